From an optimization exercise on the open Yosys and OpenROAD flow, aimed at small area and a short achievable clock period; shortcuts taken in it are not production practice. Function was checked by simulation only, so behaviour that the tests miss may differ from the original. Runs are listed by start time; runs that overlapped did not see each other's results, and the first one shown may already differ from the original design. Some runs may be left out. An edit can pass the tests and still lose a function that they never use. Power figures rest on the tool's default switching activity, not on a simulated workload.

## flow/design.v

```verilog
module alu_top (
    input  logic        clk,
    input  logic [31:0] a,
    input  logic [31:0] b,
    input  logic [3:0]  op,
    output logic [31:0] z
);
    logic [31:0] a_q, b_q, z_q, z_c;
    logic [3:0]  op_q;
    always_ff @(posedge clk) begin
        a_q  <= a;
        b_q  <= b;
        op_q <= op;
        z_q  <= z_c;
    end
    alu #(.width(32)) u_alu (.A(a_q), .B(b_q), .op(op_q), .Z(z_c));
    assign z = z_q;
endmodule

module alu 
#(parameter int width = 8)
(A, B, op, Z);
    input logic [width-1:0] A,B;
    input logic [3:0] op;
    output logic [width-1:0] Z;
    always @(*) begin;
        if (op == 4'b0000) Z = A+B;  
        else if (op == 4'b0001) Z = A-B;  
        else if (op == 4'b0010) Z = A*B;  
        else if (op == 4'b0011) Z = (B == 0) ? {width{1'b1}} : A/B;  
        else if (op == 4'b0100) Z = A&B;  
        else if (op == 4'b0101) Z = A|B;  
        else if (op == 4'b0110) Z = !A;  
        else if (op == 4'b0111) Z = A<<B;  
        else if (op == 4'b1000) Z = A>>B;  
        else Z=0;
    end
endmodule
```

## flow/run.sh

```bash
#!/bin/bash
# synth_recipe.tcl (not shown) runs the flow's synth.tcl, then flattens the netlist and writes it again
# the make line also repeats each setting of config.mk as NAME=value (left out here)
make -C /OpenROAD-flow-scripts/flow DESIGN_CONFIG=/design/flow/config.mk WORK_HOME=/design/flow/orfs CLKGATE_MAP_FILE= SYNTH_SCRIPT=/design/flow/synth_recipe.tcl finish
```

## flow/config.mk

```make
export PLATFORM = sky130hd
export DESIGN_NAME = alu_top
export DESIGN_NICKNAME = alu_top
export VERILOG_FILES = /design/flow/design.v
export SDC_FILE = /design/flow/constraint.sdc
export NUM_CORES = 4
export LEC_CHECK = 0
export CAP_MARGIN = 20
export CORE_MARGIN = 2
export CORE_UTILIZATION = 55
export CTS_CLUSTER_DIAMETER = 40
export CTS_CLUSTER_SIZE = 8
export SLEW_MARGIN = 20
```

## flow/constraint.sdc

```tcl
create_clock -name core_clock -period 90.0 [get_ports {clk}]
set_input_delay 18.0000 -clock core_clock [delete_from_list [all_inputs] [get_ports {clk}]]
set_output_delay 18.0000 -clock core_clock [all_outputs]
set_load 0.01 [all_outputs]
```

==> key figures, run 1 <==
Placement
  – Pre-CTS setup slack: ~7400 ps
  – Sum of net half-perimeters after detailed placement: 196000 um
  – Number of input and output port buffers inserted: 100
  – Weighted congestion reported at the end of routability-driven placement: 1.11

Global routing
  – Remaining global-route overflow: 0
  – Global-route wire length before repair: 375000 um
  – Largest net degree at the start of global routing: 61
  – Vias in the first global route: 57800
  – Antenna violations before repair: 20
  – Gr usage total: a little under 50%

STA
  – Slew @ Worst Pin: 1310 ps
  – Setup violators final: 0
  – Final Worst Setup Slack: 4680 ps
  – FMAX: approximately 12 MHz
  – Worst Skew: 21.9 ps
  – Max-slew violation count: 0
  – Final period utilization: between 90 and 100%
  – Slew headroom: between 10% and 20%
  – Period minus WS final: 85320 ps
  – Hold Violations, Final: 0
  – Setup TNS Final: 0 ps
  – RSZ-0062 raised after global routing: no

Worst setup path
  – Type of the worst setup path: register to register
  – Startpoint types: register
  – Crit. End Element: register
  – Crit path required time: 90330 ps
  – Worst reg-to-reg setup slack: 4680 ps
  – CP Max Fanout: 44
  – Most frequent cell on the critical path: sky130_fd_sc_hd__ha_1
  – Launch point of the worst reg-to-reg path: b_q[16]
  – Library cell contributing the largest single delay on the critical path: sky130_fd_sc_hd__o211ai_1
  – Worst endpoint data arrival time: 85650 ps
  – Cell count of the worst reg-to-reg path: 278
  – Slowest Stage Delay on Critical Path: 1050 ps
  – Critical R2R Capture: z_q[0]

Synth
  – Top cell type by total area after synthesis: sky130_fd_sc_hd__ha_1
  – Register bit total from synthesis: 100
  – Synth top area cells: sky130_fd_sc_hd__ha_1 17%, sky130_fd_sc_hd__fa_1 15%, sky130_fd_sc_hd__nand2_1 6.3%, sky130_fd_sc_hd__nor2_1 5.3%, sky130_fd_sc_hd__a21oi_1 5.2%
  – Top cell type's share of synthesized area: 17.3%
  – Library cell with the highest instance count after synthesis: sky130_fd_sc_hd__nand2_1
  – Post-Synthesis Mean Instance Area: 7.21 um^2
  – Count of flip-flops with a built-in enable after synthesis: 0
  – Primary FF master, synth: sky130_fd_sc_hd__dfxtp_1
  – Part of the Yosys area used for sequential elements: under 10%
  – Post-synthesis async set-or-reset flop share: 0%
  – Synth cell types: 97
  – Synth Warn #: 2
  – Total nets after synthesis: 8741
  – Post-synthesis instance area: 0.0542 mm^2
  – Top cell types by occurrence after synthesis: 908 x sky130_fd_sc_hd__nand2_1, 758 x sky130_fd_sc_hd__nor2_1, 750 x sky130_fd_sc_hd__ha_1, 685 x sky130_fd_sc_hd__inv_1, 560 x sky130_fd_sc_hd__a21oi_1
  – Number of instances in the synthesized netlist: 7512

Run status
  – Result of the run: finished clean

Clocking
  – CTS tree: built
  – Setup repair bufs after CTS: 0
  – Count of cells resized by post-cts repair: 0
  – Clock buffer depth: 2
  – Clock latency (worst-skew pair): 450 ps
  – TritonCTS Sinks: 100
  – Root buffer cell: sky130_fd_sc_hd__clkbuf_16
  – H-tree levels: 3
  – Hold Buf Count CTS: 0
  – Clock slew at the register clock pins of the worst setup and hold paths: 100 ps
  – Number of clock buffers inserted by TritonCTS: 9

Route
  – Final routed wire length divided by cell count: 29.5 um
  – Total vias in the final route: 61400
  – DRC errors left: 0
  – First-pass iteration count of the detailed router: 7
  – Antenna violation net count after detailed routing: 0
  – Post-detailed-routing wire length: ~260000 um
  – Drt first-iter violations: 9170
  – DR vias/cell: 7.02

Power
  – P_leak: 26.8 nW
  – Worst IR drop on VDD: between 0.2 and 0.25 mV
  – Power per unit of standard cell area: between 30 and 40 mW/mm^2

Final layout
  – Area grow syn2layout: 5.63%
  – Proportion of layout cells with a drive suffix above 1: approximately 5.3%
  – Number of nets in the layout: 8669

Min path
  – Hold Crit Class: register to register
  – Number of stages on the worst hold path: 4
  – Min-delay src: op_q[0]
  – Worst min-delay path endpoint: z_q[31]

Floorplan
  – Horizontal die dimension: 318 um
  – Std-Cell Rows: between 100 and 150
  – I/O pin cnt: 101
  – Starting Density: roughly 55%
  – Area of the placeable core: between 0.09 and 0.1 mm^2
  – Die Span Y: about 320 um
  – Die area: 0.101 mm^2

Job
  – MaxCap Viol Count: 0
## routing by layer
layer	track usage [%]	wire (um)
met5	0.615	311
met4	32.8	21800
met2	67.3	97500
met1	63.4	96200
met3	20.3	42300
## state kept, by name (all words and copies together) (netlist names)
register and flops:
a_q 32, op_q 4, z_q 32, b_q 32
## placed cells by master, fill, tap and decap left out, types with 23 or more instances in the layout
| cell | Yosys | layout |
|---|---|---|
| sky130_fd_sc_hd__xnor2_1 | 271 | 271 |
| sky130_fd_sc_hd__nor2b_1 | 59 | 59 |
| sky130_fd_sc_hd__o211ai_1 | 88 | 88 |
| sky130_fd_sc_hd__nor2_1 | 758 | 755 |
| sky130_fd_sc_hd__o21a_1 | 118 | 118 |
| sky130_fd_sc_hd__o31ai_1 | 55 | 54 |
| sky130_fd_sc_hd__ha_1 | 750 | 750 |
| sky130_fd_sc_hd__dfxtp_1 | 100 | 93 |
| sky130_fd_sc_hd__and2_1 | 50 | 50 |
| sky130_fd_sc_hd__nand4_1 | 67 | 67 |
| sky130_fd_sc_hd__a211o_1 | 27 | 27 |
| sky130_fd_sc_hd__xor2_1 | 152 | 152 |
| sky130_fd_sc_hd__a31o_2 | 24 | 24 |
| sky130_fd_sc_hd__nand3_1 | 135 | 135 |
| sky130_fd_sc_hd__nor4_1 | 38 | 36 |
| sky130_fd_sc_hd__o221ai_1 | 34 | 34 |
| sky130_fd_sc_hd__or3_1 | 72 | 72 |
| sky130_fd_sc_hd__nand2_1 | 908 | 908 |
| sky130_fd_sc_hd__nor3_1 | 187 | 180 |
| sky130_fd_sc_hd__a21oi_1 | 560 | 557 |
| sky130_fd_sc_hd__clkdlybuf4s50_1 | 0 | 100 |
| sky130_fd_sc_hd__inv_1 | 685 | 675 |
| sky130_fd_sc_hd__a221oi_1 | 36 | 36 |
| sky130_fd_sc_hd__mux2_2 | 56 | 56 |
| sky130_fd_sc_hd__or2_2 | 43 | 43 |
| sky130_fd_sc_hd__o21ai_0 | 412 | 412 |
| sky130_fd_sc_hd__a2111oi_0 | 25 | 25 |
| sky130_fd_sc_hd__nand2b_1 | 66 | 66 |
| sky130_fd_sc_hd__a31oi_1 | 82 | 79 |
| sky130_fd_sc_hd__a21boi_0 | 29 | 29 |
| sky130_fd_sc_hd__fa_1 | 410 | 410 |
| sky130_fd_sc_hd__buf_4 | 0 | 161 |
| sky130_fd_sc_hd__o21bai_1 | 50 | 49 |
| sky130_fd_sc_hd__a211oi_1 | 122 | 121 |
| sky130_fd_sc_hd__and3_1 | 53 | 53 |
| sky130_fd_sc_hd__o31a_1 | 23 | 23 |
| sky130_fd_sc_hd__o22ai_1 | 48 | 48 |
| sky130_fd_sc_hd__mux2i_1 | 61 | 61 |
| sky130_fd_sc_hd__a21o_1 | 186 | 186 |
## worst max-delay path by stage
stage	slack (ps)	to	from	depth (start not counted)
final	4680	z_q[0]	b_q[16]	278
after global routing	1030	z_q[0]	b_q[16]	278
after CTS	7070	z_q[0]	b_q[16]	279
after detailed placement	7370	z_q[0]	b_q[16]	280
after global placement	8260	z_q[0]	b_q[16]	278
after floorplan	20400	z_q[0]	b_q[0]	312
## stage by stage
step	instances	instance area, um^2	hold WS, ps	utilization, %	power (mW)
final	8748	57200	1010	58.4	1.86
after global routing	8733	57200	1050	58.4	2.03
after CTS	8732	57100	985	58.3	1.82
after detailed placement	8716	56900	957	58.0	1.76
after global placement	8716	56800	966	58.0	1.72
after floorplan	7512	54200	769	-	1.28
## area by class of cell
type | instances | area (um^2)
tap | 1287 | 1610
clock inverter | 6 | 57.6
inverter | 695 | 2610
fill | 9375 | 40800
clock buffer | 10 | 239
sequential | 100 | 2020
antenna | 16 | 40.0
multi-input combinational | 6373 | 48400
timing repair buffer | 261 | 2210
## worst max-delay path, delay by kind of cell (launching register included)
family	cells	cell delay (ps)
AO/OA/AOI/OAI	152	47050
AND/OR/NAND/NOR	78	22810
adder cells (fa/ha/maj)	31	10570
buffers and inverters	14	2760
multiplexers	3	1140
flip-flops	1	660
## cell families (layout without fill, tap and decap cells)
group	after synthesis	count (layout)	synth area share (%)
simple gates	2504	2504	20.8
compound gates	2161	2161	26.3
fa+ha+maj	1160	1160	32.5
buf+inv	1039	972	7.23
xor+xnor	423	423	6.84
mux	125	125	2.62
flops	100	100	3.70
other cells	0	16	0
## power by group
group          internal [mW]  switching, mW  total (mW)
clock                 0.0202         0.0268      0.0470
sequential            0.0514        0.00713      0.0585
combinational          0.703           1.05        1.75
==> run 2, diff against run 1 <==
==> flow/design.v (replaced) <==
module alu_top (
    input  logic        clk,
    input  logic [31:0] a,
    input  logic [31:0] b,
    input  logic [3:0]  op,
    output logic [31:0] z
);
    logic [31:0] a_q, b_q, z_q, z_c;
    logic [3:0]  op_q;
    always_ff @(posedge clk) begin
        a_q  <= a;
        b_q  <= b;
        op_q <= op;
        z_q  <= z_c;
    end
    alu #(.width(32)) u_alu (.A(a_q), .B(b_q), .op(op_q), .Z(z_c));
    assign z = z_q;
endmodule

module alu
#(parameter int width = 8)
(A, B, op, Z);
    input  logic [width-1:0] A, B;
    input  logic [3:0]       op;
    output logic [width-1:0] Z;
    localparam int W = 35;           
    localparam int NR = 17;          
    logic is_add, is_sub, is_mul, is_div, is_and, is_or, is_not, is_shl, is_shr;
    assign is_add = (op == 4'd0);
    assign is_sub = (op == 4'd1);
    assign is_mul = (op == 4'd2);
    assign is_div = (op == 4'd3);
    assign is_and = (op == 4'd4);
    assign is_or  = (op == 4'd5);
    assign is_not = (op == 4'd6);
    assign is_shl = (op == 4'd7);
    assign is_shr = (op == 4'd8);
    logic [31:0] n16, n8, n4, n2, D;
    logic [4:0]  s;
    assign s[4] = ~|B[31:16];
    assign n16  = s[4] ? {B[15:0], 16'b0} : B;
    assign s[3] = ~|n16[31:24];
    assign n8   = s[3] ? {n16[23:0], 8'b0} : n16;
    assign s[2] = ~|n8[31:28];
    assign n4   = s[2] ? {n8[27:0], 4'b0} : n8;
    assign s[1] = ~|n4[31:30];
    assign n2   = s[1] ? {n4[29:0], 2'b0} : n4;
    assign s[0] = ~n2[31];
    assign D    = s[0] ? {n2[30:0], 1'b0} : n2;
    logic [4:0]  amt;
    logic [62:0] L;
    logic [62:0] l4, l3, l2, l1;
    assign amt = is_div ? s : (is_shl ? B[4:0] : ~B[4:0]);
    assign l4 = amt[4] ? {15'b0, A, 16'b0} : {31'b0, A};
    assign l3 = amt[3] ? {l4[54:0], 8'b0} : l4;
    assign l2 = amt[2] ? {l3[58:0], 4'b0} : l3;
    assign l1 = amt[1] ? {l2[60:0], 2'b0} : l2;
    assign L  = amt[0] ? {l1[61:0], 1'b0} : l1;
    logic [31:0] X;
    assign X = is_mul ? A : D;
    logic [W-1:0] S [0:NR];
    logic [W-1:0] C [0:NR];
    logic [33:0]  qpos, qneg;       
    assign S[NR] = is_div ? {6'b0, L[62:34]} : '0;
    assign C[NR] = '0;
    genvar j, k;
    generate
        for (j = NR - 1; j >= 0; j = j - 1) begin : row
            logic [W-1:0] a, b, y;
            logic [1:0]   nb;
            logic [6:0]   est;
            logic         q_one, q_two, q_neg, q_pos;
            logic         m_one, m_two, m_neg;
            logic         one, two, neg;
            assign nb = is_div ? L[2*j+1:2*j] : 2'b00;
            assign a = {S[j+1][W-3:0], nb};
            assign b = {C[j+1][W-3:0], 1'b0, neg};
            assign est = a[W-1:W-7] + b[W-1:W-7];
            srt_sel u_sel (.e(est), .d(D[30:28]), .one(q_one), .two(q_two), .pos(q_pos), .neg(q_neg));
            if (j < 16) begin : booth
                logic b_hi, b_mid, b_lo;
                assign b_hi  = B[2*j+1];
                assign b_mid = B[2*j];
                if (j == 0) begin : b0
                    assign b_lo = 1'b0;
                end else begin : bn
                    assign b_lo = B[2*j-1];
                end
                assign m_one = b_mid ^ b_lo;
                assign m_two = (b_hi & ~b_mid & ~b_lo) | (~b_hi & b_mid & b_lo);
                assign m_neg = b_hi;
            end else begin : nobooth
                assign m_one = 1'b0;
                assign m_two = 1'b0;
                assign m_neg = 1'b0;
            end
            assign one = is_mul ? m_one : q_one;
            assign two = is_mul ? m_two : q_two;
            assign neg = is_mul ? m_neg : q_pos;
            for (k = 0; k < W; k = k + 1) begin : bit_
                logic x1, x2;
                if (k < 32) begin : g1
                    assign x1 = X[k];
                end else begin : z1
                    assign x1 = 1'b0;
                end
                if (k >= 1 && k <= 32) begin : g2
                    assign x2 = X[k-1];
                end else begin : z2
                    assign x2 = 1'b0;
                end
                assign y[k] = ((one & x1) | (two & x2)) ^ neg;
            end
            assign S[j] = a ^ b ^ y;
            assign C[j] = {((a & b) | (a & y) | (b & y)), 1'b0} >> 0;
            if (j < 16) begin : qd
                assign qpos[2*j+1:2*j] = {q_two & q_pos, q_one & q_pos};
                assign qneg[2*j+1:2*j] = {q_two & q_neg, q_one & q_neg};
            end
        end
    endgenerate
    logic [W-1:0] rem;
    logic         rem_neg;
    assign rem     = S[0] + C[0];
    assign rem_neg = rem[W-1];
    logic [31:0] fa, fb, sum;
    logic        fc;
    always_comb begin
        if (is_mul) begin
            fa = S[0][31:0]; fb = C[0][31:0]; fc = 1'b0;
        end else if (is_div) begin
            fa = qpos[31:0]; fb = ~qneg[31:0]; fc = ~rem_neg;
        end else if (is_sub) begin
            fa = A; fb = ~B; fc = 1'b1;
        end else begin
            fa = A; fb = B; fc = 1'b0;
        end
    end
    assign sum = fa + fb + {31'b0, fc};
    logic bz, big;
    assign bz  = ~|B;
    assign big = |B[31:5];
    always_comb begin
        case (op)
            4'd0, 4'd1, 4'd2: Z = sum;
            4'd3:             Z = bz ? 32'hFFFFFFFF : sum;
            4'd4:             Z = A & B;
            4'd5:             Z = A | B;
            4'd6:             Z = {31'b0, ~|A};
            4'd7:             Z = big ? 32'b0 : L[31:0];
            4'd8:             Z = big ? 32'b0 : L[62:31];
            default:          Z = 32'b0;
        endcase
    end
endmodule
module srt_sel (
    input  logic [6:0] e,
    input  logic [2:0] d,
    output logic       one, two, pos, neg
);
    logic signed [6:0] se;
    logic [7:0] dd;
    assign se = e;
    assign dd = 8'b1 << d;
    logic ge2, ge1, ge0, gem1;
    assign ge2  = (dd[0] & (se >= 7'sd12)) |
                   (dd[1] & (se >= 7'sd14)) |
                   (dd[2] & (se >= 7'sd15)) |
                   (dd[3] & (se >= 7'sd17)) |
                   (dd[4] & (se >= 7'sd19)) |
                   (dd[5] & (se >= 7'sd20)) |
                   (dd[6] & (se >= 7'sd22)) |
                   (dd[7] & (se >= 7'sd24));
    assign ge1  = (dd[0] & (se >= 7'sd4)) |
                   (dd[1] & (se >= 7'sd5)) |
                   (dd[2] & (se >= 7'sd5)) |
                   (dd[3] & (se >= 7'sd6)) |
                   (dd[4] & (se >= 7'sd7)) |
                   (dd[5] & (se >= 7'sd7)) |
                   (dd[6] & (se >= 7'sd8)) |
                   (dd[7] & (se >= 7'sd9));
    assign ge0  = (dd[0] & (se >= -7'sd4)) |
                   (dd[1] & (se >= -7'sd5)) |
                   (dd[2] & (se >= -7'sd5)) |
                   (dd[3] & (se >= -7'sd5)) |
                   (dd[4] & (se >= -7'sd6)) |
                   (dd[5] & (se >= -7'sd6)) |
                   (dd[6] & (se >= -7'sd6)) |
                   (dd[7] & (se >= -7'sd7));
    assign gem1 = (dd[0] & (se >= -7'sd13)) |
                   (dd[1] & (se >= -7'sd15)) |
                   (dd[2] & (se >= -7'sd16)) |
                   (dd[3] & (se >= -7'sd17)) |
                   (dd[4] & (se >= -7'sd19)) |
                   (dd[5] & (se >= -7'sd20)) |
                   (dd[6] & (se >= -7'sd21)) |
                   (dd[7] & (se >= -7'sd23));
    assign two = ge2 | ~gem1;
    assign one = (ge1 & ~ge2) | (gem1 & ~ge0);
    assign pos = ge1;
    assign neg = ~ge0;
endmodule
==> run 2 against run 1 <==
- the layout now fails its checks (max-capacitance violations, max-slew violations)
- routed wire length is 5.5% lower
- die area shrank 14%
- clock-buffer cell count is 1 lower
- critical endpoint is now z_q[31]
- design area decreased by 11%
- non-clock buffer count up 163
- cell count shrank 18%
- critical path type unchanged
- worst setup slack got worse by 190 ps
- area after synthesis down 15%
- sequential share of layout area up 0.43 points
- flip-flop and latch count unchanged
- maximum frequency decreased by 0.23%
==> key figures, run 2 <==
Synth
  – Synth cell types: 118 (was 97)
  – Count of flip-flops with a built-in enable after synthesis: 0 (unchanged)
  – Library cell with the highest instance count after synthesis: sky130_fd_sc_hd__fa_1 (was sky130_fd_sc_hd__nand2_1)
  – Total nets after synthesis: 6901 (was 8741)
  – Multiplexer area fraction after synthesis: 4.70% (was 2.62%)
  – Share of synthesized cell area in full adder, half adder and majority cells: 27.3% (was 32.5%)
  – Number of instances in the synthesized netlist: 6115 (was 7512)
  – Primary FF master, synth: sky130_fd_sc_hd__dfxtp_1 (unchanged)
  – Post-Synthesis Mean Instance Area: 7.57 um^2 (was 7.21 um^2)
  – Top cell type's share of synthesized area: 20.9% (was 17.3%)
  – Top cell type by total area after synthesis: sky130_fd_sc_hd__fa_1 (was sky130_fd_sc_hd__ha_1)
  – Top cell types by occurrence after synthesis: 484 x sky130_fd_sc_hd__fa_1, 464 x sky130_fd_sc_hd__nand2_1, 451 x sky130_fd_sc_hd__a21oi_1, 449 x sky130_fd_sc_hd__inv_1, 448 x sky130_fd_sc_hd__xnor2_1 (was 908 x sky130_fd_sc_hd__nand2_1, 758 x sky130_fd_sc_hd__nor2_1, 750 x sky130_fd_sc_hd__ha_1, 685 x sky130_fd_sc_hd__inv_1, 560 x sky130_fd_sc_hd__a21oi_1)
  – Part of the Yosys area used for sequential elements: 4.33% (was 3.70%)
  – Synthesized-area fraction occupied by ao, oa, aoi and oai cells: 28.2% (was 26.3%)
  – Synth Area in Simple Gates: 14.2% (was 20.8%)
  – Largest family of logic cells by synthesized area: compound AO/OA/AOI/OAI gates (was adder cells)
  – Xor-xnor portion of the synthesized cell area: 13.4% (was 6.84%)
  – Register bit total from synthesis: 100 (unchanged)
  – Post-synthesis instance area: 0.0463 mm^2 (was 0.0542 mm^2)
  – Synth Warn #: 4 (was 2)
  – Post-synthesis async set-or-reset flop share: 0% (unchanged)
  – Synth top area cells: sky130_fd_sc_hd__fa_1 21%, sky130_fd_sc_hd__xnor2_1 8.5%, sky130_fd_sc_hd__ha_1 6.3%, sky130_fd_sc_hd__a21oi_1 4.9%, sky130_fd_sc_hd__xor2_1 4.7% (was sky130_fd_sc_hd__ha_1 17%, sky130_fd_sc_hd__fa_1 15%, sky130_fd_sc_hd__nand2_1 6.3%, sky130_fd_sc_hd__nor2_1 5.3%, sky130_fd_sc_hd__a21oi_1 5.2%)

Final layout
  – Number of fillers in the final layout: 7741 (was 9375)
  – Summed area of non-filler cells in the final layout: 0.0508 mm^2 (was 0.0572 mm^2)
  – Proportion of layout cells with a drive suffix above 1: 10.4% (was 5.35%)
  – Biggest regs: a_q x32, b_q x32, z_q x32 (unchanged)
  – Most common cell after layout, fill and taps aside: sky130_fd_sc_hd__fa_1 (was sky130_fd_sc_hd__nand2_1)
  – Number of nets in the layout: 6826 (was 8669)
  – Most frequent cells in the layout: 483 x sky130_fd_sc_hd__fa_1, 456 x sky130_fd_sc_hd__nand2_1, 447 x sky130_fd_sc_hd__inv_1 (was 908 x sky130_fd_sc_hd__nand2_1, 755 x sky130_fd_sc_hd__nor2_1, 750 x sky130_fd_sc_hd__ha_1)
  – Area grow syn2layout: 9.82% (was 5.63%)

Clocking
  – Clock buffer depth: 2 (unchanged)
  – Clock latency (worst-skew pair): 370 ps (was 450 ps)
  – TritonCTS Sinks: 100 (unchanged)
  – CTS tree: built (unchanged)
  – Number of clock buffers inserted by TritonCTS: 9 (unchanged)
  – Hold Buf Count CTS: 0 (unchanged)
  – Root buffer cell: sky130_fd_sc_hd__clkbuf_16 (unchanged)
  – H-tree levels: 3 (unchanged)
  – Clock slew at the register clock pins of the worst setup and hold paths: 90 ps (was 100 ps)

Placement
  – Sum of net half-perimeters after detailed placement: 186000 um (was 196000 um)
  – Pre-CTS setup slack: -1020 ps (was 7370 ps)
  – Weighted congestion reported at the end of routability-driven placement: 1.15 (was 1.11)
  – Cell area after placement: 0.0491 mm^2 (was 0.0569 mm^2)
  – Number of input and output port buffers inserted: 100 (unchanged)

Worst setup path
  – Crit path depth: 412 (was 278)
  – Crit. End Element: register (unchanged)
  – Cell count of the worst reg-to-reg path: 412 (was 278)
  – Worst path buffer plus inverter count: 66 (was 14)
  – CP delay by family, top: compound AO/OA/AOI/OAI gates (unchanged)
  – Type of the worst setup path: register to register (unchanged)
  – Slowest Stage Delay on Critical Path: 970 ps (was 1050 ps)
  – CP Max Fanout: 32 (was 44)
  – Crit path required time: 90220 ps (was 90330 ps)
  – Startpoint types: register (unchanged)
  – Worst endpoint data arrival time: 85730 ps (was 85650 ps)
  – Library cell contributing the largest single delay on the critical path: sky130_fd_sc_hd__dfxtp_1 (was sky130_fd_sc_hd__o211ai_1)

Global routing
  – Vias in the first global route: 49200 (was 57800)
  – Largest net degree at the start of global routing: 85 (was 61)
  – Global-route wire length before repair: 347000 um (was 375000 um)
  – Gr usage total: 54.8% (was 49.4%)
  – Remaining global-route overflow: 0 (unchanged)
  – Antenna violations before repair: 22 (was 20)

STA
  – Worst Skew: 15.4 ps (was 21.9 ps)
  – Final Worst Setup Slack: 4490 ps (was 4680 ps)
  – Slew @ Worst Pin: 1750 ps (was 1310 ps)
  – Period minus WS final: 85510 ps (was 85320 ps)
  – Max-slew violation count: 4 (was 0)
  – Slew headroom: -17.0% (was 11.7%)
  – Setup violators final: 0 (unchanged)
  – Final period utilization: 95.0% (was 94.8%)
  – FMAX: 11.7 MHz (about the same)
  – Hold Violations, Final: 0 (unchanged)

Run status
  – Violated checks: max-capacitance violations, max-slew violations
  – Result of the run: finished with violations (was finished clean)

Route
  – Total vias in the final route: 52800 (was 61400)
  – First-pass iteration count of the detailed router: 14 (was 7)
  – Final routed wire length divided by cell count: 34.1 um (was 29.5 um)
  – DR vias/cell: 7.39 (was 7.02)
  – Post-detailed-routing wire length: 244000 um (was 258000 um)
  – DRC errors left: 0 (unchanged)
  – Drt first-iter violations: 8324 (was 9170)
  – Antenna violation net count after detailed routing: 0 (unchanged)

Min path
  – Number of stages on the worst hold path: 3 (was 4)
  – Hold Crit Class: register to register (unchanged)

Floorplan
  – Area of the placeable core: 0.0834 mm^2 (was 0.0980 mm^2)
  – Starting Density: 55.5% (was 55.3%)
  – Die area: 0.0865 mm^2 (was 0.101 mm^2)
  – I/O pin cnt: 101 (unchanged)
  – Die Span Y: 294 um (was 318 um)
  – Horizontal die dimension: 294 um (was 318 um)
  – Std-Cell Rows: 106 (was 115)

Job
  – MaxCap Viol Count: 1 (was 0)
## run 2: changes by cell type after synthesis, moves of 111 or more
| cell | before | now |
|---|---|---|
| sky130_fd_sc_hd__ha_1 | 750 | 233 |
| sky130_fd_sc_hd__inv_1 | 685 | 449 |
| sky130_fd_sc_hd__mux2i_1 | 61 | 197 |
| sky130_fd_sc_hd__xnor2_1 | 271 | 448 |
| sky130_fd_sc_hd__a21o_1 | 186 | 75 |
| sky130_fd_sc_hd__a22oi_1 | 20 | 270 |
| sky130_fd_sc_hd__clkbuf_1 | 270 | 425 |
| sky130_fd_sc_hd__nand2_1 | 908 | 464 |
| sky130_fd_sc_hd__nor2_1 | 758 | 414 |
| sky130_fd_sc_hd__o22ai_1 | 48 | 305 |
## run 2: routing by layer
metal  part of all wire [%]  GRT usage (%)  vias to the layer above  wire, um
met5                   0.19           1.70                        -       454
met4                     11           42.1                       24     26200
met3                     16           23.1                     1491     39800
met2                     39           76.1                     4882     94200
met1                     34           66.4                    24800     83300
li1                       -              -                    21600         -
## run 2: logic make-up after synthesis
logic type               after synthesis
AO/OA/AOI/OAI                       2000
AND/OR/NAND/NOR                     1413
buffers and inverters                965
adder cells (fa/ha/maj)              720
XOR/XNOR                             702
multiplexers                         215
flip-flops                           100
## run 2: layout make-up
cell class	count	area, um^2	share of cell area (%)
well taps	1080	1350	2.66
clock inverters	7	76.3	0.150
multi-input cells	5054	41800	82.3
repair buffers	424	3600	7.08
diodes	18	45.0	0.0886
flip-flops and latches	100	2010	3.96
inverters	451	1690	3.33
clock buffers	9	225	0.443
## run 2: path summary, 6_finish.rpt
path	start	endpoint	slack (ps)
worst min-delay path	op_q[3]	z_q[0]	750
worst max-delay path	b_q[10]	z_q[31]	4490
worst min register to register	op_q[3]	z_q[0]	750
worst max register to register	b_q[10]	z_q[31]	4490
## run 2: per-stage QoR
stage / hold WS, ps / std cells / setup TNS [ps] / utilization [%]
final: 748 / 7143 / 0 / 60.9
after global routing: 792 / 7129 / -1070 / 60.9
after CTS: 745 / 7060 / 0 / 59.3
after detailed placement: 722 / 7042 / -3480 / 58.8
after global placement: 730 / 7041 / 0 / 58.8
after floorplan: 571 / 6115 / 0 / -
## run 2: timing repair
item | in CTS | in global routing
resized for setup | 11 | 186
hold endpoints to repair | 0 | 0
pin swaps | 1 | 45
buffers inserted | 0 | 62
endpoints found under the setup margin | 8 | 32
gates cloned | 2 | 2
## run 2: worst min-delay path, cell delays in order (launching register included)
cell and delay [ps]:
sky130_fd_sc_hd__dfxtp_1 370, sky130_fd_sc_hd__inv_1 120, sky130_fd_sc_hd__a221oi_1 90, sky130_fd_sc_hd__o2111ai_1 120
Power of run 2 is left out: the tool's default activity adds up to more than one toggle a clock period on the data nets, which glitch-free logic cannot reach.
==> run 3, diff against run 2 <==
==> flow/design.v (replaced) <==
module alu_top (
    input  logic        clk,
    input  logic [31:0] a,
    input  logic [31:0] b,
    input  logic [3:0]  op,
    output logic [31:0] z
);
    logic [31:0] a_q, b_q, z_q, z_c;
    logic [3:0]  op_q;
    always_ff @(posedge clk) begin
        a_q  <= a;
        b_q  <= b;
        op_q <= op;
        z_q  <= z_c;
    end
    alu #(.width(32)) u_alu (.A(a_q), .B(b_q), .op(op_q), .Z(z_c));
    assign z = z_q;
endmodule

module alu
#(parameter int width = 8)
(A, B, op, Z);
    input  logic [width-1:0] A, B;
    input  logic [3:0]       op;
    output logic [width-1:0] Z;
    localparam int W  = 36;          
    localparam int NR = 16;          
    logic is_mul, is_div, is_shl;
    assign is_mul = (op == 4'd2);
    assign is_div = (op == 4'd3);
    assign is_shl = (op == 4'd7);
    logic [31:0] n16, n8, n4, n2, D;
    logic [4:0]  s;
    assign s[4] = ~|B[31:16];
    assign n16  = s[4] ? {B[15:0], 16'b0} : B;
    assign s[3] = ~|n16[31:24];
    assign n8   = s[3] ? {n16[23:0], 8'b0} : n16;
    assign s[2] = ~|n8[31:28];
    assign n4   = s[2] ? {n8[27:0], 4'b0} : n8;
    assign s[1] = ~|n4[31:30];
    assign n2   = s[1] ? {n4[29:0], 2'b0} : n4;
    assign s[0] = ~n2[31];
    assign D    = s[0] ? {n2[30:0], 1'b0} : n2;
    logic [4:0]  amt;
    logic [62:0] L, l4, l3, l2, l1;
    assign amt = is_div ? s : (is_shl ? B[4:0] : ~B[4:0]);
    assign l4 = amt[4] ? {15'b0, A, 16'b0} : {31'b0, A};
    assign l3 = amt[3] ? {l4[54:0], 8'b0} : l4;
    assign l2 = amt[2] ? {l3[58:0], 4'b0} : l3;
    assign l1 = amt[1] ? {l2[60:0], 2'b0} : l2;
    assign L  = amt[0] ? {l1[61:0], 1'b0} : l1;
    logic [31:0] X;
    logic [33:0] D3;
    logic        d3c;
    assign X = is_mul ? A : D;
    pfx_add #(.N(34), .LV(6)) u_d3 (.a({2'b0, D}), .b({1'b0, D, 1'b0}), .ci(1'b0), .s(D3), .co(d3c));
    logic [W-1:0] S [0:NR];
    logic [W-1:0] C [0:NR];
    logic [31:0]  qpos, qneg;       
    assign S[NR] = is_div ? {5'b0, L[62:32]} : '0;
    assign C[NR] = '0;
    genvar j, k;
    generate
        for (j = NR - 1; j >= 0; j = j - 1) begin : row
            logic [W-1:0] a, b, y, mj;
            logic [1:0]   nb;
            logic         q_one, q_two, q_three, q_pos, q_neg;
            logic         m_one, m_two, m_neg;
            logic         one, two, three, neg;
            assign nb = is_div ? L[2*j+1:2*j] : 2'b00;
            assign a = {S[j+1][W-3:0], nb};
            assign b = {C[j+1][W-3:0], 2'b00};
            srt_sel u_sel (.sa(a[W-1:W-6]), .sb(b[W-1:W-6]), .d(D[30:29]), .one(q_one), .two(q_two),
                           .three(q_three), .pos(q_pos), .neg(q_neg));
            logic b_hi, b_mid, b_lo;
            assign b_hi  = B[2*j+1];
            assign b_mid = B[2*j];
            if (j == 0) begin : b0
                assign b_lo = 1'b0;
            end else begin : bn
                assign b_lo = B[2*j-1];
            end
            assign m_one = b_mid ^ b_lo;
            assign m_two = (b_hi & ~b_mid & ~b_lo) | (~b_hi & b_mid & b_lo);
            assign m_neg = b_hi & ~(b_mid & b_lo);
            assign one   = is_mul ? m_one : q_one;
            assign two   = is_mul ? m_two : q_two;
            assign three = ~is_mul & q_three;
            assign neg   = is_mul ? m_neg : q_pos;
            for (k = 0; k < W; k = k + 1) begin : bit_
                logic x1, x2, x3;
                if (k < 32) begin : g1
                    assign x1 = X[k];
                end else begin : z1
                    assign x1 = 1'b0;
                end
                if (k >= 1 && k <= 32) begin : g2
                    assign x2 = X[k-1];
                end else begin : z2
                    assign x2 = 1'b0;
                end
                if (k < 34) begin : g3
                    assign x3 = D3[k];
                end else begin : z3
                    assign x3 = 1'b0;
                end
                assign y[k] = ((one & x1) | (two & x2) | (three & x3)) ^ neg;
            end
            assign S[j] = a ^ b ^ y;
            assign mj   = (a & b) | (a & y) | (b & y);
            assign C[j] = {mj[W-2:0], neg};
            assign qpos[2*j+1:2*j] = {(q_two | q_three) & q_pos, (q_one | q_three) & q_pos};
            assign qneg[2*j+1:2*j] = {(q_two | q_three) & q_neg, (q_one | q_three) & q_neg};
        end
    endgenerate
    logic rem_neg;
    pfx_sign #(.N(W), .LV(6)) u_rem (.a(S[0]), .b(C[0]), .neg(rem_neg));
    logic [31:0] fa, fb, sum;
    logic        fc, sco;
    always_comb begin
        if (is_mul) begin
            fa = S[0][31:0]; fb = C[0][31:0]; fc = 1'b0;
        end else if (is_div) begin
            fa = qpos; fb = ~qneg; fc = ~rem_neg;
        end else if (op[0]) begin
            fa = A; fb = ~B; fc = 1'b1;
        end else begin
            fa = A; fb = B; fc = 1'b0;
        end
    end
    pfx_add #(.N(32), .LV(5)) u_sum (.a(fa), .b(fb), .ci(fc), .s(sum), .co(sco));
    logic bz, big;
    assign bz  = ~|B;
    assign big = |B[31:5];
    always_comb begin
        case (op)
            4'd0, 4'd1, 4'd2: Z = sum;
            4'd3:             Z = bz ? 32'hFFFFFFFF : sum;
            4'd4:             Z = A & B;
            4'd5:             Z = A | B;
            4'd6:             Z = {31'b0, ~|A};
            4'd7:             Z = big ? 32'b0 : L[31:0];
            4'd8:             Z = big ? 32'b0 : L[62:31];
            default:          Z = 32'b0;
        endcase
    end
endmodule
module pfx_add #(parameter int N = 8, parameter int LV = 3) (
    input  logic [N-1:0] a, b,
    input  logic         ci,
    output logic [N-1:0] s,
    output logic         co
);
    logic [N-1:0] g [0:LV];
    logic [N-1:0] p [0:LV];
    logic [N-1:0] p0;
    assign p0 = a ^ b;
    assign g[0] = (a & b) | {{(N-1){1'b0}}, p0[0] & ci};
    assign p[0] = p0;
    genvar l, i;
    generate
        for (l = 0; l < LV; l = l + 1) begin : lvl
            for (i = 0; i < N; i = i + 1) begin : nd
                if (((i >> l) & 1) == 1) begin : cmb
                    localparam int K = ((i >> l) << l) - 1;
                    assign g[l+1][i] = g[l][i] | (p[l][i] & g[l][K]);
                    assign p[l+1][i] = p[l][i] & p[l][K];
                end else begin : pass
                    assign g[l+1][i] = g[l][i];
                    assign p[l+1][i] = p[l][i];
                end
            end
        end
    endgenerate
    assign s  = p0 ^ {g[LV][N-2:0], ci};
    assign co = g[LV][N-1];
endmodule
module pfx_sign #(parameter int N = 8, parameter int LV = 3) (
    input  logic [N-1:0] a, b,
    output logic         neg
);
    localparam int M  = N - 1;
    logic [M-1:0] g [0:LV];
    logic [M-1:0] p [0:LV];
    assign g[0] = a[M-1:0] & b[M-1:0];
    assign p[0] = a[M-1:0] ^ b[M-1:0];
    genvar l, i;
    generate
        for (l = 0; l < LV; l = l + 1) begin : lvl
            for (i = 0; i < M; i = i + 1) begin : nd
                if (i >= (1 << l)) begin : cmb
                    assign g[l+1][i] = g[l][i] | (p[l][i] & g[l][i - (1 << l)]);
                    assign p[l+1][i] = p[l][i] & p[l][i - (1 << l)];
                end else begin : pass
                    assign g[l+1][i] = g[l][i];
                    assign p[l+1][i] = p[l][i];
                end
            end
        end
    endgenerate
    assign neg = a[M] ^ b[M] ^ g[LV][M-1];
endmodule
module srt_sel (
    input  logic [5:0] sa, sb,
    input  logic [1:0] d,
    output logic       one, two, three, pos, neg
);
    logic [5:0] g0, p0, g1, p1, g2, p2, g3, e;
    assign g0 = sa & sb;
    assign p0 = sa ^ sb;
    assign g1 = {g0[5:1] | (p0[5:1] & g0[4:0]), g0[0]};
    assign p1 = {p0[5:1] & p0[4:0], p0[0]};
    assign g2 = {g1[5:2] | (p1[5:2] & g1[3:0]), g1[1:0]};
    assign p2 = {p1[5:2] & p1[3:0], p1[1:0]};
    assign g3 = {g2[5:4] | (p2[5:4] & g2[1:0]), g2[3:0]};
    assign e  = p0 ^ {g3[4:0], 1'b0};
    logic [4:0] r;
    always_comb begin
        case ({d, e})
            8'd32: r = 5'b00101;
            8'd33: r = 5'b00101;
            8'd34: r = 5'b00101;
            8'd35: r = 5'b00101;
            8'd36: r = 5'b00101;
            8'd37: r = 5'b00101;
            8'd38: r = 5'b00101;
            8'd39: r = 5'b00101;
            8'd40: r = 5'b00101;
            8'd41: r = 5'b00101;
            8'd42: r = 5'b00101;
            8'd43: r = 5'b00101;
            8'd44: r = 5'b00101;
            8'd45: r = 5'b00101;
            8'd46: r = 5'b00101;
            8'd47: r = 5'b00101;
            8'd48: r = 5'b00101;
            8'd49: r = 5'b00101;
            8'd50: r = 5'b00101;
            8'd51: r = 5'b00101;
            8'd52: r = 5'b00101;
            8'd53: r = 5'b00101;
            8'd54: r = 5'b00101;
            8'd55: r = 5'b00101;
            8'd56: r = 5'b00101;
            8'd57: r = 5'b00101;
            8'd58: r = 5'b01001;
            8'd59: r = 5'b01001;
            8'd60: r = 5'b10001;
            8'd61: r = 5'b10001;
            8'd62: r = 5'b10001;
            8'd63: r = 5'b00000;
            8'd0: r = 5'b00000;
            8'd1: r = 5'b10010;
            8'd2: r = 5'b10010;
            8'd3: r = 5'b01010;
            8'd4: r = 5'b01010;
            8'd5: r = 5'b00110;
            8'd6: r = 5'b00110;
            8'd7: r = 5'b00110;
            8'd8: r = 5'b00110;
            8'd9: r = 5'b00110;
            8'd10: r = 5'b00110;
            8'd11: r = 5'b00110;
            8'd12: r = 5'b00110;
            8'd13: r = 5'b00110;
            8'd14: r = 5'b00110;
            8'd15: r = 5'b00110;
            8'd16: r = 5'b00110;
            8'd17: r = 5'b00110;
            8'd18: r = 5'b00110;
            8'd19: r = 5'b00110;
            8'd20: r = 5'b00110;
            8'd21: r = 5'b00110;
            8'd22: r = 5'b00110;
            8'd23: r = 5'b00110;
            8'd24: r = 5'b00110;
            8'd25: r = 5'b00110;
            8'd26: r = 5'b00110;
            8'd27: r = 5'b00110;
            8'd28: r = 5'b00110;
            8'd29: r = 5'b00110;
            8'd30: r = 5'b00110;
            8'd31: r = 5'b00110;
            8'd96: r = 5'b00101;
            8'd97: r = 5'b00101;
            8'd98: r = 5'b00101;
            8'd99: r = 5'b00101;
            8'd100: r = 5'b00101;
            8'd101: r = 5'b00101;
            8'd102: r = 5'b00101;
            8'd103: r = 5'b00101;
            8'd104: r = 5'b00101;
            8'd105: r = 5'b00101;
            8'd106: r = 5'b00101;
            8'd107: r = 5'b00101;
            8'd108: r = 5'b00101;
            8'd109: r = 5'b00101;
            8'd110: r = 5'b00101;
            8'd111: r = 5'b00101;
            8'd112: r = 5'b00101;
            8'd113: r = 5'b00101;
            8'd114: r = 5'b00101;
            8'd115: r = 5'b00101;
            8'd116: r = 5'b00101;
            8'd117: r = 5'b00101;
            8'd118: r = 5'b00101;
            8'd119: r = 5'b00101;
            8'd120: r = 5'b00101;
            8'd121: r = 5'b01001;
            8'd122: r = 5'b01001;
            8'd123: r = 5'b01001;
            8'd124: r = 5'b10001;
            8'd125: r = 5'b10001;
            8'd126: r = 5'b10001;
            8'd127: r = 5'b00000;
            8'd64: r = 5'b00000;
            8'd65: r = 5'b10010;
            8'd66: r = 5'b10010;
            8'd67: r = 5'b01010;
            8'd68: r = 5'b01010;
            8'd69: r = 5'b01010;
            8'd70: r = 5'b00110;
            8'd71: r = 5'b00110;
            8'd72: r = 5'b00110;
            8'd73: r = 5'b00110;
            8'd74: r = 5'b00110;
            8'd75: r = 5'b00110;
            8'd76: r = 5'b00110;
            8'd77: r = 5'b00110;
            8'd78: r = 5'b00110;
            8'd79: r = 5'b00110;
            8'd80: r = 5'b00110;
            8'd81: r = 5'b00110;
            8'd82: r = 5'b00110;
            8'd83: r = 5'b00110;
            8'd84: r = 5'b00110;
            8'd85: r = 5'b00110;
            8'd86: r = 5'b00110;
            8'd87: r = 5'b00110;
            8'd88: r = 5'b00110;
            8'd89: r = 5'b00110;
            8'd90: r = 5'b00110;
            8'd91: r = 5'b00110;
            8'd92: r = 5'b00110;
            8'd93: r = 5'b00110;
            8'd94: r = 5'b00110;
            8'd95: r = 5'b00110;
            8'd160: r = 5'b00101;
            8'd161: r = 5'b00101;
            8'd162: r = 5'b00101;
            8'd163: r = 5'b00101;
            8'd164: r = 5'b00101;
            8'd165: r = 5'b00101;
            8'd166: r = 5'b00101;
            8'd167: r = 5'b00101;
            8'd168: r = 5'b00101;
            8'd169: r = 5'b00101;
            8'd170: r = 5'b00101;
            8'd171: r = 5'b00101;
            8'd172: r = 5'b00101;
            8'd173: r = 5'b00101;
            8'd174: r = 5'b00101;
            8'd175: r = 5'b00101;
            8'd176: r = 5'b00101;
            8'd177: r = 5'b00101;
            8'd178: r = 5'b00101;
            8'd179: r = 5'b00101;
            8'd180: r = 5'b00101;
            8'd181: r = 5'b00101;
            8'd182: r = 5'b00101;
            8'd183: r = 5'b00101;
            8'd184: r = 5'b01001;
            8'd185: r = 5'b01001;
            8'd186: r = 5'b01001;
            8'd187: r = 5'b10001;
            8'd188: r = 5'b10001;
            8'd189: r = 5'b10001;
            8'd190: r = 5'b10001;
            8'd191: r = 5'b00000;
            8'd128: r = 5'b00000;
            8'd129: r = 5'b10010;
            8'd130: r = 5'b10010;
            8'd131: r = 5'b10010;
            8'd132: r = 5'b01010;
            8'd133: r = 5'b01010;
            8'd134: r = 5'b01010;
            8'd135: r = 5'b00110;
            8'd136: r = 5'b00110;
            8'd137: r = 5'b00110;
            8'd138: r = 5'b00110;
            8'd139: r = 5'b00110;
            8'd140: r = 5'b00110;
            8'd141: r = 5'b00110;
            8'd142: r = 5'b00110;
            8'd143: r = 5'b00110;
            8'd144: r = 5'b00110;
            8'd145: r = 5'b00110;
            8'd146: r = 5'b00110;
            8'd147: r = 5'b00110;
            8'd148: r = 5'b00110;
            8'd149: r = 5'b00110;
            8'd150: r = 5'b00110;
            8'd151: r = 5'b00110;
            8'd152: r = 5'b00110;
            8'd153: r = 5'b00110;
            8'd154: r = 5'b00110;
            8'd155: r = 5'b00110;
            8'd156: r = 5'b00110;
            8'd157: r = 5'b00110;
            8'd158: r = 5'b00110;
            8'd159: r = 5'b00110;
            8'd224: r = 5'b00101;
            8'd225: r = 5'b00101;
            8'd226: r = 5'b00101;
            8'd227: r = 5'b00101;
            8'd228: r = 5'b00101;
            8'd229: r = 5'b00101;
            8'd230: r = 5'b00101;
            8'd231: r = 5'b00101;
            8'd232: r = 5'b00101;
            8'd233: r = 5'b00101;
            8'd234: r = 5'b00101;
            8'd235: r = 5'b00101;
            8'd236: r = 5'b00101;
            8'd237: r = 5'b00101;
            8'd238: r = 5'b00101;
            8'd239: r = 5'b00101;
            8'd240: r = 5'b00101;
            8'd241: r = 5'b00101;
            8'd242: r = 5'b00101;
            8'd243: r = 5'b00101;
            8'd244: r = 5'b00101;
            8'd245: r = 5'b00101;
            8'd246: r = 5'b00101;
            8'd247: r = 5'b01001;
            8'd248: r = 5'b01001;
            8'd249: r = 5'b01001;
            8'd250: r = 5'b01001;
            8'd251: r = 5'b10001;
            8'd252: r = 5'b10001;
            8'd253: r = 5'b10001;
            8'd254: r = 5'b10001;
            8'd255: r = 5'b00000;
            8'd192: r = 5'b00000;
            8'd193: r = 5'b10010;
            8'd194: r = 5'b10010;
            8'd195: r = 5'b10010;
            8'd196: r = 5'b01010;
            8'd197: r = 5'b01010;
            8'd198: r = 5'b01010;
            8'd199: r = 5'b01010;
            8'd200: r = 5'b00110;
            8'd201: r = 5'b00110;
            8'd202: r = 5'b00110;
            8'd203: r = 5'b00110;
            8'd204: r = 5'b00110;
            8'd205: r = 5'b00110;
            8'd206: r = 5'b00110;
            8'd207: r = 5'b00110;
            8'd208: r = 5'b00110;
            8'd209: r = 5'b00110;
            8'd210: r = 5'b00110;
            8'd211: r = 5'b00110;
            8'd212: r = 5'b00110;
            8'd213: r = 5'b00110;
            8'd214: r = 5'b00110;
            8'd215: r = 5'b00110;
            8'd216: r = 5'b00110;
            8'd217: r = 5'b00110;
            8'd218: r = 5'b00110;
            8'd219: r = 5'b00110;
            8'd220: r = 5'b00110;
            8'd221: r = 5'b00110;
            8'd222: r = 5'b00110;
            8'd223: r = 5'b00110;
            default: r = 5'b00000;
        endcase
    end
    assign {one, two, three, pos, neg} = r;
endmodule
--- a/flow/config.mk
+++ b/flow/config.mk
@@ -5,6 +5,7 @@
 export SDC_FILE = /design/flow/constraint.sdc
 export NUM_CORES = 4
 export LEC_CHECK = 0
+export ABC_AREA = 1
 export CAP_MARGIN = 20
 export CORE_MARGIN = 2
 export CORE_UTILIZATION = 55
==> run 3 against run 2 <==
- now clean on timing, DRC and antenna
- global-route usage is 0.68 points lower
- non-clock buffer count decreased by 118
- maximum frequency increased by 11%
- synthesized cell count increased by 17%
- routed wire length is 2.7% higher
- sequential share of layout area about the same
==> key figures, run 3 <==
Final layout
  – Number of fillers in the final layout: 8564 (was 7741)
  – Most common cell after layout, fill and taps aside: sky130_fd_sc_hd__nand2_1 (was sky130_fd_sc_hd__fa_1)
  – Final core utilization: 58.1% (was 60.9%)
  – Biggest regs: a_q x32, b_q x32, z_q x32 (unchanged)
  – Most frequent cells in the layout: 1387 x sky130_fd_sc_hd__nand2_1, 995 x sky130_fd_sc_hd__inv_1, 564 x sky130_fd_sc_hd__o21ai_0 (was 483 x sky130_fd_sc_hd__fa_1, 456 x sky130_fd_sc_hd__nand2_1, 447 x sky130_fd_sc_hd__inv_1)
  – Area grow syn2layout: 5.14% (was 9.82%)
  – Number of nets in the layout: 7865 (was 6826)
  – Proportion of layout cells with a drive suffix above 1: 6.91% (was 10.4%)

STA
  – Max-slew violation count: 0 (was 4)
  – Slew @ Worst Pin: 1350 ps (was 1750 ps)
  – Worst Skew: 24.4 ps (was 15.4 ps)
  – Final Worst Setup Slack: 12720 ps (was 4490 ps)
  – Period minus WS final: 77280 ps (was 85510 ps)
  – FMAX: 12.9 MHz (was 11.7 MHz)
  – Setup TNS Final: 0 ps (unchanged)
  – Setup violators final: 0 (unchanged)
  – Slew headroom: 9.33% (was -17.0%)
  – Final period utilization: 85.9% (was 95.0%)
  – Hold Violations, Final: 0 (unchanged)
  – RSZ-0062 raised after global routing: no

Worst setup path
  – Slowest Stage Delay on Critical Path: 880 ps (was 970 ps)
  – Crit path required time: 90310 ps (was 90220 ps)
  – Launch point of the worst reg-to-reg path: b_q[29] (was b_q[10])
  – Crit. End Element: register (unchanged)
  – Type of the worst setup path: register to register (unchanged)
  – Library cell contributing the largest single delay on the critical path: sky130_fd_sc_hd__o32ai_1 (was sky130_fd_sc_hd__dfxtp_1)
  – CP Max Fanout: 36 (was 32)
  – First element of the critical path: b_q[29] (was b_q[10])
  – Most frequent cell on the critical path: sky130_fd_sc_hd__nand2_1
  – Startpoint types: register (unchanged)
  – Worst endpoint data arrival time: 77590 ps (was 85730 ps)
  – Worst reg-to-reg setup slack: 12720 ps (was 4490 ps)

Route
  – Antenna violation net count after detailed routing: 0 (unchanged)
  – Total vias in the final route: 56800 (was 52800)
  – Final routed wire length divided by cell count: 30.6 um (was 34.1 um)
  – DR vias/cell: 6.94 (was 7.39)
  – Post-detailed-routing wire length: 250000 um (was 244000 um)
  – DRC errors left: 0 (unchanged)
  – First-pass iteration count of the detailed router: 8 (was 14)
  – Drt first-iter violations: 10100 (was 8324)

Placement
  – Sum of net half-perimeters after detailed placement: 196000 um (was 186000 um)
  – Weighted congestion reported at the end of routability-driven placement: 1.14 (was 1.15)
  – Pre-CTS setup slack: 14230 ps (was -1020 ps)
  – Number of input and output port buffers inserted: 100 (unchanged)

Clocking
  – Root buffer cell: sky130_fd_sc_hd__clkbuf_16 (unchanged)
  – Hold Buf Count CTS: 0 (unchanged)
  – Clock latency (worst-skew pair): 400 ps (was 370 ps)
  – Number of clock buffers inserted by TritonCTS: 9 (unchanged)
  – Clock buffer depth: 2 (unchanged)
  – Count of cells resized by post-cts repair: 0 (was 11)
  – H-tree levels: 3 (unchanged)
  – Clock slew at the register clock pins of the worst setup and hold paths: 100 ps (was 90 ps)
  – Setup repair bufs after CTS: 0 (unchanged)
  – TritonCTS Sinks: 100 (unchanged)
  – CTS tree: built (unchanged)

Global routing
  – Antenna violations before repair: 9 (was 22)
  – Vias in the first global route: 53200 (was 49200)
  – Remaining global-route overflow: 0 (unchanged)
  – Largest net degree at the start of global routing: 81 (was 85)
  – Gr usage total: 54.1% (was 54.8%)
  – Global-route wire length before repair: 362000 um (was 347000 um)

Min path
  – Hold Crit Class: register to register (unchanged)
  – Min-delay src: b_q[26] (was op_q[3])

Synth
  – Number of instances in the synthesized netlist: 7167 (was 6115)
  – Share of synthesized cell area in full adder, half adder and majority cells: 27.6% (was 27.3%)
  – Xor-xnor portion of the synthesized cell area: 10.7% (was 13.4%)
  – Top cell type's share of synthesized area: 19.7% (was 20.9%)
  – Synthesized-area fraction occupied by ao, oa, aoi and oai cells: 21.6% (was 28.2%)
  – Top cell type by total area after synthesis: sky130_fd_sc_hd__fa_1 (unchanged)
  – Post-synthesis instance area: 0.0486 mm^2 (was 0.0463 mm^2)
  – Synth top area cells: sky130_fd_sc_hd__fa_1 20%, sky130_fd_sc_hd__nand2_1 11%, sky130_fd_sc_hd__xor2_1 9.6%, sky130_fd_sc_hd__ha_1 7.9%, sky130_fd_sc_hd__inv_1 7.7% (was sky130_fd_sc_hd__fa_1 21%, sky130_fd_sc_hd__xnor2_1 8.5%, sky130_fd_sc_hd__ha_1 6.3%, sky130_fd_sc_hd__a21oi_1 4.9%, sky130_fd_sc_hd__xor2_1 4.7%)
  – Register bit total from synthesis: 100 (unchanged)
  – Post-Synthesis Mean Instance Area: 6.78 um^2 (was 7.57 um^2)
  – Part of the Yosys area used for sequential elements: 4.12% (was 4.33%)
  – Library cell with the highest instance count after synthesis: sky130_fd_sc_hd__nand2_1 (was sky130_fd_sc_hd__fa_1)
  – Total nets after synthesis: 8021 (was 6901)
  – Post-synthesis async set-or-reset flop share: 0% (unchanged)
  – Synth Warn #: 16 (was 4)
  – Multiplexer area fraction after synthesis: 0.0412% (was 4.70%)
  – Synth Area in Simple Gates: 23.7% (was 14.2%)
  – Largest family of logic cells by synthesized area: adder cells (was compound AO/OA/AOI/OAI gates)
  – Primary FF master, synth: sky130_fd_sc_hd__dfxtp_1 (unchanged)
  – Top cell types by occurrence after synthesis: 1392 x sky130_fd_sc_hd__nand2_1, 997 x sky130_fd_sc_hd__inv_1, 567 x sky130_fd_sc_hd__o21ai_0, 534 x sky130_fd_sc_hd__xor2_1, 478 x sky130_fd_sc_hd__fa_1 (was 484 x sky130_fd_sc_hd__fa_1, 464 x sky130_fd_sc_hd__nand2_1, 451 x sky130_fd_sc_hd__a21oi_1, 449 x sky130_fd_sc_hd__inv_1, 448 x sky130_fd_sc_hd__xnor2_1)
  – Synth cell types: 68 (was 118)
  – Count of flip-flops with a built-in enable after synthesis: 0 (unchanged)

Floorplan
  – Die Span Y: 301 um (was 294 um)
  – I/O pin cnt: 101 (unchanged)
  – Area of the placeable core: 0.0880 mm^2 (was 0.0834 mm^2)
  – Std-Cell Rows: 109 (was 106)
  – Horizontal die dimension: 301 um (was 294 um)
  – Die area: 0.0908 mm^2 (was 0.0865 mm^2)
  – Starting Density: 55.2% (was 55.5%)

Job
  – MaxCap Viol Count: 0 (was 1)

Run status
  – Result of the run: finished clean (was finished with violations)
## run 3: logic make-up after synthesis
logic type                 after synthesis
AOI/OAI and AO/OA                     1601
buffers and inverters                 1527
adders and majority gates              785
muxes                                    2
xor gates and xnor gates               593
and+or+nand+nor                       2559
DFF                                    100
## run 3: layout make-up
type | instances | area, um^2 | area share (%)
multi-input combinational | 5540 | 40800 | 79.8
sequential | 100 | 2000 | 3.92
clock buffer | 9 | 225 | 0.441
clock inverter | 7 | 91.3 | 0.179
inverter | 1054 | 3970 | 7.77
antenna | 1 | 2.50 | 0.00490
timing repair buffer | 306 | 2580 | 5.06
tap | 1165 | 1460 | 2.85
## run 3: worst paths after layout
check / to / cells after the start
max: z_q[31] / 453
min: z_q[26] / 2
max reg2reg: z_q[31] / 453
min reg2reg: z_q[26] / 2
## run 3: metal layers
layer | track usage (%) | vias to the layer above | part of all wire [%]
met5 | 1.85 | - | 0.22
met2 | 74.6 | 5374 | 38
met4 | 36.0 | 26 | 9.6
met3 | 24.5 | 1582 | 17
met1 | 67.1 | 26200 | 35
li1 | - | 23600 | -
## run 3: metrics by stage
| stage | std cells | area (um^2) | hold WS, ps |
|---|---|---|---|
| floorplan | 7167 | 48600 | 526 |
| global placement | 8162 | 50700 | 698 |
| detailed placement | 8162 | 50700 | 700 |
| CTS | 8178 | 51000 | 730 |
| global route | 8181 | 51100 | 780 |
| finish | 8182 | 51100 | 751 |
## run 3: worst max-delay path: cells and delay by family, from the launching register on
kind	cells	cell delay (ps)
buf+inv	78	12140
compound gates	115	20990
flops	1	440
fa+ha+maj	35	14350
simple gates	193	22450
xor+xnor	32	6570
Power of run 3 is left out for the same reason.
==> run 4, diff against run 3 <==
==> flow/design.v (replaced) <==
module alu_top (
    input  logic        clk,
    input  logic [31:0] a,
    input  logic [31:0] b,
    input  logic [3:0]  op,
    output logic [31:0] z
);
    logic [31:0] a_q, b_q, z_q, z_c;
    logic [3:0]  op_q;
    always_ff @(posedge clk) begin
        a_q  <= a;
        b_q  <= b;
        op_q <= op;
        z_q  <= z_c;
    end
    alu #(.width(32)) u_alu (.A(a_q), .B(b_q), .op(op_q), .Z(z_c));
    assign z = z_q;
endmodule

module alu
#(parameter int width = 8)
(A, B, op, Z);
    input  logic [width-1:0] A, B;
    input  logic [3:0]       op;
    output logic [width-1:0] Z;
    localparam int W  = 36;          
    localparam int NR = 16;          
    logic is_mul, is_div, is_shl;
    assign is_mul = (op == 4'd2);
    assign is_div = (op == 4'd3);
    assign is_shl = (op == 4'd7);
    logic [31:0] n16, n8, n4, n2, D;
    logic [4:0]  s;
    assign s[4] = ~|B[31:16];
    assign n16  = s[4] ? {B[15:0], 16'b0} : B;
    assign s[3] = ~|n16[31:24];
    assign n8   = s[3] ? {n16[23:0], 8'b0} : n16;
    assign s[2] = ~|n8[31:28];
    assign n4   = s[2] ? {n8[27:0], 4'b0} : n8;
    assign s[1] = ~|n4[31:30];
    assign n2   = s[1] ? {n4[29:0], 2'b0} : n4;
    assign s[0] = ~n2[31];
    assign D    = s[0] ? {n2[30:0], 1'b0} : n2;
    logic [4:0]  amt;
    logic [62:0] L, l4, l3, l2, l1;
    assign amt = is_div ? s : (is_shl ? B[4:0] : ~B[4:0]);
    assign l4 = amt[4] ? {15'b0, A, 16'b0} : {31'b0, A};
    assign l3 = amt[3] ? {l4[54:0], 8'b0} : l4;
    assign l2 = amt[2] ? {l3[58:0], 4'b0} : l3;
    assign l1 = amt[1] ? {l2[60:0], 2'b0} : l2;
    assign L  = amt[0] ? {l1[61:0], 1'b0} : l1;
    logic [31:0] X;
    logic [33:0] D3;
    logic        d3c;
    assign X = is_mul ? A : D;
    pfx_add #(.N(34), .LV(6)) u_d3 (.a({2'b0, D}), .b({1'b0, D, 1'b0}), .ci(1'b0), .s(D3), .co(d3c));
    logic [W-1:0] S [0:NR];
    logic [W-1:0] C [0:NR];
    logic [31:0]  qpos, qneg;       
    assign S[NR] = is_div ? {5'b0, L[62:32]} : '0;
    assign C[NR] = '0;
    genvar j, k;
    generate
        for (j = NR - 1; j >= 0; j = j - 1) begin : row
            logic [W-1:0] a, b, y, mj;
            logic [1:0]   nb;
            logic         q_one, q_two, q_three, q_pos, q_neg;
            logic         m_one, m_two, m_neg;
            logic         one, two, three, neg;
            assign nb = is_div ? L[2*j+1:2*j] : 2'b00;
            assign a = {S[j+1][W-3:0], nb};
            assign b = {C[j+1][W-3:0], 2'b00};
            srt_sel u_sel (.sa(a[W-1:W-6]), .sb(b[W-1:W-6]), .d(D[30:29]), .one(q_one), .two(q_two),
                           .three(q_three), .pos(q_pos), .neg(q_neg));
            logic b_hi, b_mid, b_lo;
            assign b_hi  = B[2*j+1];
            assign b_mid = B[2*j];
            if (j == 0) begin : b0
                assign b_lo = 1'b0;
            end else begin : bn
                assign b_lo = B[2*j-1];
            end
            assign m_one = b_mid ^ b_lo;
            assign m_two = (b_hi & ~b_mid & ~b_lo) | (~b_hi & b_mid & b_lo);
            assign m_neg = b_hi & ~(b_mid & b_lo);
            assign one   = is_mul ? m_one : q_one;
            assign two   = is_mul ? m_two : q_two;
            if (j == NR - 1) begin : no3
                assign three = 1'b0;
            end else begin : has3
                assign three = ~is_mul & q_three;
            end
            assign neg   = is_mul ? m_neg : q_pos;
            for (k = 0; k < W; k = k + 1) begin : bit_
                logic x1, x2, x3;
                if (k < 32) begin : g1
                    assign x1 = X[k];
                end else begin : z1
                    assign x1 = 1'b0;
                end
                if (k >= 1 && k <= 32) begin : g2
                    assign x2 = X[k-1];
                end else begin : z2
                    assign x2 = 1'b0;
                end
                if (k < 34) begin : g3
                    assign x3 = D3[k];
                end else begin : z3
                    assign x3 = 1'b0;
                end
                assign y[k] = ((one & x1) | (two & x2) | (three & x3)) ^ neg;
            end
            assign S[j] = a ^ b ^ y;
            assign mj   = (a & b) | (a & y) | (b & y);
            assign C[j] = {mj[W-2:0], neg};
            assign qpos[2*j+1:2*j] = {(q_two | q_three) & q_pos, (q_one | q_three) & q_pos};
            assign qneg[2*j+1:2*j] = {(q_two | q_three) & q_neg, (q_one | q_three) & q_neg};
        end
    endgenerate
    logic rem_neg;
    pfx_sign #(.N(W), .LV(6)) u_rem (.a(S[0]), .b(C[0]), .neg(rem_neg));
    logic [31:0] fa, fb, sum;
    logic        fc, sco;
    always_comb begin
        if (is_mul) begin
            fa = S[0][31:0]; fb = C[0][31:0]; fc = 1'b0;
        end else if (is_div) begin
            fa = qpos; fb = ~qneg; fc = ~rem_neg;
        end else if (op[0]) begin
            fa = A; fb = ~B; fc = 1'b1;
        end else begin
            fa = A; fb = B; fc = 1'b0;
        end
    end
    pfx_add #(.N(32), .LV(5)) u_sum (.a(fa), .b(fb), .ci(fc), .s(sum), .co(sco));
    logic bz, b1, big;
    assign bz  = ~|B;
    assign b1  = (B == 32'd1);
    assign big = |B[31:5];
    always_comb begin
        case (op)
            4'd0, 4'd1, 4'd2: Z = sum;
            4'd3:             Z = bz ? 32'hFFFFFFFF : (b1 ? A : sum);
            4'd4:             Z = A & B;
            4'd5:             Z = A | B;
            4'd6:             Z = {31'b0, ~|A};
            4'd7:             Z = big ? 32'b0 : L[31:0];
            4'd8:             Z = big ? 32'b0 : L[62:31];
            default:          Z = 32'b0;
        endcase
    end
endmodule
module pfx_add #(parameter int N = 8, parameter int LV = 3) (
    input  logic [N-1:0] a, b,
    input  logic         ci,
    output logic [N-1:0] s,
    output logic         co
);
    logic [N-1:0] g [0:LV];
    logic [N-1:0] p [0:LV];
    logic [N-1:0] p0;
    assign p0 = a ^ b;
    assign g[0] = (a & b) | {{(N-1){1'b0}}, p0[0] & ci};
    assign p[0] = p0;
    genvar l, i;
    generate
        for (l = 0; l < LV; l = l + 1) begin : lvl
            for (i = 0; i < N; i = i + 1) begin : nd
                if (((i >> l) & 1) == 1) begin : cmb
                    localparam int K = ((i >> l) << l) - 1;
                    assign g[l+1][i] = g[l][i] | (p[l][i] & g[l][K]);
                    assign p[l+1][i] = p[l][i] & p[l][K];
                end else begin : pass
                    assign g[l+1][i] = g[l][i];
                    assign p[l+1][i] = p[l][i];
                end
            end
        end
    endgenerate
    assign s  = p0 ^ {g[LV][N-2:0], ci};
    assign co = g[LV][N-1];
endmodule
module pfx_sign #(parameter int N = 8, parameter int LV = 3) (
    input  logic [N-1:0] a, b,
    output logic         neg
);
    localparam int M  = N - 1;
    logic [M-1:0] g [0:LV];
    logic [M-1:0] p [0:LV];
    assign g[0] = a[M-1:0] & b[M-1:0];
    assign p[0] = a[M-1:0] ^ b[M-1:0];
    genvar l, i;
    generate
        for (l = 0; l < LV; l = l + 1) begin : lvl
            for (i = 0; i < M; i = i + 1) begin : nd
                if (i >= (1 << l)) begin : cmb
                    assign g[l+1][i] = g[l][i] | (p[l][i] & g[l][i - (1 << l)]);
                    assign p[l+1][i] = p[l][i] & p[l][i - (1 << l)];
                end else begin : pass
                    assign g[l+1][i] = g[l][i];
                    assign p[l+1][i] = p[l][i];
                end
            end
        end
    endgenerate
    assign neg = a[M] ^ b[M] ^ g[LV][M-1];
endmodule
module srt_sel (
    input  logic [5:0] sa, sb,
    input  logic [1:0] d,
    output logic       one, two, three, pos, neg
);
    logic [5:0] g, p, e;
    logic c1, c2, c3, c4, c5;
    assign g = sa & sb;
    assign p = sa ^ sb;
    assign c1 = g[0];
    assign c2 = g[1] | ((p[1] & sa[0]) & sb[0]);
    assign c3 = g[2] | (p[2] & g[1]) | (((p[2] & p[1]) & sa[0]) & sb[0]);
    assign c4 = g[3] | (p[3] & g[2]) | ((p[3] & p[2]) & g[1]) | ((((p[3] & p[2]) & p[1]) & sa[0]) & sb[0]);
    assign c5 = g[4] | (p[4] & g[3]) | ((p[4] & p[3]) & g[2]) | (((p[4] & p[3]) & p[2]) & g[1])
              | (((((p[4] & p[3]) & p[2]) & p[1]) & sa[0]) & sb[0]);
    assign e = p ^ {c5, c4, c3, c2, c1, 1'b0};
    logic [3:0] dd;
    assign dd = {d == 2'd3, d == 2'd2, d == 2'd1, d == 2'd0};
    logic ge_p3;
    assign ge_p3 = ~e[5] & (e[4] | (e[3] | (e[2] | (e[1] & e[0]))));
    logic ge_p4;
    assign ge_p4 = ~e[5] & (e[4] | (e[3] | e[2]));
    logic ge_p5;
    assign ge_p5 = ~e[5] & (e[4] | (e[3] | (e[2] & (e[1] | e[0]))));
    logic ge_p6;
    assign ge_p6 = ~e[5] & (e[4] | (e[3] | (e[2] & e[1])));
    logic ge_p8;
    assign ge_p8 = ~e[5] & (e[4] | e[3]);
    logic ge_m1;
    assign ge_m1 = ~e[5] | (e[4] & (e[3] & (e[2] & (e[1] & e[0]))));
    logic ge_m4;
    assign ge_m4 = ~e[5] | (e[4] & (e[3] & e[2]));
    logic ge_m6;
    assign ge_m6 = ~e[5] | (e[4] & (e[3] & (e[2] | e[1])));
    logic ge_m7;
    assign ge_m7 = ~e[5] | (e[4] & (e[3] & (e[2] | (e[1] | e[0]))));
    logic ge_m8;
    assign ge_m8 = ~e[5] | (e[4] & e[3]);
    logic ge_m10;
    assign ge_m10 = ~e[5] | (e[4] & (e[3] | (e[2] & e[1])));
    logic t3, t2, t1, t0, tm1, tm2;
    assign t3  = (dd[0] & ge_p5) | (dd[1] & ge_p6) | ((dd[2] | dd[3]) & ge_p8);
    assign t2  = (dd[0] & ge_p3) | (~dd[0] & ge_p4);
    assign t1  = ~e[5];
    assign t0  = ge_m1;
    assign tm1 = ((dd[0] | dd[1]) & ge_m4) | ((dd[2] | dd[3]) & ge_m6);
    assign tm2 = (dd[0] & ge_m6) | (dd[1] & ge_m7) | (dd[2] & ge_m8) | (dd[3] & ge_m10);
    assign three = t3 | ~tm2;
    assign two   = (t2 & ~t3) | (tm2 & ~tm1);
    assign one   = (t1 & ~t2) | (tm1 & ~t0);
    assign pos   = t1;
    assign neg   = ~t0;
endmodule
==> flow/flow/run.sh (new file) <==
#!/bin/bash
# Layout flow: the standard layout (standard.sh, which runs the standard
# synthesis and the ORFS steps on the standard flow's config.mk and constraint.sdc), with
# one change: the setup repair after clock-tree synthesis is asked to reach
# MARGIN ns of setup slack beyond the constraint, working on the worst path
# only (TNS_END_PERCENT=0), so that gates on the critical path are sized up
# instead of left at the sizes synthesis picked. The remaining steps (global
# and detailed routing, finishing) then run exactly as in the standard flow.
# The clock period, the I/O delays and every other setting are the standard
# flow's.
set -uo pipefail
MARGIN=28
bash standard.sh SETUP_SLACK_MARGIN=$MARGIN TNS_END_PERCENT=0 cts > standard_flow_to_cts.log 2>&1 || exit $?
bash standard.sh finish > standard_flow_finish.log 2>&1
exit $?
==> flow/standard.sh (new file) <==
#!/bin/bash
# synth_recipe.tcl (not shown) runs the flow's synth.tcl, then flattens the netlist and writes it again
# the make line also repeats each setting of config.mk as NAME=value (left out here)
make -C /OpenROAD-flow-scripts/flow DESIGN_CONFIG=/design/flow/config.mk WORK_HOME=/design/flow/orfs CLKGATE_MAP_FILE= SYNTH_SCRIPT=/design/flow/synth_recipe.tcl "${@:-finish}"
removed: flow/run.sh
==> run 4 against run 3 <==
- die area decreased by 4.7%
- critical path depth is 36 lower
- design area grew 0.83%
- clock-buffer cell count stayed put
- register-to-register slack gained 9700 ps
- flip-flop and latch count stayed put
- non-clock buffer count rose by 130
- hold slack worse by 74 ps
- worst setup slack better by 9700 ps
- critical endpoint is now z_q[25]
==> key figures, run 4 <==
Run status
  – Result of the run: finished clean (unchanged)

STA
  – RSZ-0062 raised after global routing: no (unchanged)
  – Worst Skew: 43.4 ps (was 24.4 ps)
  – Setup TNS Final: 0 ps (unchanged)
  – Slew headroom: 5.85% (was 9.33%)
  – Final period utilization: 75.1% (was 85.9%)
  – Hold Violations, Final: 0 (unchanged)
  – Final Worst Setup Slack: 22420 ps (was 12720 ps)
  – Period minus WS final: 67580 ps (was 77280 ps)
  – Max-slew violation count: 0 (unchanged)
  – Slew @ Worst Pin: 1400 ps (was 1350 ps)
  – Setup violators final: 0 (unchanged)
  – FMAX: 14.8 MHz (was 12.9 MHz)
  – Hold slack final: 677 ps (was 751 ps)

Final layout
  – Area grow syn2layout: 11.3% (was 5.14%)
  – Most common cell after layout, fill and taps aside: sky130_fd_sc_hd__nand2_1 (unchanged)
  – Biggest regs: a_q x32, b_q x32, z_q x32 (unchanged)
  – Area used by sequential logic in the layout: 0.00203 mm^2 (was 0.00200 mm^2)
  – Summed area of non-filler cells in the final layout: 0.0515 mm^2 (was 0.0511 mm^2)
  – Most frequent cells in the layout: 1300 x sky130_fd_sc_hd__nand2_1, 887 x sky130_fd_sc_hd__inv_1, 574 x sky130_fd_sc_hd__xor2_1 (was 1387 x sky130_fd_sc_hd__nand2_1, 995 x sky130_fd_sc_hd__inv_1, 564 x sky130_fd_sc_hd__o21ai_0)
  – Area occupied by multi-input gates: 0.0395 mm^2 (was 0.0408 mm^2)
  – Number of nets in the layout: 7499 (was 7865)
  – Number of fillers in the final layout: 7822 (was 8564)
  – Proportion of layout cells with a drive suffix above 1: 12.5% (was 6.91%)

Floorplan
  – Horizontal die dimension: 294 um (was 301 um)
  – I/O pin cnt: 101 (unchanged)
  – Starting Density: 55.5% (was 55.2%)
  – Area of the placeable core: 0.0834 mm^2 (was 0.0880 mm^2)
  – Die Span Y: 294 um (was 301 um)
  – Std-Cell Rows: 106 (was 109)
  – Die area: 0.0865 mm^2 (was 0.0908 mm^2)

Route
  – Post-detailed-routing wire length: 262000 um (was 250000 um)
  – First-pass iteration count of the detailed router: 14 (was 8)
  – Final routed wire length divided by cell count: 33.6 um (was 30.6 um)
  – Antenna violation net count after detailed routing: 0 (unchanged)
  – DRC errors left: 0 (unchanged)
  – Drt first-iter violations: 10900 (was 10100)
  – DR vias/cell: 7.13 (was 6.94)
  – Total vias in the final route: 55600 (was 56800)

Clocking
  – Root buffer cell: sky130_fd_sc_hd__clkbuf_16 (unchanged)
  – CTS tree: built (unchanged)
  – Number of clock buffers inserted by TritonCTS: 9 (unchanged)
  – Hold Buf Count CTS: 0 (unchanged)
  – H-tree levels: 3 (unchanged)
  – Clock buffer depth: 2 (unchanged)
  – TritonCTS Sinks: 100 (unchanged)
  – Clock latency (worst-skew pair): 410 ps (was 400 ps)
  – Clock slew at the register clock pins of the worst setup and hold paths: 110 ps (was 100 ps)

Synth
  – Synth cell types: 72 (was 68)
  – Register bit total from synthesis: 100 (unchanged)
  – Primary FF master, synth: sky130_fd_sc_hd__dfxtp_1 (unchanged)
  – Top cell type by total area after synthesis: sky130_fd_sc_hd__fa_1 (unchanged)
  – Post-synthesis instance area: 0.0463 mm^2 (was 0.0486 mm^2)
  – Post-Synthesis Mean Instance Area: 6.94 um^2 (was 6.78 um^2)
  – Synth top area cells: sky130_fd_sc_hd__fa_1 21%, sky130_fd_sc_hd__xor2_1 11%, sky130_fd_sc_hd__nand2_1 11%, sky130_fd_sc_hd__o221ai_1 7.8%, sky130_fd_sc_hd__inv_1 7.4% (was sky130_fd_sc_hd__fa_1 20%, sky130_fd_sc_hd__nand2_1 11%, sky130_fd_sc_hd__xor2_1 9.6%, sky130_fd_sc_hd__ha_1 7.9%, sky130_fd_sc_hd__inv_1 7.7%)
  – Total nets after synthesis: 7482 (was 8021)
  – Part of the Yosys area used for sequential elements: 4.33% (was 4.12%)
  – Post-synthesis async set-or-reset flop share: 0% (unchanged)
  – Top cell types by occurrence after synthesis: 1326 x sky130_fd_sc_hd__nand2_1, 911 x sky130_fd_sc_hd__inv_1, 580 x sky130_fd_sc_hd__xor2_1, 476 x sky130_fd_sc_hd__fa_1, 451 x sky130_fd_sc_hd__o21ai_0 (was 1392 x sky130_fd_sc_hd__nand2_1, 997 x sky130_fd_sc_hd__inv_1, 567 x sky130_fd_sc_hd__o21ai_0, 534 x sky130_fd_sc_hd__xor2_1, 478 x sky130_fd_sc_hd__fa_1)
  – Synth Warn #: 15 (was 16)
  – Count of flip-flops with a built-in enable after synthesis: 0 (unchanged)
  – Top cell type's share of synthesized area: 20.6% (was 19.7%)
  – Number of instances in the synthesized netlist: 6673 (was 7167)
  – Library cell with the highest instance count after synthesis: sky130_fd_sc_hd__nand2_1 (unchanged)

Global routing
  – Largest net degree at the start of global routing: 83 (was 81)
  – Gr usage total: 59.5% (was 54.1%)
  – Global-route wire length before repair: 370000 um (was 362000 um)
  – Antenna violations before repair: 26 (was 9)
  – Vias in the first global route: 51900 (was 53200)
  – Remaining global-route overflow: 0 (unchanged)

Worst setup path
  – Startpoint types: register (unchanged)
  – Most frequent cell on the critical path: sky130_fd_sc_hd__nand2_1 (unchanged)
  – Worst reg-to-reg setup slack: 22420 ps (was 12720 ps)
  – Cell count of the worst reg-to-reg path: 417 (was 453)
  – Critical R2R Capture: z_q[25] (was z_q[31])
  – Crit path required time: 90250 ps (was 90310 ps)
  – Type of the worst setup path: register to register (unchanged)
  – Worst endpoint data arrival time: 67840 ps (was 77590 ps)
  – Launch point of the worst reg-to-reg path: b_q[7] (was b_q[29])
  – Crit. End Element: register (unchanged)
  – CP Max Fanout: 33 (was 36)
  – Library cell contributing the largest single delay on the critical path: sky130_fd_sc_hd__o21ai_1 (was sky130_fd_sc_hd__o32ai_1)
  – Slowest Stage Delay on Critical Path: 890 ps (was 880 ps)

Placement
  – Cell area after placement: 0.0480 mm^2 (was 0.0507 mm^2)
  – Sum of net half-perimeters after detailed placement: 196000 um (about the same)
  – Pre-CTS setup slack: 12790 ps (was 14230 ps)
  – Number of input and output port buffers inserted: 100 (unchanged)
  – Weighted congestion reported at the end of routability-driven placement: 1.15 (was 1.14)

Job
  – MaxCap Viol Count: 0 (unchanged)

Min path
  – Number of stages on the worst hold path: 2 (unchanged)
  – Hold Crit Class: register to register (unchanged)
  – Worst min-delay path endpoint: z_q[12] (was z_q[26])
  – Min-delay src: a_q[12] (was b_q[26])
==> run 4: cell types whose count changed after synthesis, sizes merged, moves of 28 or more <==
| cell | before | now |
|---|---|---|
| a22oi | 74 | 42 |
| clkbuf | 369 | 341 |
| nand3 | 471 | 327 |
| nor2 | 403 | 364 |
| xnor2 | 59 | 23 |
| o21ai | 629 | 481 |
| xor2 | 534 | 580 |
| o22ai | 64 | 128 |
| ha | 307 | 264 |
| inv | 1022 | 939 |
==> run 4: area by class of cell <==
cell class | count | share of cell area, %
tap | 1080 | 2.62
timing repair inverter | 16 | 0.180
timing repair buffer | 436 | 8.30
multi-input combinational | 5157 | 76.7
sequential | 100 | 3.95
clock inverter | 6 | 0.204
antenna | 22 | 0.107
clock buffer | 9 | 0.437
inverter | 970 | 7.50
==> run 4: worst max path at each step <==
| stage | start | end | slack (ps) | depth (start not counted) |
|---|---|---|---|---|
| floorplan | b_q[16] | z_q[29] | 28010 | 440 |
| global placement | b_q[13] | z_q[29] | 14460 | 430 |
| detailed placement | b_q[13] | z_q[29] | 12790 | 431 |
| CTS | b_q[21] | z_q[29] | 25230 | 446 |
| global route | b_q[30] | z_q[29] | 18500 | 452 |
| finish | b_q[7] | z_q[25] | 22420 | 417 |
==> run 4: cell families after synthesis <==
kind of cell	Yosys count	synth area share [%]
adder cells (fa/ha/maj)	740	27.7
multiplexers	7	0.151
flip-flops	100	4.33
AND/OR/NAND/NOR	2325	22.6
AO/OA/AOI/OAI	1478	21.3
buffers and inverters	1420	12.6
XOR/XNOR	603	11.4
==> run 4: per-layer routing <==
metal	global-route usage [%]	up-vias	routed length (um)
met3	34.8	1845	50100
li1	-	22300	-
met5	6.35	-	1000
met2	77.0	5683	94700
met1	70.1	25700	87900
met4	46.4	34	28500
==> run 4: metrics by stage <==
step,utilization (%),std cells
after global routing,61.7,7782
after floorplan,-,6673
after global placement,57.5,7586
after CTS,61.7,7773
final,61.8,7796
after detailed placement,57.5,7586
==> run 4: timing repair <==
action	CTS	global route
buffers inserted	139	0
resized for setup	359	0
setup endpoints to repair	32	0
endpoints found under the hold margin	0	0
==> run 4: critical path: cells and delay by family (launching register included) <==
kind	cells	cell delay, ps
adder cells (fa/ha/maj)	34	13630
buffers and inverters	82	9080
XOR/XNOR	27	5280
AND/OR/NAND/NOR	156	18640
multiplexers	1	170
AO/OA/AOI/OAI	117	19660
flip-flops	1	790
Power of run 4 is left out for the same reason.

==> what the ideal ports hide <==
Ports are ideal in the flow. The routed layouts listed here were re-timed in OpenROAD.
Step 1 sets driving cells, clkbuf_16 on the clock port and buf_2 on the other inputs (assumed; they add their load-dependent delay and slew).
Step 2, shift: input delay + t, output delay - t, t = (earliest + latest rising clock arrival at the registers) / 2. This alone moves slack from input paths to output paths.
a / b / c = ideal ports / drivers / drivers and shift; a / b = the first two.
run	t (ns)	slack for setup (ns)	hold slack, ns	latest minus earliest clock arrival (ns)	pins driven straight from the clock port
run 1	0.510	4.680 / 4.680 / 4.680	1.014 / 1.014 / 1.014	0.022 / 0.022	1
run 2	0.415	4.486 / 4.486 / 4.486	0.748 / 0.748 / 0.748	0.015 / 0.016	1
run 3	0.428	12.721 / 12.721 / 12.721	0.751 / 0.751 / 0.751	0.024 / 0.024	1
run 4	0.439	22.417 / 22.417 / 22.417	0.677 / 0.677 / 0.677	0.044 / 0.044	1
